Context: an optimization exercise on an open-source flow, tuned for small area. The choices shown serve that exercise and are no tape-out recipe. At most, simulation tests tie the RTL to the original design; equivalence was not proved. Order is by start time. A run may have started before the one above it ended, and the first run may already hold edits. Some runs may be left out. An edit can pass the tests and still lose a function that they never use. Function not checked in runs 5 and 13: the RTL went through the layout flow alone. The clock cells of runs 8 to 13 come from the design's own scripts or RTL, not from TritonCTS. The clock port is modelled as an ideal driver, which makes a skipped or thinned clock tree look cheaper than it is; a real chip needs a root buffer or a tree. Power figures rest on the tool's default switching activity, not on a simulated workload.

<file path="flow/config.mk">
export PLATFORM = sky130hd
export DESIGN_NAME = fir4c_fig11_42
export DESIGN_NICKNAME = fir4c_fig11_42
export VERILOG_FILES = /design/flow/design.v
export SDC_FILE = /design/flow/constraint.sdc
export NUM_CORES = 4
export LEC_CHECK = 0
export CAP_MARGIN = 20
export CORE_MARGIN = 2
export CORE_UTILIZATION = 40
export SLEW_MARGIN = 20
</file>
<file path="flow/constraint.sdc">
create_clock -name core_clock -period 3.2 [get_ports {clk}]
set_input_delay 0.6400 -clock core_clock [delete_from_list [all_inputs] [get_ports {clk}]]
set_output_delay 0.6400 -clock core_clock [all_outputs]
set_load 0.01 [all_outputs]
</file>
<file path="flow/design.v">
module fir4c_fig11_42 #(parameter w=16)(
  input                       clk, 
                              reset,
  input        [w-1:0] a, 		 
  output logic [w+1:0] s);		 
  logic        signed [w-1:0] ar, br, cr, dr;
  logic         [w-1:0] csa4_s;    
  logic         [w  :0] csa4_c;
  logic         [w  :0] csa5_s;    
  logic         [w+1:0] csa5_c;
  logic         [w+1:0] sum;	   
  always_comb begin
    csa4_c[0] = 0;                 
    csa5_c[0] = 0; 
    for(int i=0; i<w; i++)
      {csa4_c[i+1],csa4_s[i]} = ar[i]+br[i]+cr[i];
    for(int i=0; i<w; i++)
      {csa5_c[i+1],csa5_s[i]} = csa4_c[i]+csa4_s[i]+dr[i];
    csa5_s[w] = csa4_c[w];	       
    csa5_c[w+1] = 0;
    sum = csa5_c + csa5_s;         
  end
  always_ff @(posedge clk)			 
    if(reset) begin					 
	  ar <= 'b0;
	  br <= 'b0;
	  cr <= 'b0;
	  dr <= 'b0;
	  s  <= 'b0;
    end
    else begin					     
	  ar <= a;
	  br <= ar;
	  cr <= br;
	  dr <= cr;
	  s  <= sum; 
	end
endmodule
</file>
<file path="flow/run.sh">
#!/bin/bash
# synth_recipe.tcl (not shown) runs the flow's synth.tcl, then flattens the netlist and writes it again
# the make line also repeats each setting of config.mk as NAME=value (left out here)
make -C /OpenROAD-flow-scripts/flow DESIGN_CONFIG=/design/flow/config.mk WORK_HOME=/design/flow/orfs CLKGATE_MAP_FILE= SYNTH_SCRIPT=/design/flow/synth_recipe.tcl finish
</file>
==> run_results.csv, run 1 <==
group,metric,value,unit
drt,wirelength,5685,um
sta,hold_viol_final,0,
final_layout,drive_gt1_share,10.42,%
synthesis,synthCells,313,
power,vdd_drop_max,238.0,uV
setup_path,end_kind,"flop",
cts,clock-root-buffer,"clkbuf_8",
setup_path,required,3.44,ns
synthesis,synth_top_family_by_area,"adder cells",
cts,cts_max_path_buffers,2,
synthesis,synth-async-reset-ratio,0,%
sta,setup_violations,0,
sta,maxSlewHeadroom,42.26,%
synthesis,synth-xor-area-share,1.441,%
synthesis,yosysSeqAreaShare,45.02,%
drt,antenna_left,0,
cts,clk_latency,0.35,ns
sta,tns,0,ns
power,switchingPower,548.0,uW
global_routing,antenna_found_initial,0,
synthesis,syn_avg_cell_area,11.65,um2
synthesis,synth_fa_ha_area_share,23.40,%
synthesis,synth-seq-cells,82,
sta,timing.fmax,332.1,MHz
power,share_comb_of_total_power,14.2,%
synthesis,synth-compound-area-share,8.717,%
sta,worst_slew_pin_slew,0.8661,ns
cts,cts_hold_buf,0,
cts,cts_buffers,9,
power,swShare,23.53,%
floorplan,die_area,9894,um2
power,internal-power,1781,uW
power,seqPwrFrac,47.2,%
final_layout,diodes,0,
synthesis,synth_cell_type_count,46,
placed_design,numPortBuffers,35,
synthesis,synthFlopType,"dfxtp_1",
setup_path,r2r_end,"s[13]",
final_layout,regArea,1642,um2
floorplan,start_util,41.60,%
synthesis,yosys_warnings,1,
synthesis,synth-simple-area-share,17.12,%
synthesis,mappedNetlistArea,3646,um2
global_routing,track_usage,12.95,%
final_layout,multiInputGateArea,1909,um2
flow_run,cap_violations,0,
setup_path,r2r_slack,0.19,ns
power,powerDensity,537.6,nW/um2
floorplan,die_x,99.47,um
setup_path,crit_start,"ar[1]",
synthesis,synthMuxAreaShare,1.201,%
cts,cts_tree,"done",
final_layout,layout_commonest_cell,"dfxtp_1",
power,clockPowerShare,38.6,%
drt,wire_per_inst,12.28,um
cts,cts_num_sinks,82,
setup_path,path_max_fanout,4,
outcome,outcome,"complete, no violations",
floorplan,rows,34,
drt,num_vias,2187,
global_routing,grt_start_max_net_pins,50,
drt,dr.pass1.iters,4,
global_routing,grt_pass1_wl,10120,um
sta,slew_viol_final,0,
drt,route.detailed.drc,0,
setup_path,startpoint_type,"flop",
hold_path,holdCritPathClass,"reg2reg",
final_layout,final_core_util,49.43,%
cts,clkSlewWorstSetupHoldPaths,0.08,ns
final_layout,fillers,786,
power,leakage,0.001853,uW
final_layout,area_growth_syn_to_layout,18.81,%
setup_path,cp.arrival,3.25,ns
setup_path,reg2regPathDepth,9,
drt,drt_iter0_markers,56,
synthesis,synth_top_cell_area_share,45.02,%
placed_design,hpwl,4194,um
placed_design,routabilityCongestion,0.7227,
global_routing,grt-ovfl-total,0,
floorplan,io_pins,36,
setup_path,critical_path_class,"reg2reg",
drt,via_per_inst,4.724,
final_layout,final_cell_mix,"dfxtp_1, nor2b_1, clkdlybuf4s50_1",
floorplan,dieHeight,99.47,um
floorplan,coreArea,8763,um2
setup_path,worstSetupEndpoint,"s[13]",
sta,clock_skew,0.008312,ns
cts,htreeDepth,3,
synthesis,synth_nets,380,
global_routing,grt_pass1_vias,2205,
sta,min_period,3.011,ns
setup_path,r2r-start,"ar[1]",
final_layout,nets,417,
sta,rsz0062_at_grt,"no",
sta,period_share,94.10,%
synthesis,yosysTopAreaCell,"dfxtp_1",
synthesis,synthTopCellsByArea,"dfxtp_1, fa_1, nor2b_1",
synthesis,synth_edf_count,0,
==> power by group through the flow <==
stage               combinational, uW  clock [uW]  sequential [uW]
floorplan                         211           0             1130
global placement                  325           0             1120
detailed placement                332           0             1120
CTS                               332         917             1100
global route                      376         962             1110
finish                            331         899             1100
==> worst min-delay path by stage <==
stage                     slack, ns  cells after the start   from     to
after global routing           0.48                      1  cr[5]  dr[5]
final                          0.47                      1  cr[5]  dr[5]
after floorplan                0.46                      1  cr[0]  dr[0]
after detailed placement       0.47                      1  cr[7]  dr[7]
after global placement         0.46                      1  cr[9]  dr[9]
after CTS                      0.48                      1  cr[5]  dr[5]
==> logic make-up (layout without fill, tap and decap cells) <==
group           after synthesis  after routing
compound gates               45             45
xor+xnor                      6              6
fa+ha+maj                    49             49
buf+inv                      20             62
flops                        82             82
mux                           4              4
simple gates                107            107
==> synth_stat cells (3+ instances only) <==
cell,instances
o21a_1,3
nand3_1,5
nand2_1,5
mux2_2,3
xor2_1,4
nor2_1,10
inv_1,7
fa_1,32
a21o_1,6
clkbuf_1,7
ha_1,17
dfxtp_1,82
o21ai_0,5
a21oi_1,13
nor2b_1,70
nor3_1,7
==> per-layer routing <==
metal / GRT usage [%] / share of wire, % / up-vias
met1: 17.34 / 51 / 1030
li1: - / - / 1108
met3: 4.006 / 4.8 / 10
met4: 5.269 / 1.7 / 0
met5: 0 / 0 / -
met2: 19.59 / 42 / 39
==> cell type report <==
class / instances / area share, %
Multi-Input combinational cell: 211 / 44.08
Sequential cell: 82 / 37.90
Clock inverter: 4 / 2.282
Clock buffer: 12 / 3.351
Tap cell: 108 / 3.120
Inverter: 7 / 0.6066
Timing Repair Buffer: 39 / 8.666
==> stage by stage <==
step / setup slack, ns / instances / power [uW] / hold WS [ns] / instance area (um2)
6_report: 0.1889 / 463 / 2329 / 0.4713 / 4332
5_1_grt: 0.02640 / 463 / 2444 / 0.4783 / 4332
4_1_cts: 0.03481 / 461 / 2350 / 0.4764 / 4303
3_5_place_dp: -0.003735 / 445 / 1456 / 0.4703 / 4055
3_3_place_gp: 0.09774 / 445 / 1448 / 0.4635 / 4055
2_1_floorplan: 0.2300 / 313 / 1343 / 0.4583 / 3646
==> critical path, cell delays in order, from the launching register on <==
cell and delay [ns]:
dfxtp_1 0.33, fa_1 0.55, fa_1 0.42, ha_2 0.22
fa_2 0.37, a21oi_2 0.17, o211a_1 0.23, nor2_1 0.09
a21oi_2 0.17, mux2_2 0.35
==> state kept, by name (all words and copies together) (netlist names) <==
| register | cells |
|---|---|
| cr | 16 |
| ar | 16 |
| s | 18 |
| br | 16 |
| dr | 16 |
==> repair_timing <==
item                                    4_1_cts  5_1_grt
endpoints found under the setup margin        1        3
buffers inserted                              0        2
resized for setup                             1        4
pin swaps                                     0        2
==> inputs of run 2 (changes only) <==
==> flow/flow/run.sh (new file) <==
#!/bin/bash
# Standard ORFS layout with smaller port buffers and a lighter clock tree.
set -euo pipefail
export BUFFER_PORTS_ARGS="-buffer_cell sky130_fd_sc_hd__buf_1"
export CTS_ARGS="-sink_clustering_enable -repair_clock_nets -dont_use_dummy_load -buf_list {sky130_fd_sc_hd__clkbuf_4 sky130_fd_sc_hd__clkbuf_8} -sink_clustering_size 30 -sink_clustering_max_diameter 60"
export RECOVER_POWER=100
bash standard.sh > flow_make.log 2>&1
==> flow/standard.sh (new file) <==
#!/bin/bash
# synth_recipe.tcl (not shown) runs the flow's synth.tcl, then flattens the netlist and writes it again
# the make line also repeats each setting of config.mk as NAME=value (left out here)
make -C /OpenROAD-flow-scripts/flow DESIGN_CONFIG=/design/flow/config.mk WORK_HOME=/design/flow/orfs CLKGATE_MAP_FILE= SYNTH_SCRIPT=/design/flow/synth_recipe.tcl "${@:-finish}"
--- a/flow/config.mk
+++ b/flow/config.mk
@@ -8,4 +8,5 @@
 export CAP_MARGIN = 20
 export CORE_MARGIN = 2
-export CORE_UTILIZATION = 40
+export CORE_UTILIZATION = 60
+export PLACE_DENSITY = 0.7
 export SLEW_MARGIN = 20
removed: flow/run.sh
==> run_results.csv, run 2 <==
group,metric,value,unit
drt,wl_met1,2678,um
outcome,outcome,"failed layout checks",
synthesis,synth_nets,380,
setup_path,path_max_fanout,4,
synthesis,synth_cell_type_count,46,
drt,top_layer,"met4",
sta,worst_slew_pin_slew,1.722,ns
synthesis,syn_avg_cell_area,11.65,um2
cts,clk_latency,0.35,ns
placed_design,hpwl,3882,um
global_routing,antenna_found_initial,0,
synthesis,synth-seq-cells,82,
synthesis,ys_top_cells_by_count,"dfxtp_1, nor2b_1, fa_1",
setup_path,critical-path-max-stage-delay,0.55,ns
cts,cts_max_path_buffers,2,
global_routing,grt_pass1_vias,2057,
drt,wirelength,5302,um
final_layout,stdcell_count,421,
drt,met2_length,2308,um
synthesis,yosysSeqAreaShare,45.02,%
floorplan,dieHeight,81.95,um
synthesis,mappedNetlistArea,3646,um2
drt,num_vias,2146,
outcome,failed_checks,"max-capacitance violations, max-slew violations",
power,vdd_drop_max,388.6,uV
sta,layout_setup_ws,0.1577,ns
hold_path,holdCritPathClass,"reg2reg",
setup_path,critical_path_class,"reg2reg",
synthesis,yosysTopAreaCell,"dfxtp_1",
setup_path,required,3.42,ns
floorplan,die_x,81.95,um
setup_path,startpoint_type,"flop",
final_layout,area_growth_syn_to_layout,7.584,%
sta,rsz0062_at_grt,"no",
final_layout,largest_register,"s",
floorplan,rows,28,
global_routing,track_usage,18.27,%
cts,cts_num_sinks,82,
setup_path,slowest_stage,"fa_1",
final_layout,final_cell_mix,"dfxtp_1, nor2b_1, buf_1",
cts,cts_buffers,9,
placed_design,routabilityCongestion,0.8045,
global_routing,grt_pass1_wl,9128,um
final_layout,diodes,0,
floorplan,coreArea,5886,um2
final_layout,layout_commonest_cell,"dfxtp_1",
setup_path,end_kind,"flop",
power,powerDensity,494.3,nW/um2
sta,min_period,3.042,ns
sta,setup_violations,0,
drt,via_per_inst,5.097,
sta,tns,0,ns
cts,clkSlewWorstSetupHoldPaths,0.07,ns
global_routing,grt-ovfl-total,0,
synthesis,synthCells,313,
drt,antenna_left,0,
synthesis,synth_edf_count,0,
cts,cts_tree,"done",
floorplan,start_util,61.95,%
setup_path,crit_path_cell_trace,"fa_1 > fa_1 > ha_1 > fa_2 > a21oi_2 > o211a_1 > nor2_1 > a21oi_2 > mux2_2",
sta,period_share,95.07,%
final_layout,nets,415,
cts,htreeDepth,3,
synthesis,synth_top_cell_area_share,45.02,%
synthesis,yosys_warnings,1,
flow_run,cap_violations,1,
sta,timing.fmax,328.7,MHz
sta,hold_viol_final,0,
placed_design,place_inst,412,
drt,dr.pass1.iters,4,
synthesis,synth-async-reset-ratio,0,%
drt,wire_per_inst,12.59,um
drt,route.met3.wl,241,um
global_routing,grt_start_max_net_pins,43,
drt,drt_iter0_markers,41,
power,leakage,0.001693,uW
placed_design,pre_cts_ws,0.04457,ns
final_layout,fillers,460,
drt,route.detailed.drc,0,
floorplan,die_area,6716,um2
synthesis,synthFlopType,"dfxtp_1",
floorplan,io_pins,36,
synthesis,yosysMostFrequentCell,"dfxtp_1",
sta,clock_skew,0.01827,ns
cts,clock-root-buffer,"clkbuf_8",
final_layout,largest_reg_flops,18,
placed_design,numPortBuffers,35,
final_layout,drive_gt1_share,6.936,%
setup_path,cp.arrival,3.26,ns
sta,maxSlewHeadroom,-14.80,%
synthesis,synthTopCellsByArea,"dfxtp_1, fa_1, nor2b_1",
sta,slew_viol_final,43,
==> run 2: cell counts after synthesis <==
No cell type changed its count.
==> run 2: layer usage <==
| layer | global-route usage (%) | vias up |
|---|---|---|
| met5 | 0 | - |
| met4 | 6.000 | 0 |
| met3 | 6.923 | 8 |
| met2 | 27.56 | 38 |
| met1 | 24.32 | 1001 |
| li1 | - | 1099 |
==> run 2: final cells by class <==
cell class                      count  area [um2]  area share [%]
Tap cell                           75       93.84           2.392
Clock buffer                        9       123.9           3.158
Sequential cell                    82        1642           41.85
Inverter                            7       26.28          0.6699
Timing Repair Buffer               37       138.9           3.541
Multi-Input combinational cell    211        1898           48.39
==> run 2: what timing repair did <==
item,4_1_cts,5_1_grt
buffers inserted,0,0
setup endpoints to repair,0,2
gates resized for setup,0,3
hold buffers,0,0
==> run 2: per-stage QoR <==
step	power (uW)	cell area (um2)	utilization [%]	hold WS [ns]
6_report	1939	3923	66.65	0.4802
5_1_grt	2043	3923	66.65	0.4766
4_1_cts	1966	3925	66.69	0.4697
3_5_place_dp	1406	3801	64.58	0.4710
3_3_place_gp	1400	3801	64.58	0.4620
2_1_floorplan	1343	3646	-	0.4583
==> run 2: path summary, 6_finish.rpt <==
| path | startpoint | end | slack (ns) | cells past startpoint |
|---|---|---|---|---|
| min | cr[6] | dr[6] | 0.48 | 1 |
| max | ar[1] | s[13] | 0.16 | 9 |
| max reg2reg | ar[1] | s[13] | 0.16 | 9 |
| min reg2reg | cr[6] | dr[6] | 0.48 | 1 |
==> run 2: report_power, final <==
group	internal [uW]	leakage, uW	switching [uW]	total, uW
Clock	251	0.0000647	306	557
Sequential	1070	0.000673	25.6	1100
Combinational	121	0.000955	162	282
==> run 2: logic make-up (layout without fill, tap and decap cells) <==
| family | count (synthesis) | count (layout) | synth area share [%] |
|---|---|---|---|
| AND/OR/NAND/NOR | 107 | 107 | 17.12 |
| flip-flops | 82 | 82 | 45.02 |
| adder cells (fa/ha/maj) | 49 | 49 | 23.40 |
| AO/OA/AOI/OAI | 45 | 45 | 8.716 |
| buffers and inverters | 20 | 53 | 3.089 |
| XOR/XNOR | 6 | 6 | 1.441 |
| multiplexers | 4 | 4 | 1.201 |
==> run 2: worst max-delay path: cells and delay by family (launching register included) <==
family	cells	cell delay, ns
AO/OA/AOI/OAI	3	0.57
multiplexers	1	0.34
AND/OR/NAND/NOR	1	0.09
adder cells (fa/ha/maj)	4	1.60
flip-flops	1	0.32
==> inputs of run 3 (changes only) <==
==> flow/flow/run.sh (replaced) <==
#!/bin/bash
# Standard ORFS layout with smaller port buffers and a lighter clock tree.
set -euo pipefail
export BUFFER_PORTS_ARGS="-buffer_cell sky130_fd_sc_hd__buf_1"
export CTS_ARGS="-sink_clustering_enable -repair_clock_nets -dont_use_dummy_load -buf_list {sky130_fd_sc_hd__clkbuf_2 sky130_fd_sc_hd__clkbuf_4}"
bash standard.sh > flow_make.log 2>&1
==> run_results.csv, run 3 <==
group,metric,value,unit
power,powerDensity,465.0,nW/um2
final_layout,layout_commonest_cell,"dfxtp_1",
cts,clk_latency,0.43,ns
placed_design,place_inst,412,
synthesis,synthTopCellsByArea,"dfxtp_1, fa_1, nor2b_1",
setup_path,reg2regPathDepth,9,
floorplan,io_pins,36,
outcome,outcome,"complete, no violations",
drt,wirelength,5256,um
cts,cts_buffers,9,
cts,cts_tree,"done",
sta,hold_viol_final,0,
setup_path,critical_path_class,"reg2reg",
drt,num_vias,2154,
synthesis,synthFlopType,"dfxtp_1",
flow_run,cap_violations,0,
synthesis,ys_top_cells_by_count,"dfxtp_1, nor2b_1, fa_1",
synthesis,yosysMostFrequentCell,"dfxtp_1",
global_routing,grt_pass1_vias,2058,
power,share_comb_of_total_power,15.7,%
hold_path,whs_path_depth,2,
sta,slew_viol_final,0,
setup_path,startpoint_type,"flop",
synthesis,syn_avg_cell_area,11.65,um2
floorplan,die_area,6716,um2
setup_path,cp.arrival,3.34,ns
drt,dr.pass1.iters,4,
cts,htreeDepth,3,
global_routing,grt_pass1_wl,9080,um
floorplan,coreArea,5886,um2
cts,cts_hold_buf,0,
sta,period_share,94.91,%
setup_path,r2r_slack,0.16,ns
final_layout,drive_gt1_share,8.092,%
drt,wire_per_inst,12.48,um
final_layout,stdcell_count,421,
sta,tns,0,ns
final_layout,largest_register,"s",
synthesis,synthCells,313,
floorplan,start_util,61.95,%
sta,worst_slew_pin_slew,0.8057,ns
drt,via_per_inst,5.116,
synthesis,synth_top_cell_area_share,45.02,%
synthesis,yosysSeqAreaShare,45.02,%
global_routing,track_usage,18.10,%
sta,setup_violations,0,
synthesis,synth_edf_count,0,
drt,antenna_left,0,
cts,clkSlewWorstSetupHoldPaths,0.12,ns
global_routing,grt_start_max_net_pins,43,
hold_path,hp-start,"a[4]",
setup_path,end_kind,"flop",
final_layout,regArea,1642,um2
floorplan,die_x,81.95,um
sta,clock_skew,0.02641,ns
hold_path,worstHoldEndpoint,"ar[4]",
cts,cts_num_sinks,82,
synthesis,synth_cell_type_count,46,
floorplan,dieHeight,81.95,um
sta,maxSlewHeadroom,46.29,%
final_layout,nets,415,
placed_design,routabilityCongestion,0.8045,
synthesis,yosys_warnings,1,
power,switchingPower,477.6,uW
setup_path,crit_path_cell_trace,"fa_1 > fa_1 > ha_1 > fa_2 > a21oi_2 > o211a_1 > nor2_1 > a21oi_2 > mux2_2",
power,leakage,0.001680,uW
synthesis,yosysTopAreaCell,"dfxtp_1",
setup_path,r2r_end,"s[13]",
setup_path,slowest_stage,"fa_1",
power,internal-power,1326,uW
power,seqPwrFrac,60.9,%
sta,min_period,3.037,ns
global_routing,grt-ovfl-total,0,
sta,timing.fmax,329.3,MHz
hold_path,holdCritPathClass,"in2reg",
final_layout,area_growth_syn_to_layout,6.383,%
synthesis,mappedNetlistArea,3646,um2
synthesis,synth_nets,380,
drt,route.detailed.drc,0,
final_layout,largest_reg_flops,18,
power,swShare,26.49,%
placed_design,hpwl,3882,um
global_routing,antenna_found_initial,0,
setup_path,path_max_fanout,4,
cts,cts_max_path_buffers,2,
placed_design,numPortBuffers,35,
drt,drt_iter0_markers,48,
power,vdd_drop_max,295.3,uV
floorplan,rows,28,
final_layout,final_cell_mix,"dfxtp_1, nor2b_1, buf_1",
synthesis,synth-async-reset-ratio,0,%
setup_path,critical-path-max-stage-delay,0.55,ns
final_layout,diodes,0,
sta,rsz0062_at_grt,"no",
cts,clock-root-buffer,"clkbuf_4",
power,clockPowerShare,23.4,%
synthesis,synth-seq-cells,82,
setup_path,r2r-start,"ar[1]",
final_layout,multiInputGateArea,1902,um2
setup_path,required,3.50,ns
final_layout,fillers,463,
[run 3: logic make-up after synthesis]
kind of cell / count (synthesis) / share of synthesized area, %
and+or+nand+nor: 107 / 17.12
DFF: 82 / 45.02
adders and majority gates: 49 / 23.40
AOI/OAI and AO/OA: 45 / 8.716
buffers and inverters: 20 / 3.089
xor gates and xnor gates: 6 / 1.441
muxes: 4 / 1.201
[run 3: timing repair]
action                                  in CTS  in global routing
endpoints found under the setup margin       0                  2
gates resized for setup                      0                  3
buffers inserted                             0                  0
[run 3: through the flow]
| step | hold slack, ns | worst slack [ns] | cell area, um2 | utilization, % | power [uW] |
|---|---|---|---|---|---|
| 2_1_floorplan | 0.4583 | 0.2300 | 3646 | - | 1343 |
| 4_1_cts | 0.3686 | 0.01059 | 3869 | 65.73 | 1829 |
| 5_1_grt | 0.3826 | 0.01436 | 3879 | 65.90 | 1905 |
| 3_3_place_gp | 0.4620 | 0.1177 | 3801 | 64.58 | 1400 |
| 6_report | 0.3988 | 0.1629 | 3879 | 65.90 | 1803 |
| 3_5_place_dp | 0.4710 | 0.04457 | 3801 | 64.58 | 1406 |
[run 3: worst max-delay path: cells and delay by family (launching register included)]
kind | cells | cell delay [ns]
mux | 1 | 0.34
compound gates | 3 | 0.58
flops | 1 | 0.33
simple gates | 1 | 0.09
fa+ha+maj | 4 | 1.59
[run 3: metal layers]
layer	vias to the layer above	part of all wire (%)	global-route usage [%]
li1	1104	-	-
met1	996	50	24.00
met2	42	44	27.07
met3	12	4.6	4.945
met4	0	1.6	9.500
met5	-	0	0
[run 3: how the worst max path moves through the flow]
stage	from	slack, ns	cells past startpoint	endpoint
after floorplan	ar[1]	0.23	9	s[13]
after global placement	ar[1]	0.12	9	s[13]
after detailed placement	ar[1]	0.04	9	s[13]
after CTS	ar[1]	0.01	9	s[13]
after global routing	ar[2]	0.01	8	s[12]
final	ar[1]	0.16	9	s[13]
[run 3: power by group through the flow]
stage / combinational [uW] / clock [uW] / sequential [uW]
2_1_floorplan: 211 / 0 / 1130
3_3_place_gp: 278 / 0 / 1120
3_5_place_dp: 282 / 0 / 1120
4_1_cts: 285 / 444 / 1100
5_1_grt: 328 / 471 / 1110
6_report: 284 / 421 / 1100
[run 3: cell type report]
cell class / instances / share of cell area [%]
clock buffer: 9 / 1.742
inverter: 7 / 0.6774
multi-input combinational: 211 / 49.03
sequential: 82 / 42.32
tap: 75 / 2.419
timing repair buffer: 37 / 3.806
==> inputs of run 4 (changes only) <==
==> flow/design.v (replaced) <==
module fir4c_fig11_42 #(parameter w=16)(
  input                clk,
                       reset,
  input        [w-1:0] a,
  output logic [w+1:0] s);
  logic [w-1:0] ar, br, cr, dr;
  logic [w-1:0] s1;            
  logic [w  :0] c1;
  logic [w  :0] s2;            
  logic [w+1:0] c2;
  logic [w+1:0] sum;
  always_comb begin
    c1[0] = 1'b0;
    c2[0] = 1'b0;
    for (int i=0; i<w; i++)
      {c1[i+1], s1[i]} = ar[i] + br[i] + cr[i];
    for (int i=0; i<w; i++)
      {c2[i+1], s2[i]} = s1[i] + c1[i] + dr[i];
    s2[w]   = c1[w];
    c2[w+1] = 1'b0;
  end
  logic [w+1:0] x, y, p, g;
  assign x = {1'b0, s2};
  assign y = c2;
  assign p = x ^ y;
  assign g = x & y;
  wire gg1 = g[1] | (p[1] & g[0]);
  wire pp1 = p[1] & p[0];
  wire gg2 = g[3] | (p[3] & g[2]);
  wire pp2 = p[3] & p[2];
  wire gg3 = g[5] | (p[5] & g[4]);
  wire pp3 = p[5] & p[4];
  wire gg4 = g[7] | (p[7] & g[6]);
  wire pp4 = p[7] & p[6];
  wire gg5 = g[9] | (p[9] & g[8]);
  wire pp5 = p[9] & p[8];
  wire gg6 = g[11] | (p[11] & g[10]);
  wire pp6 = p[11] & p[10];
  wire gg7 = g[13] | (p[13] & g[12]);
  wire pp7 = p[13] & p[12];
  wire gg8 = g[15] | (p[15] & g[14]);
  wire pp8 = p[15] & p[14];
  wire gg9 = g[17] | (p[17] & g[16]);
  wire pp9 = p[17] & p[16];
  wire gg10 = gg2 | (pp2 & gg1);
  wire pp10 = pp2 & pp1;
  wire gg11 = gg4 | (pp4 & gg3);
  wire pp11 = pp4 & pp3;
  wire gg12 = gg6 | (pp6 & gg5);
  wire pp12 = pp6 & pp5;
  wire gg13 = gg8 | (pp8 & gg7);
  wire pp13 = pp8 & pp7;
  wire gg14 = gg11 | (pp11 & gg10);
  wire pp14 = pp11 & pp10;
  wire gg15 = gg13 | (pp13 & gg12);
  wire pp15 = pp13 & pp12;
  wire gg16 = gg15 | (pp15 & gg14);
  wire pp16 = pp15 & pp14;
  wire gg17 = gg12 | (pp12 & gg14);
  wire pp17 = pp12 & pp14;
  wire gg18 = gg3 | (pp3 & gg10);
  wire pp18 = pp3 & pp10;
  wire gg19 = gg5 | (pp5 & gg14);
  wire pp19 = pp5 & pp14;
  wire gg20 = gg7 | (pp7 & gg17);
  wire pp20 = pp7 & pp17;
  wire gg21 = gg9 | (pp9 & gg16);
  wire pp21 = pp9 & pp16;
  wire gg22 = g[2] | (p[2] & gg1);
  wire pp22 = p[2] & pp1;
  wire gg23 = g[4] | (p[4] & gg10);
  wire pp23 = p[4] & pp10;
  wire gg24 = g[6] | (p[6] & gg18);
  wire pp24 = p[6] & pp18;
  wire gg25 = g[8] | (p[8] & gg14);
  wire pp25 = p[8] & pp14;
  wire gg26 = g[10] | (p[10] & gg19);
  wire pp26 = p[10] & pp19;
  wire gg27 = g[12] | (p[12] & gg17);
  wire pp27 = p[12] & pp17;
  wire gg28 = g[14] | (p[14] & gg20);
  wire pp28 = p[14] & pp20;
  wire gg29 = g[16] | (p[16] & gg16);
  wire pp29 = p[16] & pp16;
  assign sum[0] = p[0];
  assign sum[1] = p[1] ^ g[0];
  assign sum[2] = p[2] ^ gg1;
  assign sum[3] = p[3] ^ gg22;
  assign sum[4] = p[4] ^ gg10;
  assign sum[5] = p[5] ^ gg23;
  assign sum[6] = p[6] ^ gg18;
  assign sum[7] = p[7] ^ gg24;
  assign sum[8] = p[8] ^ gg14;
  assign sum[9] = p[9] ^ gg25;
  assign sum[10] = p[10] ^ gg19;
  assign sum[11] = p[11] ^ gg26;
  assign sum[12] = p[12] ^ gg17;
  assign sum[13] = p[13] ^ gg27;
  assign sum[14] = p[14] ^ gg20;
  assign sum[15] = p[15] ^ gg28;
  assign sum[16] = p[16] ^ gg16;
  assign sum[17] = p[17] ^ gg29;
  always_ff @(posedge clk)
    if (reset) begin
      ar <= '0; br <= '0; cr <= '0; dr <= '0; s <= '0;
    end else begin
      ar <= a; br <= ar; cr <= br; dr <= cr; s <= sum;
    end
endmodule
==> flow/flow/run.sh (replaced) <==
#!/bin/bash
# Standard ORFS layout with smaller port buffers and a lighter clock tree.
set -euo pipefail
export BUFFER_PORTS_ARGS="-buffer_cell sky130_fd_sc_hd__buf_1"
export CTS_ARGS="-sink_clustering_enable -repair_clock_nets -dont_use_dummy_load -buf_list sky130_fd_sc_hd__clkbuf_4 -sink_clustering_size 40 -sink_clustering_max_diameter 80"
bash standard.sh > flow_make.log 2>&1
==> run_results.csv, run 4 <==
group,metric,value,unit
outcome,outcome,"failed layout checks",
outcome,failed_checks,"negative setup slack",
sta,worst_slew_pin_slew,0.7237,ns
setup_path,cp.arrival,3.50,ns
synthesis,synth_nets,348,
setup_path,startpoint_type,"flop",
sta,period_share,100.7,%
synthesis,synthCells,275,
final_layout,nets,391,
cts,clk_latency,0.41,ns
synthesis,syn_avg_cell_area,12.48,um2
final_layout,diodes,0,
synthesis,mappedNetlistArea,3433,um2
final_layout,layout_commonest_cell,"dfxtp_1",
floorplan,start_util,62.35,%
synthesis,synth_cell_type_count,25,
cts,htreeDepth,3,
drt,dr.pass1.iters,4,
drt,wirelength,4640,um
drt,via_per_inst,4.881,
final_layout,area_growth_syn_to_layout,9.730,%
sta,rsz0062_at_grt,"yes",
setup_path,critical-path-max-stage-delay,0.56,ns
power,powerDensity,470.9,nW/um2
synthesis,yosys_warnings,1,
setup_path,crit_buf_inv,0,
floorplan,die_area,6343,um2
setup_path,end_kind,"flop",
sta,hold_viol_final,0,
setup_path,crit_top_cell,"fa_1",
synthesis,synth-async-reset-ratio,0,%
setup_path,slowest_stage,"fa_1",
final_layout,final_core_util,68.42,%
global_routing,grt_pass1_wl,7838,um
floorplan,io_pins,36,
sta,timing.fmax,310.4,MHz
setup_path,crit_path_cell_trace,"fa_1 > fa_1 > ha_1 > a211o_1 > a211o_1 > a41oi_2 > a21oi_2 > fa_1 > xnor2_1 > nor2_1",
power,leakage,0.001640,uW
global_routing,grt-ovfl-total,0,
placed_design,place_inst,377,
sta,maxSlewHeadroom,51.75,%
hold_path,holdCritPathClass,"in2reg",
global_routing,grt_start_max_net_pins,47,
setup_path,path_max_fanout,3,
flow_run,cap_violations,0,
sta,clock_skew,0.02799,ns
synthesis,synthTopCellsByArea,"dfxtp_1, fa_1, nor2b_1",
placed_design,routabilityCongestion,0.8156,
synthesis,yosysMostFrequentCell,"dfxtp_1",
final_layout,fillers,413,
cts,clkSlewWorstSetupHoldPaths,0.12,ns
cts,clock-root-buffer,"clkbuf_4",
synthesis,synth_edf_count,0,
setup_path,required,3.48,ns
floorplan,rows,27,
sta,setup_violations,2,
power,fin_total_pwr,1774,uW
power,vdd_drop_max,305.9,uV
floorplan,dieHeight,79.65,um
drt,antenna_left,0,
placed_design,numPortBuffers,35,
final_layout,drive_gt1_share,7.278,%
synthesis,synth_top_cell_area_share,47.81,%
synthesis,ys_top_cells_by_count,"dfxtp_1, nor2b_1, fa_1",
setup_path,cpLargestDelayFamily,"adder cells",
synthesis,yosysSeqAreaShare,47.81,%
drt,wire_per_inst,11.96,um
synthesis,synthFlopType,"dfxtp_1",
placed_design,hpwl,3521,um
final_layout,largest_register,"s",
sta,slew_viol_final,0,
floorplan,coreArea,5507,um2
synthesis,synth-seq-cells,82,
global_routing,track_usage,16.61,%
final_layout,largest_reg_flops,18,
floorplan,die_x,79.65,um
cts,cts_buffers,9,
cts,cts_num_sinks,82,
global_routing,antenna_found_initial,0,
sta,layout_setup_ws,-0.02136,ns
drt,route.detailed.drc,0,
final_layout,final_cell_mix,"dfxtp_1, nor2b_1, fa_1",
setup_path,critical_path_class,"reg2reg",
global_routing,grt_pass1_vias,1819,
cts,cts_max_path_buffers,2,
final_layout,stdcell_count,388,
synthesis,yosysTopAreaCell,"dfxtp_1",
cts,cts_tree,"done",
drt,num_vias,1894,
sta,min_period,3.221,ns
cts,cts_hold_buf,0,
drt,drt_iter0_markers,42,
-- run 4: cell count changes in the layout (fill, tap and decap cells not counted), sizes merged, moves of 4 or more --
cell   change
buf        +4
inv        +5
a21oi     -10
nor2       +6
nor3       -6
nand3      -5
fa         +7
o21ai      -4
-- run 4: layer usage --
layer	wire [um]	global-route usage (%)
met5	0	0
met4	115	9.310
met3	151	4.412
met2	2107	24.87
met1	2266	21.93
-- run 4: power breakdown --
| group | leakage, uW | switching, uW | total [uW] | internal [uW] |
|---|---|---|---|---|
| logic | 0.000925 | 134 | 260 | 125 |
| clock network | 0.0000414 | 284 | 415 | 131 |
| registers | 0.000674 | 26.2 | 1100 | 1070 |
-- run 4: path summary, 6_finish.rpt --
check,startpoint,depth (start not counted),slack [ns],end
worst max-delay path,ar[2],10,-0.02,s[15]
worst min-delay path,a[10],2,0.42,ar[10]
worst max register to register,ar[2],10,-0.02,s[15]
worst min register to register,br[10],1,0.46,cr[10]
-- run 4: final cells by class --
| type | instances | area [um2] | area share [%] |
|---|---|---|---|
| clock buffers | 9 | 67.56 | 1.793 |
| multi-input cells | 172 | 1729 | 45.90 |
| repair buffers | 41 | 190.2 | 5.048 |
| well taps | 72 | 90.09 | 2.391 |
| inverters | 12 | 45.04 | 1.196 |
| flip-flops and latches | 82 | 1645 | 43.67 |
-- run 4: worst register-to-register path: cells and delay by family (launching register included) --
family	cells	cell delay, ns
compound gates	4	0.89
xor+xnor	1	0.14
simple gates	1	0.05
flops	1	0.34
fa+ha+maj	4	1.68
-- run 4: logic make-up (layout without fill, tap and decap cells) --
family | count (synthesis) | in the layout | synth area share [%]
AOI/OAI and AO/OA | 22 | 22 | 4.848
xor gates and xnor gates | 7 | 7 | 1.786
DFF | 82 | 82 | 47.81
buffers and inverters | 21 | 62 | 2.296
and+or+nand+nor | 88 | 88 | 14.69
adders and majority gates | 55 | 55 | 28.57
-- run 4: what timing repair did --
item | CTS | global route
buffers inserted | 1 | 1
pin swaps | 7 | 6
setup endpoints to repair | 5 | 5
resized for setup | 3 | 2
-- run 4: metrics by stage --
stage	hold WS [ns]	setup slack (ns)	area (um2)	TNS [ns]
after floorplan	0.4583	0.04143	3433	0
after global placement	0.4615	-0.03633	3665	-0.03633
after detailed placement	0.4707	-0.09140	3665	-0.1528
after CTS	0.3905	-0.07848	3746	-0.1638
after global routing	0.3929	-0.1594	3767	-0.5296
final	0.4176	-0.02136	3767	-0.02517
==> inputs of run 5 (changes only) <==
==> flow/design.v (replaced) <==
module fir4c_fig11_42 #(parameter w=16)(
  input                clk,
                       reset,
  input        [w-1:0] a,
  output logic [w+1:0] s);
  logic [w-1:0] ar, br, cr, dr;
  logic [w-1:0] s1;            
  logic [w  :0] c1;
  logic [w  :0] s2;            
  logic [w+1:0] c2;
  logic [w+1:0] sum;
  always_comb begin
    c1[0] = 1'b0;
    c2[0] = 1'b0;
    for (int i=0; i<w; i++)
      {c1[i+1], s1[i]} = ar[i] + br[i] + cr[i];
    for (int i=0; i<w; i++)
      {c2[i+1], s2[i]} = s1[i] + c1[i] + dr[i];
    s2[w]   = c1[w];
    c2[w+1] = 1'b0;
  end
  logic [w+1:0] x, y, p, g;
  assign x = {1'b0, s2};
  assign y = c2;
  assign p = x ^ y;
  assign g = x & y;
  wire gg1 = g[1] | (p[1] & g[0]);
  wire pp1 = p[1] & p[0];
  wire gg2 = g[3] | (p[3] & g[2]);
  wire pp2 = p[3] & p[2];
  wire gg3 = g[5] | (p[5] & g[4]);
  wire pp3 = p[5] & p[4];
  wire gg4 = g[7] | (p[7] & g[6]);
  wire pp4 = p[7] & p[6];
  wire gg5 = g[9] | (p[9] & g[8]);
  wire pp5 = p[9] & p[8];
  wire gg6 = g[11] | (p[11] & g[10]);
  wire pp6 = p[11] & p[10];
  wire gg7 = g[13] | (p[13] & g[12]);
  wire pp7 = p[13] & p[12];
  wire gg8 = g[15] | (p[15] & g[14]);
  wire pp8 = p[15] & p[14];
  wire gg9 = g[17] | (p[17] & g[16]);
  wire pp9 = p[17] & p[16];
  wire gg10 = g[2] | (p[2] & gg1);
  wire pp10 = p[2] & pp1;
  wire gg11 = gg2 | (pp2 & gg1);
  wire pp11 = pp2 & pp1;
  wire gg12 = g[6] | (p[6] & gg3);
  wire pp12 = p[6] & pp3;
  wire gg13 = gg4 | (pp4 & gg3);
  wire pp13 = pp4 & pp3;
  wire gg14 = g[10] | (p[10] & gg5);
  wire pp14 = p[10] & pp5;
  wire gg15 = gg6 | (pp6 & gg5);
  wire pp15 = pp6 & pp5;
  wire gg16 = g[14] | (p[14] & gg7);
  wire pp16 = p[14] & pp7;
  wire gg17 = gg8 | (pp8 & gg7);
  wire pp17 = pp8 & pp7;
  wire gg18 = g[4] | (p[4] & gg11);
  wire pp18 = p[4] & pp11;
  wire gg19 = gg3 | (pp3 & gg11);
  wire pp19 = pp3 & pp11;
  wire gg20 = gg12 | (pp12 & gg11);
  wire pp20 = pp12 & pp11;
  wire gg21 = gg13 | (pp13 & gg11);
  wire pp21 = pp13 & pp11;
  wire gg22 = g[12] | (p[12] & gg15);
  wire pp22 = p[12] & pp15;
  wire gg23 = gg7 | (pp7 & gg15);
  wire pp23 = pp7 & pp15;
  wire gg24 = gg16 | (pp16 & gg15);
  wire pp24 = pp16 & pp15;
  wire gg25 = gg17 | (pp17 & gg15);
  wire pp25 = pp17 & pp15;
  wire gg26 = g[8] | (p[8] & gg21);
  wire pp26 = p[8] & pp21;
  wire gg27 = gg5 | (pp5 & gg21);
  wire pp27 = pp5 & pp21;
  wire gg28 = gg14 | (pp14 & gg21);
  wire pp28 = pp14 & pp21;
  wire gg29 = gg15 | (pp15 & gg21);
  wire pp29 = pp15 & pp21;
  wire gg30 = gg22 | (pp22 & gg21);
  wire pp30 = pp22 & pp21;
  wire gg31 = gg23 | (pp23 & gg21);
  wire pp31 = pp23 & pp21;
  wire gg32 = gg24 | (pp24 & gg21);
  wire pp32 = pp24 & pp21;
  wire gg33 = gg25 | (pp25 & gg21);
  wire pp33 = pp25 & pp21;
  wire gg34 = g[16] | (p[16] & gg33);
  wire pp34 = p[16] & pp33;
  wire gg35 = gg9 | (pp9 & gg33);
  wire pp35 = pp9 & pp33;
  assign sum[0] = p[0];
  assign sum[1] = p[1] ^ g[0];
  assign sum[2] = p[2] ^ gg1;
  assign sum[3] = p[3] ^ gg10;
  assign sum[4] = p[4] ^ gg11;
  assign sum[5] = p[5] ^ gg18;
  assign sum[6] = p[6] ^ gg19;
  assign sum[7] = p[7] ^ gg20;
  assign sum[8] = p[8] ^ gg21;
  assign sum[9] = p[9] ^ gg26;
  assign sum[10] = p[10] ^ gg27;
  assign sum[11] = p[11] ^ gg28;
  assign sum[12] = p[12] ^ gg29;
  assign sum[13] = p[13] ^ gg30;
  assign sum[14] = p[14] ^ gg31;
  assign sum[15] = p[15] ^ gg32;
  assign sum[16] = p[16] ^ gg33;
  assign sum[17] = p[17] ^ gg34;
  always_ff @(posedge clk)
    if (reset) begin
      ar <= '0; br <= '0; cr <= '0; dr <= '0; s <= '0;
    end else begin
      ar <= a; br <= ar; cr <= br; dr <= cr; s <= sum;
    end
endmodule
--- a/flow/config.mk
+++ b/flow/config.mk
@@ -10,3 +10,4 @@
 export CORE_UTILIZATION = 60
 export PLACE_DENSITY = 0.7
+export SETUP_SLACK_MARGIN = 0.1
 export SLEW_MARGIN = 20
==> run_results.csv, run 5 <==
group,metric,value,unit
power,switchingPower,460.9,uW
setup_path,critical-path-max-stage-delay,0.55,ns
setup_path,path_max_fanout,2,
cts,clkSlewWorstSetupHoldPaths,0.12,ns
power,powerDensity,458.9,nW/um2
sta,rsz0062_at_grt,"yes",
sta,worst_slew_pin_slew,0.6839,ns
final_layout,area_growth_syn_to_layout,15.27,%
synthesis,yosysMostFrequentCell,"dfxtp_1",
global_routing,met3_usage,3.846,%
power,swShare,25.32,%
floorplan,rows,27,
drt,num_vias,1938,
synthesis,ys_top_cells_by_count,"dfxtp_1, nor2b_1, fa_1",
setup_path,end_kind,"flop",
flow_run,cap_violations,0,
placed_design,routabilityCongestion,0.7333,
drt,dr.pass1.iters,4,
sta,whs,0.4147,ns
drt,wirelength,4690,um
floorplan,start_util,62.49,%
synthesis,syn_avg_cell_area,12.20,um2
placed_design,hpwl,3452,um
global_routing,antenna_found_initial,0,
cts,cts_max_path_buffers,2,
synthesis,synth_cell_type_count,34,
sta,hold_viol_final,0,
global_routing,grt_use_met1,21.54,%
drt,via_per_inst,4.715,
power,vdd_drop_max,271.8,uV
outcome,failed_checks,"negative setup slack",
sta,slew_viol_final,0,
floorplan,coreArea,5507,um2
synthesis,synth_edf_count,0,
sta,timing.fmax,295.2,MHz
power,leakage,0.001743,uW
sta,period_share,105.9,%
synthesis,synth-seq-cells,82,
floorplan,die_x,79.73,um
global_routing,met2_usage,25.29,%
synthesis,yosys_warnings,1,
setup_path,crit_buf_inv,0,
placed_design,numPortBuffers,35,
cts,clock-root-buffer,"clkbuf_4",
setup_path,cp.arrival,3.74,ns
setup_path,critical_path_class,"reg2reg",
setup_path,startpoint_type,"flop",
final_layout,final_cell_mix,"dfxtp_1, nor2b_1, buf_1",
synthesis,synthFlopType,"dfxtp_1",
final_layout,drive_gt1_share,16.22,%
sta,clock_skew,0.03325,ns
drt,route.detailed.drc,0,
global_routing,track_usage,16.64,%
synthesis,synth_nets,351,
sta,min_period,3.388,ns
synthesis,synthCells,282,
hold_path,holdCritPathClass,"in2reg",
drt,antenna_left,0,
cts,cts_hold_buf,0,
floorplan,dieHeight,79.73,um
cts,cts_tree,"done",
setup_path,required,3.56,ns
floorplan,io_pins,36,
sta,layout_setup_ws,-0.1876,ns
sta,setup_violations,1,
cts,htreeDepth,3,
global_routing,grt_pass1_vias,1907,
synthesis,synth-async-reset-ratio,0,%
global_routing,grt_pass1_wl,7969,um
final_layout,largest_reg_flops,18,
final_layout,final_core_util,72.03,%
global_routing,grt.busiest_layer,"met2",
setup_path,slowest_stage,"fa_1",
synthesis,synth_top_cell_area_share,47.71,%
final_layout,fillers,391,
synthesis,yosysTopAreaCell,"dfxtp_1",
cts,cts_num_sinks,82,
global_routing,grt-ovfl-total,0,
synthesis,yosysSeqAreaShare,47.71,%
setup_path,crit_top_cell,"fa_1",
drt,wire_per_inst,11.41,um
drt,drt_iter0_markers,33,
power,share_comb_of_total_power,16.6,%
outcome,outcome,"failed layout checks",
placed_design,pre_cts_ws,-0.3471,ns
sta,maxSlewHeadroom,54.40,%
floorplan,die_area,6356,um2
global_routing,grt_start_max_net_pins,56,
final_layout,layout_commonest_cell,"dfxtp_1",
synthesis,mappedNetlistArea,3441,um2
synthesis,synthTopCellsByArea,"dfxtp_1, fa_1, nor2b_1",
setup_path,cpLargestDelayFamily,"adder cells",
cts,cts_buffers,9,
power,seqPwrFrac,60.5,%
setup_path,crit_path_cell_trace,"fa_1 > fa_1 > ha_1 > a21o_1 > a21oi_2 > o21ai_2 > a211o_2 > a221o_2 > a21oi_2 > fa_1 > nor2_1",
power,internal-power,1359,uW
final_layout,largest_register,"s",
cts,clk_latency,0.41,ns
final_layout,nets,410,
power,clockPowerShare,22.9,%
final_layout,diodes,0,
==> run 5: power groups by stage <==
stage	registers, uW	clock network, uW	logic, uW
floorplan	1130	0	181
global placement	1120	0	282
detailed placement	1120	0	290
CTS	1100	442	303
global route	1110	474	345
finish	1100	417	303
==> run 5: worst paths after layout <==
check / from / to / slack, ns / cells after the start
setup reg to reg: ar[2] / s[16] / -0.19 / 11
hold reg to reg: cr[3] / dr[3] / 0.46 / 1
setup / recovery: ar[2] / s[16] / -0.19 / 11
hold / removal: a[5] / ar[5] / 0.41 / 2
==> run 5: area by class of cell <==
class | instances | area [um2] | area share [%]
flip-flops and latches | 82 | 1645 | 41.48
multi-input cells | 175 | 1789 | 45.11
inverters | 16 | 60.06 | 1.514
repair buffers | 57 | 314.1 | 7.918
clock buffers | 9 | 67.56 | 1.703
well taps | 72 | 90.09 | 2.271
==> run 5: metal layers <==
layer,vias to the layer above,wire (um),share of wire (%)
li1,994,-,-
met1,897,2327,50
met2,34,2045,44
met3,13,191,4.1
met4,0,125,2.7
met5,-,0,0
==> run 5: what timing repair did <==
item | in CTS | in global routing
resized for setup | 9 | 7
setup endpoints to repair | 7 | 8
buffers inserted | 3 | 1
pin swaps | 12 | 10
==> run 5: stage by stage <==
stage	power (uW)	setup TNS (ns)	area [um2]	instances
CTS	1846	-0.3650	3934	410
finish	1820	-0.1876	3966	411
global placement	1406	-0.4374	3794	398
floorplan	1315	-0.1983	3457	282
global route	1927	-0.7073	3966	411
detailed placement	1415	-0.8456	3794	398
==> run 5: kinds of logic after synthesis <==
| family | after synthesis | share of synthesized area, % |
|---|---|---|
| buffers and inverters | 25 | 2.727 |
| xor gates and xnor gates | 7 | 1.782 |
| and+or+nand+nor | 94 | 15.89 |
| muxes | 3 | 1.091 |
| DFF | 82 | 47.71 |
| AOI/OAI and AO/OA | 20 | 4.618 |
| adders and majority gates | 51 | 26.18 |
==> inputs of run 6 (changes only) <==
==> flow/design.v: back to that of run 4 <==
==> run_results.csv, run 6 <==
group,metric,value,unit
power,fin_total_pwr,1795,uW
drt,via_per_inst,4.851,
sta,rsz0062_at_grt,"yes",
power,powerDensity,467.8,nW/um2
floorplan,dieHeight,79.65,um
drt,antenna_left,0,
synthesis,synth_edf_count,0,
final_layout,diodes,0,
cts,cts_hold_buf,0,
setup_path,r2r_end,"s[14]",
sta,clock_skew,0.03325,ns
setup_path,r2r_slack,-0.1,ns
drt,drt_iter0_markers,58,
final_layout,final_cell_mix,"dfxtp_1, nor2b_1, fa_1",
synthesis,ys_top_cells_by_count,"dfxtp_1, nor2b_1, fa_1",
synthesis,synth-seq-cells,82,
setup_path,required,3.53,ns
hold_path,worstHoldEndpoint,"ar[9]",
setup_path,reg2regPathDepth,9,
outcome,failed_checks,"negative setup slack",
hold_path,holdCritPathClass,"in2reg",
final_layout,final_core_util,69.69,%
synthesis,synthTopCellsByArea,"dfxtp_1, fa_1, nor2b_1",
power,vdd_drop_max,350.9,uV
synthesis,synth_top_cell_area_share,47.81,%
placed_design,numPortBuffers,35,
cts,cts_max_path_buffers,2,
floorplan,rows,27,
sta,period_share,103.0,%
drt,dr.pass1.iters,4,
global_routing,grt_pass1_wl,8045,um
sta,maxSlewHeadroom,42.39,%
placed_design,routabilityCongestion,0.7458,
final_layout,largest_register,"s",
synthesis,yosysSeqAreaShare,47.81,%
floorplan,die_area,6343,um2
setup_path,path_max_fanout,3,
flow_run,cap_violations,0,
cts,clkSlewWorstSetupHoldPaths,0.12,ns
floorplan,io_pins,36,
setup_path,cp.arrival,3.63,ns
drt,wire_per_inst,12.65,um
cts,cts_tree,"done",
global_routing,grt-ovfl-total,0,
final_layout,area_growth_syn_to_layout,11.77,%
final_layout,drive_gt1_share,11.71,%
placed_design,postPlaceCellArea,3666,um2
setup_path,critical_path_class,"reg2reg",
sta,slew_viol_final,0,
final_layout,fin_area,3837,um2
hold_path,hp-start,"a[9]",
placed_design,hpwl,3425,um
final_layout,layout_commonest_cell,"dfxtp_1",
synthesis,synthCells,275,
sta,tns,-0.3043,ns
setup_path,r2r-start,"ar[2]",
synthesis,synth-async-reset-ratio,0,%
global_routing,grt_start_max_net_pins,42,
synthesis,yosysTopAreaCell,"dfxtp_1",
cts,cts_buffers,9,
final_layout,largest_reg_flops,18,
outcome,outcome,"failed layout checks",
floorplan,die_x,79.65,um
global_routing,antenna_found_initial,0,
global_routing,grt_pass1_vias,1882,
global_routing,track_usage,17.07,%
synthesis,yosys_warnings,1,
synthesis,synth_cell_type_count,25,
synthesis,syn_avg_cell_area,12.48,um2
setup_path,startpoint_type,"flop",
synthesis,mappedNetlistArea,3433,um2
cts,clock-root-buffer,"clkbuf_4",
sta,hold_viol_final,0,
floorplan,start_util,62.35,%
final_layout,nets,391,
drt,route.detailed.drc,0,
drt,num_vias,1882,
sta,min_period,3.297,ns
synthesis,synthFlopType,"dfxtp_1",
sta,setup_violations,5,
cts,htreeDepth,3,
drt,wirelength,4910,um
cts,cts_num_sinks,82,
power,leakage,0.001634,uW
final_layout,stdcell_count,388,
floorplan,coreArea,5507,um2
cts,clk_latency,0.41,ns
synthesis,synth_nets,348,
setup_path,end_kind,"flop",
hold_path,whs_path_depth,2,
placed_design,place_inst,378,
synthesis,yosysMostFrequentCell,"dfxtp_1",
sta,layout_setup_ws,-0.09714,ns
sta,worst_slew_pin_slew,0.8642,ns
sta,timing.fmax,303.3,MHz
## run 6: cell type report
cell class / instances / area (um2)
clock buffer: 9 / 67.56
fill: 427 / 1669
inverter: 12 / 45.04
multi-input combinational: 172 / 1809
sequential: 82 / 1648
tap: 72 / 90.09
timing repair buffer: 41 / 177.7
## run 6: how the worst max path moves through the flow
stage                from    end  slack (ns)  depth (start not counted)
detailed placement  ar[2]  s[14]       -0.05                          9
global route        ar[2]  s[14]       -0.20                          9
global placement    ar[2]  s[14]       0.006                          9
floorplan           ar[2]  s[14]        0.11                          9
finish              ar[2]  s[14]        -0.1                          9
CTS                 ar[2]  s[14]       -0.09                          9
## run 6: repair_timing
action                                  4_1_cts  5_1_grt
setup buffers                                 0        1
gates resized for setup                       1       16
endpoints found under the setup margin        6        9
endpoints found under the hold margin         0        0
pin swaps                                     1       14
## run 6: worst max-delay path, cell delays in order (launching register included)
cell and delay, ns:
dfxtp_2 0.34, fa_1 0.50, fa_1 0.57, ha_4 0.22
a211o_1 0.28, a211o_1 0.30, a41oi_2 0.28, a21oi_2 0.10
fa_2 0.52, nor2b_4 0.12
## run 6: cells by family (layout without fill, tap and decap cells)
family / Yosys count / count (layout) / share of synthesized area (%)
flip-flops: 82 / 82 / 47.81
XOR/XNOR: 7 / 7 / 1.786
adder cells (fa/ha/maj): 55 / 55 / 28.57
buffers and inverters: 21 / 62 / 2.296
AND/OR/NAND/NOR: 88 / 88 / 14.69
AO/OA/AOI/OAI: 22 / 22 / 4.848
## run 6: report_power, final
group,total [uW],leakage (uW),switching [uW],internal [uW]
registers,1100,0.000675,25.7,1070
clock network,415,0.0000414,284,131
logic,281,0.000918,145,136
total,1800,0.00163,455,1340
## run 6: layer usage
layer / global-route usage (%) / routed length, um / up-vias
met5: 0 / 0 / -
met2: 26.30 / 2455 / 35
met3: 5.656 / 175 / 8
met4: 8.448 / 79 / 0
li1: - / - / 943
met1: 21.63 / 2200 / 896
## run 6: metrics by stage
step / worst slack, ns / hold WS, ns
6_report: -0.09714 / 0.4123
3_3_place_gp: 0.006472 / 0.4629
3_5_place_dp: -0.05234 / 0.4690
5_1_grt: -0.2041 / 0.3865
2_1_floorplan: 0.1066 / 0.4583
4_1_cts: -0.09032 / 0.3759
==> inputs of run 7 (changes only) <==
==> flow/design.v (replaced) <==
module fir4c_fig11_42 #(parameter w=16)(
  input                       clk, 
                              reset,
  input        [w-1:0] a, 		 
  output logic [w+1:0] s);		 
  logic        signed [w-1:0] ar, br, cr, dr;
  logic         [w-1:0] csa4_s;    
  logic         [w  :0] csa4_c;
  logic         [w  :0] csa5_s;    
  logic         [w+1:0] csa5_c;
  logic         [w+1:0] sum;	   
  always_comb begin
    csa4_c[0] = 0;                 
    csa5_c[0] = 0; 
    for(int i=0; i<w; i++)
      {csa4_c[i+1],csa4_s[i]} = ar[i]+br[i]+cr[i];
    for(int i=0; i<w; i++)
      {csa5_c[i+1],csa5_s[i]} = csa4_c[i]+csa4_s[i]+dr[i];
    csa5_s[w] = csa4_c[w];	       
    csa5_c[w+1] = 0;
    sum = csa5_c + csa5_s;         
  end
  always_ff @(posedge clk)			 
    if(reset) begin					 
	  ar <= 'b0;
	  br <= 'b0;
	  cr <= 'b0;
	  dr <= 'b0;
	  s  <= 'b0;
    end
    else begin					     
	  ar <= a;
	  br <= ar;
	  cr <= br;
	  dr <= cr;
	  s  <= sum; 
	end
endmodule
--- a/flow/config.mk
+++ b/flow/config.mk
@@ -10,4 +10,3 @@
 export CORE_UTILIZATION = 60
 export PLACE_DENSITY = 0.7
-export SETUP_SLACK_MARGIN = 0.1
 export SLEW_MARGIN = 20
==> run_results.csv, run 7 <==
group,metric,value,unit
power,fin_total_pwr,1803,uW
final_layout,drive_gt1_share,8.092,%
cts,cts_num_sinks,82,
synthesis,synthCells,313,
synthesis,syn_avg_cell_area,11.65,um2
setup_path,path_max_fanout,4,
setup_path,startpoint_type,"flop",
cts,cts_buffers,9,
sta,tns,0,ns
synthesis,yosysSeqAreaShare,45.02,%
setup_path,critical-path-max-stage-delay,0.55,ns
power,vdd_drop_max,295.3,uV
cts,postCtsSetupRepairBufs,0,
setup_path,end_kind,"flop",
setup_path,required,3.50,ns
floorplan,rows,28,
sta,clock_skew,0.02641,ns
final_layout,fin_area,3879,um2
drt,via_per_inst,5.116,
sta,whs,0.3988,ns
setup_path,r2r_slack,0.16,ns
synthesis,synth-compound-area-share,8.717,%
placed_design,postPlaceCellArea,3801,um2
floorplan,io_pins,36,
sta,worst_slew_pin_slew,0.8057,ns
drt,wirelength,5256,um
synthesis,synthTopCellsByArea,"dfxtp_1, fa_1, nor2b_1",
floorplan,dieHeight,81.95,um
global_routing,grt_pass1_wl,9080,um
sta,min_period,3.037,ns
synthesis,ys_top_cells_by_count,"dfxtp_1, nor2b_1, fa_1",
drt,num_vias,2154,
cts,cts_max_path_buffers,2,
placed_design,routabilityCongestion,0.8045,
global_routing,grt_start_max_net_pins,43,
sta,hold_viol_final,0,
floorplan,die_area,6716,um2
flow_run,cap_violations,0,
synthesis,yosys_warnings,1,
final_layout,nets,415,
synthesis,mappedNetlistArea,3646,um2
sta,rsz0062_at_grt,"no",
cts,cts_tree,"done",
sta,timing.fmax,329.3,MHz
placed_design,hpwl,3882,um
hold_path,holdCritPathClass,"in2reg",
cts,clk_latency,0.43,ns
final_layout,largest_register,"s",
floorplan,die_x,81.95,um
synthesis,yosysTopAreaCell,"dfxtp_1",
cts,clock-root-buffer,"clkbuf_4",
drt,dr.pass1.iters,4,
drt,wire_per_inst,12.48,um
final_layout,diodes,0,
synthesis,synthFlopType,"dfxtp_1",
cts,cts_resized,0,
sta,maxSlewHeadroom,46.29,%
synthesis,yosysMostFrequentCell,"dfxtp_1",
floorplan,coreArea,5886,um2
setup_path,critical_path_class,"reg2reg",
synthesis,synth_fa_ha_area_share,23.40,%
synthesis,synth-simple-area-share,17.12,%
synthesis,synth_nets,380,
sta,period_share,94.91,%
cts,htreeDepth,3,
setup_path,crit_path_cell_trace,"fa_1 > fa_1 > ha_1 > fa_2 > a21oi_2 > o211a_1 > nor2_1 > a21oi_2 > mux2_2",
power,leakage,0.001680,uW
global_routing,grt_pass1_vias,2058,
setup_path,slowest_stage,"fa_1",
cts,clkSlewWorstSetupHoldPaths,0.12,ns
synthesis,synth_top_family_by_area,"adder cells",
drt,drt_iter0_markers,48,
placed_design,numPortBuffers,35,
synthesis,synthMuxAreaShare,1.201,%
synthesis,synth_cell_type_count,46,
outcome,outcome,"complete, no violations",
final_layout,largest_reg_flops,18,
final_layout,area_growth_syn_to_layout,6.383,%
global_routing,track_usage,18.10,%
cts,cts_hold_buf,0,
synthesis,synth-seq-cells,82,
final_layout,final_cell_mix,"dfxtp_1, nor2b_1, buf_1",
power,powerDensity,465.0,nW/um2
drt,route.detailed.drc,0,
synthesis,synth_top_cell_area_share,45.02,%
sta,setup_violations,0,
sta,slew_viol_final,0,
setup_path,cp.arrival,3.34,ns
synthesis,synth_edf_count,0,
floorplan,start_util,61.95,%
drt,antenna_left,0,
final_layout,layout_commonest_cell,"dfxtp_1",
synthesis,synth-async-reset-ratio,0,%
global_routing,grt-ovfl-total,0,
synthesis,synth-xor-area-share,1.441,%
global_routing,antenna_found_initial,0,
[run 7: kinds of logic (layout without fill, tap and decap cells)]
group	after synthesis	count (layout)
buf+inv	20	53
simple gates	107	107
flops	82	82
xor+xnor	6	6
mux	4	4
fa+ha+maj	49	49
compound gates	45	45
[run 7: critical path, delay by kind of cell, from the launching register on]
kind | cells | cell delay (ns)
mux | 1 | 0.34
simple gates | 1 | 0.09
compound gates | 3 | 0.58
flops | 1 | 0.33
fa+ha+maj | 4 | 1.59
[run 7: final timing paths]
kind / start / endpoint / cells past startpoint
worst min-delay path: a[4] / ar[4] / 2
worst max-delay path: ar[1] / s[13] / 9
worst min register to register: br[15] / cr[15] / 1
worst max register to register: ar[1] / s[13] / 9
[run 7: cell type report]
| type | instances | area, um2 |
|---|---|---|
| fillers | 463 | 2007 |
| repair buffers | 37 | 147.6 |
| flip-flops and latches | 82 | 1642 |
| well taps | 75 | 93.84 |
| clock buffers | 9 | 67.56 |
| inverters | 7 | 26.28 |
| multi-input cells | 211 | 1902 |
[run 7: per-layer routing]
metal / track usage, % / up-vias / part of all wire [%]
met4: 9.500 / 0 / 1.6
met1: 24.00 / 996 / 50
met5: 0 / - / 0
met3: 4.945 / 12 / 4.6
met2: 27.07 / 42 / 44
li1: - / 1104 / -
[run 7: power breakdown]
group | leakage, uW | switching [uW] | internal (uW) | total [uW]
combinational | 0.000966 | 162 | 122 | 284
clock | 0.0000414 | 290 | 131 | 421
sequential | 0.000673 | 25.6 | 1070 | 1100
[run 7: through the flow]
step	std cells	setup WS [ns]	utilization [%]
global placement	412	0.1177	64.58
detailed placement	412	0.04457	64.58
floorplan	313	0.2300	-
CTS	421	0.01059	65.73
global route	421	0.01436	65.90
finish	421	0.1629	65.90
==> inputs of run 8 (changes only) <==
==> flow/design.v: back to that of run 4 <==
==> flow/flow/run.sh (replaced) <==
#!/bin/bash
# Standard ORFS layout with buf_1 port buffers and a hand-built clock tree
# (flow/cts_hook.tcl) in place of TritonCTS.
set -euo pipefail
here=$(pwd)
export BUFFER_PORTS_ARGS="-buffer_cell sky130_fd_sc_hd__buf_1"
export PRE_CTS_TCL=$here/flow/cts_hook.tcl
export CLK_ROOT_BUF=sky130_fd_sc_hd__clkbuf_4
export CLK_LEAF_BUF=sky130_fd_sc_hd__clkbuf_8
export CLK_NLEAF=3
export CLK_SKEW_CHAIN="sky130_fd_sc_hd__clkbuf_1"
export CLK_S_LEAF_BUF=sky130_fd_sc_hd__clkbuf_8
bash standard.sh > flow_make.log 2>&1
==> flow/flow/cts_hook.tcl (new file) <==
# Sourced before CTS. Replaces TritonCTS with a small hand-built clock tree.
# A root buffer on the clock port drives CLK_NLEAF leaf buffers, one per
# cluster of delay-line registers (clustered by place), and a chain of
# CLK_SKEW_CHAIN buffers that ends in one leaf buffer for the output-sum
# registers s[*]. The chain's delay gives the adder between the delay line
# and s more time; the s -> output paths have slack to spare.
rename clock_tree_synthesis my_tritoncts

proc my_center {iterms} {
  set sx 0.0; set sy 0.0
  foreach it $iterms {
    set b [[$it getInst] getBBox]
    set sx [expr {$sx + ([$b xMin] + [$b xMax]) / 2.0}]
    set sy [expr {$sy + ([$b yMin] + [$b yMax]) / 2.0}]
  }
  set n [llength $iterms]
  return [list [expr {$sx / $n}] [expr {$sy / $n}]]
}

proc my_xy {it} {
  set b [[$it getInst] getBBox]
  return [list [expr {([$b xMin] + [$b xMax]) / 2.0}] [expr {([$b yMin] + [$b yMax]) / 2.0}]]
}

# k-means on sink positions; returns a list of k lists of iterms
proc my_cluster {iterms k} {
  set pts {}
  foreach it $iterms { lappend pts [my_xy $it] }
  set n [llength $iterms]
  set sorted [lsort -real -index 0 [lmap p $pts i [lsearch -all $pts *] {list [lindex $p 0] $i}]]
  set cent {}
  for {set c 0} {$c < $k} {incr c} {
    set i [lindex $sorted [expr {int(($c + 0.5) * $n / $k)}] 1]
    lappend cent [lindex $pts $i]
  }
  for {set iter 0} {$iter < 50} {incr iter} {
    set asg {}
    foreach p $pts {
      set best 0; set bd 1e30
      for {set c 0} {$c < $k} {incr c} {
        set d [expr {abs([lindex $p 0] - [lindex $cent $c 0]) + abs([lindex $p 1] - [lindex $cent $c 1])}]
        if {$d < $bd} { set bd $d; set best $c }
      }
      lappend asg $best
    }
    set new {}
    for {set c 0} {$c < $k} {incr c} {
      set sx 0.0; set sy 0.0; set m 0
      foreach p $pts a $asg { if {$a == $c} { set sx [expr {$sx + [lindex $p 0]}]; set sy [expr {$sy + [lindex $p 1]}]; incr m } }
      if {$m > 0} { lappend new [list [expr {$sx / $m}] [expr {$sy / $m}]] } else { lappend new [lindex $cent $c] }
    }
    set cent $new
  }
  set groups {}
  for {set c 0} {$c < $k} {incr c} {
    set g {}
    foreach it $iterms a $asg { if {$a == $c} { lappend g $it } }
    if {[llength $g]} { lappend groups $g }
  }
  return $groups
}

proc my_buf {master name in_net loc} {
  set db [ord::get_db]
  set block [ord::get_db_block]
  set inst [odb::dbInst_create $block [$db findMaster $master] $name]
  set out [odb::dbNet_create $block ${name}_net]
  $out setSigType CLOCK
  [$inst findITerm A] connect $in_net
  [$inst findITerm X] connect $out
  $inst setLocation [expr {int([lindex $loc 0])}] [expr {int([lindex $loc 1])}]
  $inst setPlacementStatus PLACED
  return $out
}

proc clock_tree_synthesis {args} {
  set block [ord::get_db_block]
  set clk [$block findNet clk]
  set rs {}
  set ss {}
  foreach it [$clk getITerms] {
    if {[regexp {^s\\?\[} [[$it getInst] getName]]} { lappend ss $it } else { lappend rs $it }
  }
  set groups [my_cluster $rs $::env(CLK_NLEAF)]
  puts "clock tree: [llength $rs] delay-line sinks in [llength $groups] clusters, [llength $ss] skewed sinks"
  set all [concat $rs $ss]
  foreach it $all { $it disconnect }
  set root_net [my_buf $::env(CLK_ROOT_BUF) clkroot $clk [my_center $all]]
  set i 0
  foreach g $groups {
    set n [my_buf $::env(CLK_LEAF_BUF) clkleaf$i $root_net [my_center $g]]
    foreach it $g { $it connect $n }
    incr i
  }
  set n $root_net
  set sc [my_center $ss]
  set j 0
  foreach m $::env(CLK_SKEW_CHAIN) {
    set n [my_buf $m clkskew$j $n $sc]
    incr j
  }
  set n [my_buf $::env(CLK_S_LEAF_BUF) clksleaf $n $sc]
  foreach it $ss { $it connect $n }
  set_propagated_clock [all_clocks]
}
==> run_results.csv, run 8 <==
group,metric,value,unit
drt,dr.pass1.iters,3,
flow_run,cap_violations,0,
final_layout,nets,387,
setup_path,startpoint_type,"flop",
final_layout,layout_commonest_cell,"dfxtp_1",
power,share_comb_of_total_power,14.3,%
setup_path,r2r-start,"ar[2]",
synthesis,yosysSeqAreaShare,47.81,%
global_routing,antenna_found_initial,0,
setup_path,required,3.57,ns
global_routing,grt_start_max_net_pins,47,
setup_path,r2r_slack,0.10,ns
sta,min_period,3.098,ns
synthesis,synthTopCellsByArea,"dfxtp_1, fa_1, nor2b_1",
final_layout,stdcell_count,384,
power,swShare,25.05,%
synthesis,synth_top_family_by_area,"adder cells",
final_layout,fin_area,3744,um2
sta,layout_setup_ws,0.1017,ns
setup_path,reg2regPathDepth,10,
sta,maxSlewHeadroom,51.60,%
sta,rsz0062_at_grt,"yes",
final_layout,largest_register,"s",
setup_path,worstSetupEndpoint,"s[15]",
final_layout,multiInputGateArea,1717,um2
final_layout,final_cell_mix,"dfxtp_1, nor2b_1, fa_1",
final_layout,final_core_util,67.98,%
synthesis,yosysTopAreaCell,"dfxtp_1",
synthesis,synth_fa_ha_area_share,28.57,%
power,seqPwrFrac,62.0,%
setup_path,r2r_end,"s[15]",
drt,drt_iter0_markers,47,
global_routing,grt_pass1_wl,7893,um
synthesis,synthFlopType,"dfxtp_1",
power,clockPowerShare,23.7,%
synthesis,synth_edf_count,0,
synthesis,synth_cell_type_count,25,
hold_path,holdCritPathClass,"in2reg",
synthesis,synth-seq-cells,82,
floorplan,coreArea,5507,um2
drt,via_per_inst,4.891,
cts,clkSlewWorstSetupHoldPaths,0.12,ns
global_routing,grt_pass1_vias,1811,
drt,route.detailed.drc,0,
sta,worst_slew_pin_slew,0.7261,ns
sta,period_share,96.82,%
synthesis,yosys_warnings,1,
power,vdd_drop_max,503.1,uV
final_layout,drive_gt1_share,4.808,%
floorplan,dieHeight,79.65,um
final_layout,regArea,1643,um2
floorplan,start_util,62.35,%
drt,num_vias,1878,
sta,hold_viol_final,0,
synthesis,synth_top_cell_area_share,47.81,%
floorplan,io_pins,36,
synthesis,synthCells,275,
sta,clock_skew,0.1075,ns
global_routing,grt-ovfl-total,0,
cts,cts_hold_buf,0,
setup_path,crit_top_cell,"fa_1",
synthesis,syn_avg_cell_area,12.48,um2
power,leakage,0.001630,uW
drt,wire_per_inst,12.00,um
power,switchingPower,444.2,uW
setup_path,crit_path_cell_trace,"fa_1 > fa_1 > ha_1 > a211o_1 > a211o_1 > a41oi_2 > a21oi_2 > fa_1 > xnor2_1 > nor2_1",
final_layout,area_growth_syn_to_layout,9.038,%
synthesis,synth_nets,348,
setup_path,critical_path_class,"reg2reg",
sta,tns,0,ns
setup_path,end_kind,"flop",
cts,clk_latency,0.46,ns
drt,wirelength,4607,um
sta,timing.fmax,322.8,MHz
synthesis,mappedNetlistArea,3433,um2
setup_path,critical-path-max-stage-delay,0.56,ns
placed_design,numPortBuffers,35,
global_routing,track_usage,15.24,%
floorplan,die_area,6343,um2
sta,slew_viol_final,0,
synthesis,synthMuxAreaShare,0,%
synthesis,synth-xor-area-share,1.786,%
outcome,outcome,"complete, no violations",
placed_design,routabilityCongestion,0.8156,
floorplan,rows,27,
setup_path,crit_start,"ar[2]",
drt,antenna_left,0,
sta,setup_violations,0,
floorplan,die_x,79.65,um
setup_path,slowest_stage,"fa_1",
setup_path,path_max_fanout,3,
final_layout,diodes,0,
power,powerDensity,473.6,nW/um2
setup_path,cp.arrival,3.46,ns
placed_design,pre_cts_ws,-0.09140,ns
synthesis,synth-compound-area-share,4.847,%
final_layout,fillers,421,
synthesis,ys_top_cells_by_count,"dfxtp_1, nor2b_1, fa_1",
synthesis,yosysMostFrequentCell,"dfxtp_1",
placed_design,hpwl,3521,um
synthesis,synth-async-reset-ratio,0,%
power,internal-power,1329,uW
placed_design,postPlaceCellArea,3665,um2
placed_design,place_inst,377,
final_layout,largest_reg_flops,18,
synthesis,synth-simple-area-share,14.69,%
run 8: cell count changes after synthesis, moves of 3 or more:
cell,before,now
nor2_1,10,16
inv_1,7,12
nor3_1,7,1
nand3_1,5,0
a21oi_1,13,4
mux2_2,3,0
fa_1,32,39
nand2_1,5,2
o21ai_0,5,2
run 8: stage by stage:
stage,hold WS (ns),power (uW)
floorplan,0.4583,1303
global placement,0.4615,1372
detailed placement,0.4707,1379
CTS,0.4473,1800
global route,0.4415,1878
finish,0.4690,1773
run 8: cell type report:
| cell class | count | share of cell area [%] |
|---|---|---|
| sequential | 82 | 43.88 |
| timing repair buffer | 40 | 4.880 |
| tap | 72 | 2.406 |
| inverter | 12 | 1.203 |
| multi-input combinational | 172 | 45.86 |
| buffer | 6 | 1.771 |
run 8: metal layers:
layer | vias up | wire [um] | GRT usage [%]
li1 | 932 | - | -
met1 | 917 | 2226 | 21.55
met2 | 24 | 2198 | 26.47
met3 | 5 | 126 | 1.357
met4 | 0 | 55 | 1.897
met5 | - | 0 | 0
run 8: how the worst min path moves through the flow:
stage / start / to / slack [ns] / depth (start not counted)
after floorplan: cr[0] / dr[0] / 0.46 / 1
after global placement: cr[5] / dr[5] / 0.46 / 1
after detailed placement: cr[9] / dr[9] / 0.47 / 1
after CTS: a[4] / ar[4] / 0.45 / 2
after global routing: a[3] / ar[3] / 0.44 / 2
final: a[5] / ar[5] / 0.47 / 2
run 8: logic make-up (layout without fill, tap and decap cells):
| family | count (synthesis) | count (layout) |
|---|---|---|
| and+or+nand+nor | 88 | 88 |
| DFF | 82 | 82 |
| adders and majority gates | 55 | 55 |
| AOI/OAI and AO/OA | 22 | 22 |
| buffers and inverters | 21 | 58 |
| xor gates and xnor gates | 7 | 7 |
run 8: repair_timing:
action / 4_1_cts / 5_1_grt
gates cloned: 0 / 0
resized for setup: 2 / 0
endpoints found under the setup margin: 1 / 4
setup buffers: 0 / 1
pin swaps: 3 / 3
run 8: power by group through the flow:
stage | Combinational (uW) | Clock, uW | Sequential [uW]
2_1_floorplan | 171 | 0 | 1130
5_1_grt | 292 | 479 | 1110
4_1_cts | 257 | 442 | 1100
3_3_place_gp | 249 | 0 | 1120
6_report | 253 | 421 | 1100
3_5_place_dp | 255 | 0 | 1120
run 8: worst max-delay path: cells and delay by family, from the launching register on:
family / cells / cell delay (ns)
adders and majority gates: 4 / 1.69
AOI/OAI and AO/OA: 4 / 0.89
DFF: 1 / 0.35
xor gates and xnor gates: 1 / 0.14
and+or+nand+nor: 1 / 0.05
==> inputs of run 9 (changes only) <==
--- a/flow/flow/run.sh
+++ b/flow/flow/run.sh
@@ -9,5 +9,5 @@
 export CLK_LEAF_BUF=sky130_fd_sc_hd__clkbuf_8
 export CLK_NLEAF=3
-export CLK_SKEW_CHAIN="sky130_fd_sc_hd__clkbuf_1"
+export CLK_SKEW_CHAIN="sky130_fd_sc_hd__clkdlybuf4s50_1"
 export CLK_S_LEAF_BUF=sky130_fd_sc_hd__clkbuf_8
 bash standard.sh > flow_make.log 2>&1
--- a/flow/config.mk
+++ b/flow/config.mk
@@ -6,4 +6,5 @@
 export NUM_CORES = 4
 export LEC_CHECK = 0
+export ABC_CLOCK_PERIOD_IN_PS = 3700
 export CAP_MARGIN = 20
 export CORE_MARGIN = 2
==> run_results.csv, run 9 <==
group,metric,value,unit
outcome,outcome,"complete, no violations",
cts,clk_latency,0.85,ns
hold_path,hp-start,"dr[0]",
cts,postCtsSetupRepairBufs,0,
setup_path,end_kind,"flop",
synthesis,yosys_warnings,1,
floorplan,start_util,62.35,%
drt,route.detailed.drc,0,
setup_path,path_max_fanout,3,
setup_path,cp.arrival,3.56,ns
setup_path,crit_buf_inv,0,
floorplan,coreArea,5507,um2
synthesis,syn_avg_cell_area,12.48,um2
setup_path,r2r-start,"ar[2]",
setup_path,cpLargestDelayFamily,"adder cells",
setup_path,crit_start,"ar[2]",
power,share_comb_of_total_power,13.9,%
setup_path,required,3.96,ns
hold_path,holdCritPathClass,"reg2reg",
floorplan,io_pins,36,
drt,antenna_left,0,
global_routing,grt_start_max_net_pins,47,
setup_path,critical-path-max-stage-delay,0.56,ns
floorplan,rows,27,
sta,min_period,2.805,ns
synthesis,synth_nets,348,
synthesis,synthFlopType,"dfxtp_1",
sta,worst_slew_pin_slew,0.7163,ns
setup_path,slowest_stage,"fa_1",
power,powerDensity,477.8,nW/um2
drt,via_per_inst,4.883,
setup_path,startpoint_type,"flop",
final_layout,largest_register,"s",
synthesis,synthTopCellsByArea,"dfxtp_1, fa_1, nor2b_1",
synthesis,synth_top_cell_area_share,47.81,%
drt,wire_per_inst,12.01,um
power,switchingPower,443.6,uW
placed_design,hpwl,3521,um
sta,setup_violations,0,
synthesis,yosysMostFrequentCell,"dfxtp_1",
sta,clock_skew,0.5009,ns
power,clockPowerShare,24.5,%
power,vdd_drop_max,503.4,uV
placed_design,place_inst,377,
global_routing,grt-ovfl-total,0,
drt,drt_iter0_markers,38,
power,swShare,24.84,%
drt,num_vias,1870,
synthesis,synth_edf_count,0,
global_routing,antenna_found_initial,0,
synthesis,yosysSeqAreaShare,47.81,%
drt,dr.pass1.iters,4,
floorplan,dieHeight,79.65,um
synthesis,yosysTopAreaCell,"dfxtp_1",
setup_path,critical_path_class,"reg2reg",
sta,timing.fmax,356.5,MHz
final_layout,multiInputGateArea,1713,um2
floorplan,die_x,79.65,um
final_layout,largest_reg_flops,18,
synthesis,synthCells,275,
cts,clkSlewWorstSetupHoldPaths,0.12,ns
power,seqPwrFrac,61.6,%
synthesis,synth_cell_type_count,25,
final_layout,layout_commonest_cell,"dfxtp_1",
final_layout,regArea,1642,um2
sta,slew_viol_final,0,
global_routing,grt_pass1_wl,7935,um
power,leakage,0.001627,uW
sta,period_share,87.65,%
hold_path,whs_path_depth,2,
global_routing,grt_pass1_vias,1820,
synthesis,synth-async-reset-ratio,0,%
setup_path,r2r_end,"s[15]",
setup_path,reg2regPathDepth,10,
hold_path,worstHoldEndpoint,"s[0]",
placed_design,routabilityCongestion,0.8156,
flow_run,cap_violations,0,
final_layout,final_cell_mix,"dfxtp_1, nor2b_1, fa_1",
synthesis,synth-seq-cells,82,
placed_design,numPortBuffers,35,
setup_path,r2r_slack,0.40,ns
cts,cts_hold_buf,0,
drt,wirelength,4601,um
setup_path,crit_top_cell,"fa_1",
sta,maxSlewHeadroom,52.25,%
sta,rsz0062_at_grt,"no",
final_layout,diodes,0,
sta,whs,0.1211,ns
global_routing,track_usage,15.31,%
cts,cts_resized,0,
floorplan,die_area,6343,um2
setup_path,crit_path_cell_trace,"fa_1 > fa_1 > ha_1 > a211o_1 > a211o_1 > a41oi_2 > a21oi_1 > fa_1 > xnor2_1 > nor2_1",
final_layout,drive_gt1_share,3.859,%
final_layout,nets,386,
final_layout,area_growth_syn_to_layout,8.856,%
synthesis,ys_top_cells_by_count,"dfxtp_1, nor2b_1, fa_1",
synthesis,mappedNetlistArea,3433,um2
sta,hold_viol_final,0,
power,internal-power,1342,uW
final_layout,stdcell_count,383,
final_layout,fillers,420,
[run 9: changes by cell type in the layout (fill, tap and decap cells not counted), sizes merged]
| cell | change |
|---|---|
| buf | -1 |
| clkbuf | -1 |
| clkdlybuf4s50 | +1 |
[run 9: kinds of logic (layout without fill, tap and decap cells)]
logic type	Yosys count	count (layout)	share of synthesized area, %
compound gates	22	22	4.848
flops	82	82	47.81
fa+ha+maj	55	55	28.57
xor+xnor	7	7	1.786
buf+inv	21	57	2.296
simple gates	88	88	14.69
[run 9: per-stage QoR]
step	total power [uW]	cell area, um2	setup TNS, ns	util, %	setup WS, ns
3_3_place_gp	1372	3665	-0.03633	66.55	-0.03633
6_report	1786	3737	0	67.87	0.3953
5_1_grt	1892	3737	0	67.87	0.2913
3_5_place_dp	1379	3665	-0.1528	66.55	-0.09140
2_1_floorplan	1303	3433	0	-	0.04143
4_1_cts	1815	3737	0	67.87	0.3844
[run 9: worst reg2reg max path, stage by stage (launching register included)]
cell     delay, ns
dfxtp_1       0.34
fa_1          0.57
fa_1          0.44
ha_1          0.33
a211o_1       0.28
a211o_1       0.33
a41oi_2       0.21
a21oi_1       0.12
fa_1          0.38
xnor2_1       0.16
nor2_1        0.05
[run 9: layer usage]
layer / vias to the layer above / GRT usage (%) / wire [um]
met2: 25 / 26.64 / 2191
met3: 5 / 1.471 / 142
met5: - / 0 / 0
met1: 912 / 21.55 / 2207
met4: 0 / 1.897 / 59
li1: 928 / - / -
[run 9: final cells by class]
| class | count | area share (%) |
|---|---|---|
| tap | 72 | 2.410 |
| inverter | 12 | 1.205 |
| multi-input combinational | 172 | 45.83 |
| buffer | 6 | 1.942 |
| timing repair buffer | 39 | 4.687 |
| sequential | 82 | 43.92 |
[run 9: worst max path at each step]
stage,to,slack [ns],cells past startpoint
after floorplan,s[15],0.04,10
after global placement,s[15],-0.04,10
after detailed placement,s[15],-0.09,10
after CTS,s[15],0.38,10
after global routing,s[15],0.29,10
final,s[15],0.40,10
[run 9: power by group through the flow]
stage | Clock (uW) | Combinational [uW] | Sequential [uW]
final | 437 | 249 | 1100
after global placement | 0 | 249 | 1120
after floorplan | 0 | 171 | 1130
after CTS | 459 | 256 | 1100
after detailed placement | 0 | 255 | 1120
after global routing | 497 | 288 | 1110
==> inputs of run 10 (changes only) <==
--- a/flow/config.mk
+++ b/flow/config.mk
@@ -6,5 +6,4 @@
 export NUM_CORES = 4
 export LEC_CHECK = 0
-export ABC_CLOCK_PERIOD_IN_PS = 3700
 export CAP_MARGIN = 20
 export CORE_MARGIN = 2
==> run_results.csv, run 10 <==
group,metric,value,unit
sta,setup_violations,0,
power,vdd_drop_max,503.4,uV
global_routing,track_usage,15.31,%
setup_path,crit_start,"ar[2]",
global_routing,grt_pass1_wl,7935,um
cts,clkSlewWorstSetupHoldPaths,0.12,ns
global_routing,antenna_found_initial,0,
sta,clock_skew,0.5009,ns
synthesis,synth-async-reset-ratio,0,%
sta,maxSlewHeadroom,52.25,%
final_layout,layout_commonest_cell,"dfxtp_1",
sta,slew_viol_final,0,
final_layout,fin_area,3737,um2
hold_path,holdCritPathClass,"reg2reg",
synthesis,synthTopCellsByArea,"dfxtp_1, fa_1, nor2b_1",
synthesis,synthFlopType,"dfxtp_1",
power,powerDensity,477.8,nW/um2
sta,period_share,87.65,%
cts,cts_hold_buf,0,
drt,drt_iter0_markers,38,
setup_path,critical-path-max-stage-delay,0.56,ns
placed_design,routabilityCongestion,0.8156,
final_layout,final_core_util,67.87,%
cts,postCtsSetupRepairBufs,0,
sta,tns,0,ns
synthesis,synth_nets,348,
drt,dr.pass1.iters,4,
floorplan,dieHeight,79.65,um
global_routing,grt-ovfl-total,0,
setup_path,slowest_stage,"fa_1",
final_layout,largest_register,"s",
drt,antenna_left,0,
synthesis,synthCells,275,
floorplan,io_pins,36,
cts,clk_latency,0.85,ns
setup_path,required,3.96,ns
synthesis,synth-seq-cells,82,
power,leakage,0.001627,uW
sta,min_period,2.805,ns
floorplan,rows,27,
sta,timing.fmax,356.5,MHz
power,internal-power,1342,uW
sta,worst_slew_pin_slew,0.7163,ns
final_layout,nets,386,
final_layout,area_growth_syn_to_layout,8.856,%
synthesis,yosysSeqAreaShare,47.81,%
setup_path,cp.arrival,3.56,ns
power,switchingPower,443.6,uW
floorplan,start_util,62.35,%
power,clockPowerShare,24.5,%
final_layout,largest_reg_flops,18,
global_routing,grt_pass1_vias,1820,
drt,num_vias,1870,
setup_path,critical_path_class,"reg2reg",
synthesis,yosys_warnings,1,
flow_run,cap_violations,0,
sta,rsz0062_at_grt,"no",
placed_design,numPortBuffers,35,
sta,hold_viol_final,0,
setup_path,crit_top_cell,"fa_1",
setup_path,end_kind,"flop",
synthesis,synth_edf_count,0,
final_layout,final_cell_mix,"dfxtp_1, nor2b_1, fa_1",
synthesis,syn_avg_cell_area,12.48,um2
floorplan,die_area,6343,um2
power,swShare,24.84,%
placed_design,postPlaceCellArea,3665,um2
synthesis,ys_top_cells_by_count,"dfxtp_1, nor2b_1, fa_1",
drt,wire_per_inst,12.01,um
final_layout,diodes,0,
setup_path,startpoint_type,"flop",
power,share_comb_of_total_power,13.9,%
setup_path,crit_path_cell_trace,"fa_1 > fa_1 > ha_1 > a211o_1 > a211o_1 > a41oi_2 > a21oi_1 > fa_1 > xnor2_1 > nor2_1",
power,seqPwrFrac,61.6,%
drt,wirelength,4601,um
setup_path,path_max_fanout,3,
drt,route.detailed.drc,0,
global_routing,grt_start_max_net_pins,47,
placed_design,hpwl,3521,um
synthesis,synth_top_cell_area_share,47.81,%
floorplan,coreArea,5507,um2
outcome,outcome,"complete, no violations",
synthesis,synth_cell_type_count,25,
cts,cts_resized,0,
placed_design,place_inst,377,
final_layout,drive_gt1_share,3.859,%
floorplan,die_x,79.65,um
setup_path,r2r-start,"ar[2]",
drt,via_per_inst,4.883,
synthesis,yosysTopAreaCell,"dfxtp_1",
synthesis,mappedNetlistArea,3433,um2
final_layout,stdcell_count,383,
synthesis,yosysMostFrequentCell,"dfxtp_1",
hold_path,hp-start,"dr[0]",
==> run 10: cell counts after synthesis <==
Identical to the previous run, type by type.
==> run 10: logic make-up after synthesis <==
logic type / synth area share, %
and+or+nand+nor: 14.69
AOI/OAI and AO/OA: 4.848
xor gates and xnor gates: 1.786
DFF: 47.81
buffers and inverters: 2.296
adders and majority gates: 28.57
==> run 10: routing by layer <==
layer	track usage, %	part of all wire (%)
met1	21.55	48
met4	1.897	1.3
met2	26.64	48
met5	0	0
met3	1.471	3.1
==> run 10: cell type report <==
class | instances | area [um2]
fillers | 420 | 1769
inverters | 12 | 45.04
multi-input cells | 172 | 1713
repair buffers | 39 | 175.2
well taps | 72 | 90.09
flip-flops and latches | 82 | 1642
plain buffers | 6 | 72.57
==> run 10: worst max-delay path, delay by kind of cell (launching register included) <==
family | cells | cell delay, ns
XOR/XNOR | 1 | 0.16
AND/OR/NAND/NOR | 1 | 0.05
flip-flops | 1 | 0.34
adder cells (fa/ha/maj) | 4 | 1.71
AO/OA/AOI/OAI | 4 | 0.94
==> run 10: through the flow <==
stage | hold WS [ns] | power (uW) | worst slack (ns)
final | 0.1211 | 1786 | 0.3953
after global routing | 0.1477 | 1892 | 0.2913
after CTS | 0.1200 | 1815 | 0.3844
after detailed placement | 0.4707 | 1379 | -0.09140
after global placement | 0.4615 | 1372 | -0.03633
after floorplan | 0.4583 | 1303 | 0.04143
==> run 10: path summary, 6_finish.rpt <==
kind	to	slack, ns	cells past startpoint
setup / recovery	s[15]	0.40	10
hold / removal	s[0]	0.12	2
setup reg to reg	s[15]	0.40	10
hold reg to reg	s[0]	0.12	2
==> run 10: power by group through the flow <==
stage / sequential, uW / combinational (uW) / clock (uW)
2_1_floorplan: 1130 / 171 / 0
3_3_place_gp: 1120 / 249 / 0
3_5_place_dp: 1120 / 255 / 0
4_1_cts: 1100 / 256 / 459
5_1_grt: 1110 / 288 / 497
6_report: 1100 / 249 / 437
==> inputs of run 11 (changes only) <==
==> flow/design.v (replaced) <==
module fir4c_fig11_42 #(parameter w=16)(
  input                clk,
                       reset,
  input        [w-1:0] a,
  output logic [w+1:0] s);
  logic [w-1:0] ar;          
  logic [w  :0] q1;          
  logic [w  :0] q2n;         
  logic [w  :0] q3;          
  logic         rn;
  assign rn = ~reset;
  wire qa_p0, qa_g0;
  ha qa_h0 (.a(a[0]), .b(ar[0]), .s(qa_p0), .co(qa_g0));
  wire qa_p1, qa_g1;
  ha qa_h1 (.a(a[1]), .b(ar[1]), .s(qa_p1), .co(qa_g1));
  wire qa_p2, qa_g2;
  ha qa_h2 (.a(a[2]), .b(ar[2]), .s(qa_p2), .co(qa_g2));
  wire qa_p3, qa_g3;
  ha qa_h3 (.a(a[3]), .b(ar[3]), .s(qa_p3), .co(qa_g3));
  wire qa_p4, qa_g4;
  ha qa_h4 (.a(a[4]), .b(ar[4]), .s(qa_p4), .co(qa_g4));
  wire qa_p5, qa_g5;
  ha qa_h5 (.a(a[5]), .b(ar[5]), .s(qa_p5), .co(qa_g5));
  wire qa_p6, qa_g6;
  ha qa_h6 (.a(a[6]), .b(ar[6]), .s(qa_p6), .co(qa_g6));
  wire qa_p7, qa_g7;
  ha qa_h7 (.a(a[7]), .b(ar[7]), .s(qa_p7), .co(qa_g7));
  wire qa_p8, qa_g8;
  ha qa_h8 (.a(a[8]), .b(ar[8]), .s(qa_p8), .co(qa_g8));
  wire qa_p9, qa_g9;
  ha qa_h9 (.a(a[9]), .b(ar[9]), .s(qa_p9), .co(qa_g9));
  wire qa_p10, qa_g10;
  ha qa_h10 (.a(a[10]), .b(ar[10]), .s(qa_p10), .co(qa_g10));
  wire qa_p11, qa_g11;
  ha qa_h11 (.a(a[11]), .b(ar[11]), .s(qa_p11), .co(qa_g11));
  wire qa_p12, qa_g12;
  ha qa_h12 (.a(a[12]), .b(ar[12]), .s(qa_p12), .co(qa_g12));
  wire qa_p13, qa_g13;
  ha qa_h13 (.a(a[13]), .b(ar[13]), .s(qa_p13), .co(qa_g13));
  wire qa_p14, qa_g14;
  ha qa_h14 (.a(a[14]), .b(ar[14]), .s(qa_p14), .co(qa_g14));
  wire qa_p15, qa_g15;
  ha qa_h15 (.a(a[15]), .b(ar[15]), .s(qa_p15), .co(qa_g15));
  wire qa_t1 = qa_g1 | (qa_p1 & qa_g0);
  wire qa_t2 = qa_p1 & qa_p0;
  wire qa_t3 = qa_g3 | (qa_p3 & qa_g2);
  wire qa_t4 = qa_p3 & qa_p2;
  wire qa_t5 = qa_g5 | (qa_p5 & qa_g4);
  wire qa_t6 = qa_p5 & qa_p4;
  wire qa_t7 = qa_g7 | (qa_p7 & qa_g6);
  wire qa_t8 = qa_p7 & qa_p6;
  wire qa_t9 = qa_g9 | (qa_p9 & qa_g8);
  wire qa_t10 = qa_p9 & qa_p8;
  wire qa_t11 = qa_g11 | (qa_p11 & qa_g10);
  wire qa_t12 = qa_p11 & qa_p10;
  wire qa_t13 = qa_g13 | (qa_p13 & qa_g12);
  wire qa_t14 = qa_p13 & qa_p12;
  wire qa_t15 = qa_g15 | (qa_p15 & qa_g14);
  wire qa_t16 = qa_p15 & qa_p14;
  wire qa_t17 = qa_t3 | (qa_t4 & qa_t1);
  wire qa_t18 = qa_t4 & qa_t2;
  wire qa_t19 = qa_t7 | (qa_t8 & qa_t5);
  wire qa_t20 = qa_t8 & qa_t6;
  wire qa_t21 = qa_t11 | (qa_t12 & qa_t9);
  wire qa_t22 = qa_t12 & qa_t10;
  wire qa_t23 = qa_t15 | (qa_t16 & qa_t13);
  wire qa_t24 = qa_t16 & qa_t14;
  wire qa_t25 = qa_t19 | (qa_t20 & qa_t17);
  wire qa_t26 = qa_t20 & qa_t18;
  wire qa_t27 = qa_t23 | (qa_t24 & qa_t21);
  wire qa_t28 = qa_t24 & qa_t22;
  wire qa_t29 = qa_t27 | (qa_t28 & qa_t25);
  wire qa_t30 = qa_t28 & qa_t26;
  wire qa_t31 = qa_t21 | (qa_t22 & qa_t25);
  wire qa_t32 = qa_t22 & qa_t26;
  wire qa_t33 = qa_t5 | (qa_t6 & qa_t17);
  wire qa_t34 = qa_t6 & qa_t18;
  wire qa_t35 = qa_t9 | (qa_t10 & qa_t25);
  wire qa_t36 = qa_t10 & qa_t26;
  wire qa_t37 = qa_t13 | (qa_t14 & qa_t31);
  wire qa_t38 = qa_t14 & qa_t32;
  wire qa_t39 = qa_g2 | (qa_p2 & qa_t1);
  wire qa_t40 = qa_p2 & qa_t2;
  wire qa_t41 = qa_g4 | (qa_p4 & qa_t17);
  wire qa_t42 = qa_p4 & qa_t18;
  wire qa_t43 = qa_g6 | (qa_p6 & qa_t33);
  wire qa_t44 = qa_p6 & qa_t34;
  wire qa_t45 = qa_g8 | (qa_p8 & qa_t25);
  wire qa_t46 = qa_p8 & qa_t26;
  wire qa_t47 = qa_g10 | (qa_p10 & qa_t35);
  wire qa_t48 = qa_p10 & qa_t36;
  wire qa_t49 = qa_g12 | (qa_p12 & qa_t31);
  wire qa_t50 = qa_p12 & qa_t32;
  wire qa_t51 = qa_g14 | (qa_p14 & qa_t37);
  wire qa_t52 = qa_p14 & qa_t38;
  logic [w:0] qsum;
  assign qsum[0] = qa_p0;
  assign qsum[1] = qa_p1 ^ qa_g0;
  assign qsum[2] = qa_p2 ^ qa_t1;
  assign qsum[3] = qa_p3 ^ qa_t39;
  assign qsum[4] = qa_p4 ^ qa_t17;
  assign qsum[5] = qa_p5 ^ qa_t41;
  assign qsum[6] = qa_p6 ^ qa_t33;
  assign qsum[7] = qa_p7 ^ qa_t43;
  assign qsum[8] = qa_p8 ^ qa_t25;
  assign qsum[9] = qa_p9 ^ qa_t45;
  assign qsum[10] = qa_p10 ^ qa_t35;
  assign qsum[11] = qa_p11 ^ qa_t47;
  assign qsum[12] = qa_p12 ^ qa_t31;
  assign qsum[13] = qa_p13 ^ qa_t49;
  assign qsum[14] = qa_p14 ^ qa_t37;
  assign qsum[15] = qa_p15 ^ qa_t51;
  assign qsum[16] = qa_t29;
  wire sa_r0, sa_k1;
  ha sa_f0 (.a(q1[0]), .b(q3[0]), .s(sa_r0), .co(sa_k1));
  wire sa_r1, sa_k2;
  fa sa_f1 (.a(q1[1]), .b(q3[1]), .c(sa_k1), .s(sa_r1), .co(sa_k2));
  wire sa_r2, sa_k3;
  fa sa_f2 (.a(q1[2]), .b(q3[2]), .c(sa_k2), .s(sa_r2), .co(sa_k3));
  wire sa_p3, sa_g3;
  ha sa_h3 (.a(q1[3]), .b(q3[3]), .s(sa_p3), .co(sa_g3));
  wire sa_p4, sa_g4;
  ha sa_h4 (.a(q1[4]), .b(q3[4]), .s(sa_p4), .co(sa_g4));
  wire sa_p5, sa_g5;
  ha sa_h5 (.a(q1[5]), .b(q3[5]), .s(sa_p5), .co(sa_g5));
  wire sa_p6, sa_g6;
  ha sa_h6 (.a(q1[6]), .b(q3[6]), .s(sa_p6), .co(sa_g6));
  wire sa_p7, sa_g7;
  ha sa_h7 (.a(q1[7]), .b(q3[7]), .s(sa_p7), .co(sa_g7));
  wire sa_p8, sa_g8;
  ha sa_h8 (.a(q1[8]), .b(q3[8]), .s(sa_p8), .co(sa_g8));
  wire sa_p9, sa_g9;
  ha sa_h9 (.a(q1[9]), .b(q3[9]), .s(sa_p9), .co(sa_g9));
  wire sa_p10, sa_g10;
  ha sa_h10 (.a(q1[10]), .b(q3[10]), .s(sa_p10), .co(sa_g10));
  wire sa_p11, sa_g11;
  ha sa_h11 (.a(q1[11]), .b(q3[11]), .s(sa_p11), .co(sa_g11));
  wire sa_p12, sa_g12;
  ha sa_h12 (.a(q1[12]), .b(q3[12]), .s(sa_p12), .co(sa_g12));
  wire sa_p13, sa_g13;
  ha sa_h13 (.a(q1[13]), .b(q3[13]), .s(sa_p13), .co(sa_g13));
  wire sa_p14, sa_g14;
  ha sa_h14 (.a(q1[14]), .b(q3[14]), .s(sa_p14), .co(sa_g14));
  wire sa_p15, sa_g15;
  ha sa_h15 (.a(q1[15]), .b(q3[15]), .s(sa_p15), .co(sa_g15));
  wire sa_p16, sa_g16;
  ha sa_h16 (.a(q1[16]), .b(q3[16]), .s(sa_p16), .co(sa_g16));
  wire sa_t53 = sa_g3 | (sa_p3 & sa_k3);
  wire sa_t54 = sa_g4 | (sa_p4 & sa_t53);
  wire sa_t55 = sa_p4 & sa_p3;
  wire sa_t56 = sa_g6 | (sa_p6 & sa_g5);
  wire sa_t57 = sa_p6 & sa_p5;
  wire sa_t58 = sa_g8 | (sa_p8 & sa_g7);
  wire sa_t59 = sa_p8 & sa_p7;
  wire sa_t60 = sa_g10 | (sa_p10 & sa_g9);
  wire sa_t61 = sa_p10 & sa_p9;
  wire sa_t62 = sa_g12 | (sa_p12 & sa_g11);
  wire sa_t63 = sa_p12 & sa_p11;
  wire sa_t64 = sa_g14 | (sa_p14 & sa_g13);
  wire sa_t65 = sa_p14 & sa_p13;
  wire sa_t66 = sa_g16 | (sa_p16 & sa_g15);
  wire sa_t67 = sa_p16 & sa_p15;
  wire sa_t68 = sa_t56 | (sa_t57 & sa_t54);
  wire sa_t69 = sa_t57 & sa_t55;
  wire sa_t70 = sa_t60 | (sa_t61 & sa_t58);
  wire sa_t71 = sa_t61 & sa_t59;
  wire sa_t72 = sa_t64 | (sa_t65 & sa_t62);
  wire sa_t73 = sa_t65 & sa_t63;
  wire sa_t74 = sa_t70 | (sa_t71 & sa_t68);
  wire sa_t75 = sa_t71 & sa_t69;
  wire sa_t76 = sa_t72 | (sa_t73 & sa_t74);
  wire sa_t77 = sa_t73 & sa_t75;
  wire sa_t78 = sa_t58 | (sa_t59 & sa_t68);
  wire sa_t79 = sa_t59 & sa_t69;
  wire sa_t80 = sa_t62 | (sa_t63 & sa_t74);
  wire sa_t81 = sa_t63 & sa_t75;
  wire sa_t82 = sa_t66 | (sa_t67 & sa_t76);
  wire sa_t83 = sa_t67 & sa_t77;
  wire sa_t84 = sa_g5 | (sa_p5 & sa_t54);
  wire sa_t85 = sa_p5 & sa_t55;
  wire sa_t86 = sa_g7 | (sa_p7 & sa_t68);
  wire sa_t87 = sa_p7 & sa_t69;
  wire sa_t88 = sa_g9 | (sa_p9 & sa_t78);
  wire sa_t89 = sa_p9 & sa_t79;
  wire sa_t90 = sa_g11 | (sa_p11 & sa_t74);
  wire sa_t91 = sa_p11 & sa_t75;
  wire sa_t92 = sa_g13 | (sa_p13 & sa_t80);
  wire sa_t93 = sa_p13 & sa_t81;
  wire sa_t94 = sa_g15 | (sa_p15 & sa_t76);
  wire sa_t95 = sa_p15 & sa_t77;
  logic [w+1:0] ssum;
  assign ssum[0] = sa_r0;
  assign ssum[1] = sa_r1;
  assign ssum[2] = sa_r2;
  assign ssum[3] = sa_p3 ^ sa_k3;
  assign ssum[4] = sa_p4 ^ sa_t53;
  assign ssum[5] = sa_p5 ^ sa_t54;
  assign ssum[6] = sa_p6 ^ sa_t84;
  assign ssum[7] = sa_p7 ^ sa_t68;
  assign ssum[8] = sa_p8 ^ sa_t86;
  assign ssum[9] = sa_p9 ^ sa_t78;
  assign ssum[10] = sa_p10 ^ sa_t88;
  assign ssum[11] = sa_p11 ^ sa_t74;
  assign ssum[12] = sa_p12 ^ sa_t90;
  assign ssum[13] = sa_p13 ^ sa_t80;
  assign ssum[14] = sa_p14 ^ sa_t92;
  assign ssum[15] = sa_p15 ^ sa_t76;
  assign ssum[16] = sa_p16 ^ sa_t94;
  assign ssum[17] = sa_t82;
  logic [w:0] q2n_d, q3_d;
  for (genvar i = 0; i <= w; i++) begin : dl
    rnand g2 (.a(q1[i]),  .rn(rn),   .y(q2n_d[i]));    
    rnor  g3 (.a(q2n[i]), .r(reset), .y(q3_d[i]));     
  end
  always_ff @(posedge clk) begin
    ar  <= a & {w{rn}};
    q1  <= qsum & {(w+1){rn}};
    q2n <= q2n_d;
    q3  <= q3_d;
    s   <= ssum & {(w+2){rn}};
  end
endmodule
module fa (input a, b, c, output s, co);
  assign {co, s} = a + b + c;
endmodule
module ha (input a, b, output s, co);
  assign {co, s} = a + b;
endmodule
module rnand (input a, rn, output y);
  assign y = ~(a & rn);
endmodule
module rnor (input a, r, output y);
  assign y = ~(a | r);
endmodule
--- a/flow/flow/run.sh
+++ b/flow/flow/run.sh
@@ -8,6 +8,7 @@
 export CLK_ROOT_BUF=sky130_fd_sc_hd__clkbuf_4
 export CLK_LEAF_BUF=sky130_fd_sc_hd__clkbuf_8
-export CLK_NLEAF=3
+export CLK_NLEAF=4
 export CLK_SKEW_CHAIN="sky130_fd_sc_hd__clkdlybuf4s50_1"
 export CLK_S_LEAF_BUF=sky130_fd_sc_hd__clkbuf_8
+export CLK_S_NLEAF=2
 bash standard.sh > flow_make.log 2>&1
--- a/flow/flow/cts_hook.tcl
+++ b/flow/flow/cts_hook.tcl
@@ -34,13 +34,22 @@
     lappend cent [lindex $pts $i]
   }
-  for {set iter 0} {$iter < 50} {incr iter} {
-    set asg {}
+  set cap [expr {($n + $k - 1) / $k}]
+  for {set iter 0} {$iter < 30} {incr iter} {
+    # balanced assignment: nearest free cluster first, at most cap sinks each
+    set pairs {}
+    set i 0
     foreach p $pts {
-      set best 0; set bd 1e30
       for {set c 0} {$c < $k} {incr c} {
-        set d [expr {abs([lindex $p 0] - [lindex $cent $c 0]) + abs([lindex $p 1] - [lindex $cent $c 1])}]
-        if {$d < $bd} { set bd $d; set best $c }
+        lappend pairs [list [expr {abs([lindex $p 0] - [lindex $cent $c 0]) + abs([lindex $p 1] - [lindex $cent $c 1])}] $i $c]
       }
-      lappend asg $best
+      incr i
+    }
+    set asg [lrepeat $n -1]
+    set used [lrepeat $k 0]
+    foreach pr [lsort -real -index 0 $pairs] {
+      lassign $pr d i c
+      if {[lindex $asg $i] >= 0 || [lindex $used $c] >= $cap} continue
+      lset asg $i $c
+      lset used $c [expr {[lindex $used $c] + 1}]
     }
     set new {}
@@ -100,6 +109,10 @@
     incr j
   }
-  set n [my_buf $::env(CLK_S_LEAF_BUF) clksleaf $n $sc]
-  foreach it $ss { $it connect $n }
+  set i 0
+  foreach g [my_cluster $ss $::env(CLK_S_NLEAF)] {
+    set m [my_buf $::env(CLK_S_LEAF_BUF) clksleaf$i $n [my_center $g]]
+    foreach it $g { $it connect $m }
+    incr i
+  }
   set_propagated_clock [all_clocks]
 }
--- a/flow/config.mk
+++ b/flow/config.mk
@@ -11,2 +11,3 @@
 export PLACE_DENSITY = 0.7
 export SLEW_MARGIN = 20
+export SYNTH_HIERARCHICAL = 1
==> run_results.csv, run 11 <==
group,metric,value,unit
synthesis,synth_top_cell_area_share,52.23,%
drt,wl_met1,2525,um
synthesis,yosysTopAreaCell,"dfxtp_1",
final_layout,fin_area,3592,um2
power,seqPwrFrac,60.1,%
synthesis,ys_top_cells_by_count,"dfxtp_1, nor2_1, ha_1",
drt,drt_iter0_markers,43,
sta,whs,0.04260,ns
power,swShare,24.93,%
synthesis,yosys_warnings,7,
drt,wire_per_inst,11.55,um
setup_path,worstSetupEndpoint,"s[16]",
setup_path,r2r_slack,0.32,ns
placed_design,hpwl,3471,um
power,switchingPower,486.9,uW
power,clockPowerShare,26.5,%
final_layout,largest_register,"s",
global_routing,grt_pass1_wl,8424,um
outcome,outcome,"complete, no violations",
setup_path,reg2regPathDepth,15,
power,vdd_drop_max,468.0,uV
floorplan,start_util,62.99,%
setup_path,crit_start,"q1[0]",
final_layout,diodes,0,
setup_path,crit_path_cell_trace,"ha_1 > fa_2 > fa_1 > ha_1 > or2_2 > ha_1 > o211ai_1 > nand2_1 > a31oi_1 > nor3b_1 > nor2_1 > ha_1 > nor2_1 > xor2_1 > nor2_1",
synthesis,syn_avg_cell_area,10.61,um2
floorplan,rows,26,
setup_path,path_max_fanout,3,
cts,cts_resized,0,
final_layout,layout_commonest_cell,"dfxtp_1",
drt,top_layer,"met4",
final_layout,drive_gt1_share,4.871,%
cts,clk_latency,0.90,ns
final_layout,fillers,416,
global_routing,track_usage,16.64,%
final_layout,final_core_util,69.45,%
synthesis,synth_cell_type_count,28,
floorplan,die_x,77.69,um
sta,rsz0062_at_grt,"no",
sta,setup_violations,0,
setup_path,cp.arrival,3.67,ns
sta,timing.fmax,346.7,MHz
sta,period_share,90.13,%
setup_path,end_kind,"flop",
drt,wirelength,4838,um
setup_path,r2r-start,"q1[0]",
drt,route.met3.wl,146,um
sta,min_period,2.884,ns
synthesis,yosysSeqAreaShare,52.23,%
drt,num_vias,2043,
sta,clock_skew,0.5399,ns
cts,postCtsSetupRepairBufs,0,
hold_path,holdCritPathClass,"reg2reg",
final_layout,nets,418,
placed_design,place_inst,411,
synthesis,mappedNetlistArea,3258,um2
floorplan,coreArea,5172,um2
drt,dr.pass1.iters,4,
flow_run,cap_violations,0,
power,share_comb_of_total_power,13.3,%
synthesis,synth-async-reset-ratio,0,%
drt,antenna_left,0,
synthesis,synth_edf_count,0,
power,fin_total_pwr,1953,uW
drt,met2_length,2070,um
sta,hold_viol_final,0,
synthesis,synth-seq-cells,85,
final_layout,final_cell_mix,"dfxtp_1, nor2_1, ha_1",
final_layout,largest_reg_flops,18,
placed_design,routabilityCongestion,0.8627,
placed_design,numPortBuffers,35,
floorplan,dieHeight,77.69,um
global_routing,grt_start_max_net_pins,36,
setup_path,critical_path_class,"reg2reg",
drt,route.detailed.drc,0,
final_layout,area_growth_syn_to_layout,10.25,%
global_routing,antenna_found_initial,0,
sta,slew_viol_final,0,
final_layout,stdcell_count,419,
cts,cts_hold_buf,0,
placed_design,postPlaceCellArea,3492,um2
global_routing,grt_pass1_vias,1930,
power,leakage,0.001665,uW
setup_path,crit_top_cell,"ha_1",
setup_path,r2r_end,"s[16]",
synthesis,yosysMostFrequentCell,"dfxtp_1",
setup_path,startpoint_type,"flop",
synthesis,synthCells,307,
synthesis,synth_nets,374,
floorplan,io_pins,36,
global_routing,grt-ovfl-total,0,
sta,maxSlewHeadroom,75.24,%
power,internal-power,1466,uW
setup_path,slowest_stage,"fa_1",
setup_path,critical-path-max-stage-delay,0.37,ns
synthesis,synthTopCellsByArea,"dfxtp_1, ha_1, nor2b_1",
setup_path,required,3.98,ns
power,powerDensity,543.6,nW/um2
cts,clkSlewWorstSetupHoldPaths,0.09,ns
sta,worst_slew_pin_slew,0.3689,ns
floorplan,die_area,6036,um2
drt,via_per_inst,4.876,
synthesis,synthFlopType,"dfxtp_1",
-- run 11: cell count changes in the layout (fill, tap and decap cells not counted), moves of 6 or more --
cell,before,now
fa_1,39,1
nor2_1,16,49
ha_1,16,47
a21oi_1,4,10
xor2_1,4,13
nand2_1,2,25
nor2b_1,69,37
inv_1,12,1
-- run 11: power by group through the flow --
stage               clock network, uW  registers, uW  logic [uW]
global placement                    0           1200         258
detailed placement                  0           1200         260
global route                      583           1180         303
CTS                               539           1180         264
finish                            518           1170         261
floorplan                           0           1200         177
-- run 11: worst min path at each step --
stage,startpoint,end,cells past startpoint
after global placement,q2n[6],q3[6],1
after global routing,q3[0],s[0],2
after detailed placement,q2n[10],q3[10],1
after CTS,q3[0],s[0],2
final,q3[0],s[0],2
after floorplan,q2n[0],q3[0],1
-- run 11: logic make-up (layout without fill, tap and decap cells) --
kind of cell / after synthesis / count (layout) / synth area share (%)
AO/OA/AOI/OAI: 32 / 32 / 6.606
XOR/XNOR: 13 / 13 / 3.495
adder cells (fa/ha/maj): 49 / 49 / 19.28
buffers and inverters: 6 / 48 / 0.6912
flip-flops: 85 / 85 / 52.23
AND/OR/NAND/NOR: 122 / 122 / 17.70
-- run 11: per-module statistics from Yosys (local to each module, per instance) --
module / flops+latches / area, um2 / cells
ha: 0 / 12.51 / 1
fa: 0 / 20.02 / 1
fir4c_fig11_42: 85 / 2703 / 240
rnor: 0 / 3.754 / 1
rnand: 0 / 3.754 / 1
-- run 11: metrics by stage --
| stage | setup TNS (ns) | worst slack [ns] |
|---|---|---|
| after CTS | 0 | 0.3006 |
| after floorplan | 0 | 0.002258 |
| after detailed placement | -0.7682 | -0.2351 |
| after global routing | 0 | 0.1113 |
| final | 0 | 0.3158 |
| after global placement | -0.5466 | -0.1874 |
-- run 11: cell type report --
type	instances	area, um2	area share [%]
inverters	1	3.754	0.1045
well taps	70	87.58	2.438
repair buffers	39	162.7	4.528
flip-flops and latches	85	1702	47.37
multi-input cells	216	1536	42.77
plain buffers	8	100.1	2.786
-- run 11: metal layers --
metal / GRT usage (%) / vias to the layer above
met3: 1.860 / 9
met5: 0 / -
li1: - / 1106
met4: 3.929 / 0
met2: 27.41 / 35
met1: 23.55 / 893
-- run 11: critical path: cells and delay by family, from the launching register on --
family          cells  cell delay (ns)
fa+ha+maj           6             1.48
simple gates        6             0.94
compound gates      2             0.43
flops               1             0.32
xor+xnor            1             0.16
==> inputs of run 12 (changes only) <==
--- a/flow/flow/run.sh
+++ b/flow/flow/run.sh
@@ -7,6 +7,6 @@
 export PRE_CTS_TCL=$here/flow/cts_hook.tcl
 export CLK_ROOT_BUF=sky130_fd_sc_hd__clkbuf_4
-export CLK_LEAF_BUF=sky130_fd_sc_hd__clkbuf_8
-export CLK_NLEAF=4
+export CLK_LEAF_BUF=sky130_fd_sc_hd__clkbuf_16
+export CLK_NLEAF=2
 export CLK_SKEW_CHAIN="sky130_fd_sc_hd__clkdlybuf4s50_1"
 export CLK_S_LEAF_BUF=sky130_fd_sc_hd__clkbuf_8
==> run_results.csv, run 12 <==
group,metric,value,unit
outcome,outcome,"complete, no violations",
drt,wl_met1,2511,um
setup_path,cp.arrival,3.67,ns
power,internal-power,1468,uW
synthesis,yosysTopAreaCell,"dfxtp_1",
final_layout,drive_gt1_share,4.323,%
sta,layout_setup_ws,0.2918,ns
final_layout,largest_register,"s",
drt,wirelength,4792,um
global_routing,grt_start_max_net_pins,36,
cts,clk_latency,0.88,ns
sta,timing.fmax,343.9,MHz
synthesis,yosysSeqAreaShare,52.23,%
sta,period_share,90.88,%
placed_design,pre_cts_ws,-0.2351,ns
setup_path,crit_start,"q1[0]",
drt,num_vias,2039,
synthesis,ys_top_cells_by_count,"dfxtp_1, nor2_1, ha_1",
cts,cts_hold_buf,0,
synthesis,synth-async-reset-ratio,0,%
setup_path,critical_path_class,"reg2reg",
final_layout,final_cell_mix,"dfxtp_1, nor2_1, ha_1",
power,powerDensity,542.8,nW/um2
synthesis,synthTopCellsByArea,"dfxtp_1, ha_1, nor2b_1",
final_layout,diodes,0,
final_layout,largest_reg_flops,18,
power,vdd_drop_max,451.1,uV
final_layout,multiInputGateArea,1536,um2
synthesis,yosys_warnings,7,
sta,worst_slew_pin_slew,0.3665,ns
final_layout,layout_commonest_cell,"dfxtp_1",
sta,maxSlewHeadroom,75.40,%
power,switchingPower,479.1,uW
cts,clkSlewWorstSetupHoldPaths,0.12,ns
sta,hold_viol_final,0,
floorplan,die_area,6036,um2
synthesis,syn_avg_cell_area,10.61,um2
setup_path,end_kind,"flop",
setup_path,startpoint_type,"flop",
setup_path,path_max_fanout,3,
global_routing,grt_pass1_wl,8224,um
floorplan,dieHeight,77.69,um
sta,rsz0062_at_grt,"no",
synthesis,synth_cell_type_count,28,
sta,clock_skew,0.5233,ns
final_layout,regArea,1702,um2
floorplan,io_pins,36,
synthesis,synth_edf_count,0,
floorplan,coreArea,5172,um2
synthesis,synthFlopType,"dfxtp_1",
cts,postCtsSetupRepairBufs,0,
synthesis,synth_nets,374,
flow_run,cap_violations,0,
global_routing,track_usage,16.31,%
power,seqPwrFrac,60.3,%
setup_path,crit_path_cell_trace,"ha_1 > fa_2 > fa_1 > ha_1 > or2_2 > ha_1 > o211ai_1 > nand2_1 > a31oi_1 > nor3b_1 > nor2_1 > ha_1 > nor2_1 > xor2_1 > nor2_1",
synthesis,yosysMostFrequentCell,"dfxtp_1",
drt,dr.pass1.iters,4,
sta,slew_viol_final,0,
hold_path,holdCritPathClass,"reg2reg",
setup_path,slowest_stage,"fa_1",
cts,cts_resized,0,
placed_design,hpwl,3471,um
setup_path,required,3.97,ns
final_layout,fillers,419,
final_layout,nets,416,
global_routing,grt-ovfl-total,0,
synthesis,mappedNetlistArea,3258,um2
final_layout,area_growth_syn_to_layout,10.10,%
synthesis,synth_top_cell_area_share,52.23,%
synthesis,synthCells,307,
power,clockPowerShare,26.2,%
drt,via_per_inst,4.890,
sta,setup_violations,0,
drt,top_layer,"met4",
power,swShare,24.61,%
placed_design,routabilityCongestion,0.8627,
sta,min_period,2.908,ns
drt,antenna_left,0,
drt,drt_iter0_markers,69,
drt,route.met3.wl,144,um
floorplan,start_util,62.99,%
drt,met2_length,2069,um
hold_path,hp-start,"q3[0]",
drt,route.detailed.drc,0,
placed_design,numPortBuffers,35,
floorplan,rows,26,
setup_path,r2r-start,"q1[0]",
power,leakage,0.001661,uW
setup_path,critical-path-max-stage-delay,0.37,ns
setup_path,crit_top_cell,"ha_1",
synthesis,synth-seq-cells,85,
drt,wire_per_inst,11.49,um
global_routing,antenna_found_initial,0,
global_routing,grt_pass1_vias,1888,
power,share_comb_of_total_power,13.4,%
power,fin_total_pwr,1947,uW
floorplan,die_x,77.69,um
run 12: stage by stage:
step | util [%] | std cells | hold WS, ns | cell area [um2] | TNS (ns)
finish | 69.35 | 417 | 0.07237 | 3587 | 0
global route | 69.35 | 417 | 0.1312 | 3587 | 0
CTS | 69.35 | 417 | 0.06628 | 3587 | 0
detailed placement | 67.51 | 411 | 0.3653 | 3492 | -0.7682
global placement | 67.51 | 411 | 0.3638 | 3492 | -0.5466
floorplan | - | 307 | 0.3627 | 3261 | 0
run 12: layer usage:
layer / vias to the layer above / GRT usage, %
li1: 1101 / -
met1: 900 / 23.02
met2: 32 / 27.67
met3: 6 / 1.628
met4: 0 / 2.679
met5: - / 0
run 12: kinds of logic (layout without fill, tap and decap cells):
logic type                 after synthesis  after routing  share of synthesized area, %
buffers and inverters                    6             46                        0.6912
AOI/OAI and AO/OA                       32             32                         6.606
DFF                                     85             85                         52.23
and+or+nand+nor                        122            122                         17.70
adders and majority gates               49             49                         19.28
xor gates and xnor gates                13             13                         3.495
run 12: worst max-delay path: cells and delay by family, from the launching register on:
| kind | cells | cell delay, ns |
|---|---|---|
| adder cells (fa/ha/maj) | 6 | 1.48 |
| XOR/XNOR | 1 | 0.16 |
| AO/OA/AOI/OAI | 2 | 0.42 |
| AND/OR/NAND/NOR | 6 | 0.94 |
| flip-flops | 1 | 0.33 |
run 12: area by class of cell:
type,instances,share of cell area [%]
plain buffers,6,2.651
repair buffers,39,4.534
well taps,70,2.442
flip-flops and latches,85,47.44
inverters,1,0.1046
multi-input cells,216,42.83
run 12: power by group through the flow:
stage	logic, uW	clock network (uW)	registers [uW]
after detailed placement	260	0	1200
after global placement	258	0	1200
after CTS	265	534	1180
after floorplan	177	0	1200
after global routing	304	566	1180
final	261	511	1170
run 12: Yosys stat by module, one instance, submodules excluded:
| module | copies in the design | cell area [um2] | cells inside | flops+latches |
|---|---|---|---|---|
| fir4c_fig11_42 | 1 | 2703 | 240 | 85 |
| fa | 2 | 20.02 | 1 | 0 |
| ha | 31 | 12.51 | 1 | 0 |
| rnand | 17 | 3.754 | 1 | 0 |
| rnor | 17 | 3.754 | 1 | 0 |
run 12: final timing paths:
path / endpoint / slack [ns] / depth (start not counted)
min: s[0] / 0.07 / 2
max reg2reg: s[16] / 0.29 / 15
min reg2reg: s[0] / 0.07 / 2
max: s[16] / 0.29 / 15
==> inputs of run 13 (changes only) <==
--- a/flow/design.v
+++ b/flow/design.v
@@ -208,15 +208,19 @@
   assign ssum[16] = sa_p16 ^ sa_t94;
   assign ssum[17] = sa_t82;
+  logic       rd, rr, rrn;
+  assign rr  = reset | rd;
+  assign rrn = ~rr;
   logic [w:0] q2n_d, q3_d;
   for (genvar i = 0; i <= w; i++) begin : dl
-    rnand g2 (.a(q1[i]),  .rn(rn),   .y(q2n_d[i]));    
+    rnand g2 (.a(q1[i]),  .rn(rrn),  .y(q2n_d[i]));    
     rnor  g3 (.a(q2n[i]), .r(reset), .y(q3_d[i]));     
   end
   always_ff @(posedge clk) begin
+    rd  <= reset;
     ar  <= a & {w{rn}};
-    q1  <= qsum & {(w+1){rn}};
+    q1  <= qsum;
     q2n <= q2n_d;
     q3  <= q3_d;
-    s   <= ssum & {(w+2){rn}};
+    s   <= ssum & {(w+2){rrn}};
   end
 endmodule
==> run_results.csv, run 13 <==
group,metric,value,unit
setup_path,crit_top_cell,"ha_1",
synthesis,synth_edf_count,0,
drt,dr.pass1.iters,4,
setup_path,startpoint_type,"flop",
setup_path,end_kind,"flop",
setup_path,crit_buf_inv,0,
final_layout,drive_gt1_share,6.805,%
global_routing,grt_pass1_wl,7893,um
global_routing,grt_start_max_net_pins,35,
power,powerDensity,564.4,nW/um2
sta,worst_slew_pin_slew,0.3591,ns
drt,wire_per_inst,10.81,um
sta,rsz0062_at_grt,"no",
global_routing,grt-ovfl-total,0,
final_layout,largest_register,"s",
synthesis,yosysMostFrequentCell,"dfxtp_1",
sta,timing.fmax,347.6,MHz
floorplan,io_pins,36,
hold_path,hp-start,"q3[0]",
synthesis,synth_cell_type_count,38,
outcome,outcome,"complete, no violations",
final_layout,fin_area,3586,um2
setup_path,path_max_fanout,3,
final_layout,largest_reg_flops,18,
floorplan,dieHeight,77.82,um
flow_run,cap_violations,0,
final_layout,layout_commonest_cell,"dfxtp_1",
drt,antenna_left,0,
setup_path,reg2regPathDepth,15,
floorplan,die_area,6055,um2
setup_path,r2r_slack,0.32,ns
setup_path,r2r-start,"q1[0]",
placed_design,hpwl,3333,um
synthesis,synthTopCellsByArea,"dfxtp_1, ha_1, nor2_1",
setup_path,path_depth,15,
cts,clkSlewWorstSetupHoldPaths,0.11,ns
synthesis,synth-async-reset-ratio,0,%
synthesis,yosys_warnings,7,
placed_design,numPortBuffers,35,
power,leakage,0.001604,uW
cts,cts_hold_buf,0,
drt,drt_iter0_markers,43,
floorplan,rows,26,
floorplan,die_x,77.82,um
drt,via_per_inst,4.836,
final_layout,diodes,0,
synthesis,yosysSeqAreaShare,52.66,%
synthesis,ys_top_cells_by_count,"dfxtp_1, ha_1, nor2_1",
floorplan,coreArea,5172,um2
setup_path,slowest_stage,"fa_1",
sta,clock_skew,0.5355,ns
power,vdd_drop_max,312.6,uV
setup_path,crit_start,"q1[0]",
setup_path,critical_path_class,"reg2reg",
final_layout,nets,407,
drt,route.detailed.drc,0,
global_routing,antenna_found_initial,0,
synthesis,synthFlopType,"dfxtp_1",
sta,maxSlewHeadroom,76.06,%
setup_path,crit_path_cell_trace,"ha_1 > fa_1 > fa_1 > ha_1 > or2_2 > ha_1 > o21a_1 > o41ai_2 > o21bai_2 > a21oi_2 > a21oi_1 > ha_1 > nor2_1 > xor2_1 > nor2_1",
synthesis,syn_avg_cell_area,11.01,um2
sta,period_share,89.90,%
setup_path,required,3.97,ns
sta,hold_viol_final,0,
drt,wirelength,4409,um
setup_path,cpLargestDelayFamily,"adder cells",
final_layout,area_growth_syn_to_layout,9.682,%
synthesis,mappedNetlistArea,3269,um2
setup_path,worstSetupEndpoint,"s[16]",
cts,cts_resized,0,
setup_path,r2r_end,"s[16]",
floorplan,start_util,63.21,%
synthesis,synth_nets,364,
sta,min_period,2.877,ns
synthesis,yosysTopAreaCell,"dfxtp_1",
global_routing,track_usage,15.45,%
placed_design,postPlaceCellArea,3491,um2
placed_design,routabilityCongestion,0.8017,
final_layout,final_cell_mix,"dfxtp_1, ha_1, nor2_1",
drt,num_vias,1973,
hold_path,holdCritPathClass,"reg2reg",
synthesis,synth_top_cell_area_share,52.66,%
global_routing,grt_pass1_vias,1799,
cts,postCtsSetupRepairBufs,0,
synthesis,synth-seq-cells,86,
setup_path,cp.arrival,3.65,ns
final_layout,final_core_util,69.33,%
setup_path,critical-path-max-stage-delay,0.38,ns
sta,slew_viol_final,0,
cts,clk_latency,0.90,ns
sta,setup_violations,0,
synthesis,synthCells,297,
==> run 13: cell count changes in the layout (fill, tap and decap cells not counted), moves of 7 or more <==
cell     before  now
and2_1        2   11
xnor2_1       0    7
nor2_1       49   41
xor2_1       13    6
nor2b_1      37   17
==> run 13: routing by layer <==
metal  track usage [%]  up-vias  part of all wire [%]  wire [um]
met5                 0        -                     0          0
met4             2.321        0                   1.7         77
met3             1.395        7                   5.4        238
met2             24.83       44                    39       1734
met1             23.11      848                    54       2359
li1                  -     1074                     -          -
==> run 13: cell families after synthesis <==
family | after synthesis | synth area share (%)
adder cells (fa/ha/maj) | 49 | 19.21
AND/OR/NAND/NOR | 108 | 15.81
AO/OA/AOI/OAI | 35 | 7.846
XOR/XNOR | 13 | 3.483
buffers and inverters | 6 | 0.9947
flip-flops | 86 | 52.66
==> run 13: tightest hold or removal path, stage by stage, from the launching register on <==
cell and delay [ns]:
dfxtp_1 0.33, ha_1 0.12, and2_1 0.11
==> run 13: report_power, final <==
part	switching, uW	internal [uW]	total, uW
clock	295	206	501
sequential	43.1	1170	1210
combinational	167	143	310
total	506	1520	2020
==> run 13: area by class of cell <==
cell class | instances | area [um2]
Multi-Input combinational cell | 205 | 1515
Buffer | 6 | 95.09
Tap cell | 70 | 87.58
Sequential cell | 86 | 1722
Inverter | 3 | 12.51
Fill cell | 418 | 1587
Timing Repair Buffer | 38 | 153.9
==> run 13: per-stage QoR <==
stage	setup TNS [ns]	hold slack [ns]	setup slack, ns	power (uW)	cells
floorplan	0	0.3627	0.01869	1457	297
global placement	-0.1921	0.3636	-0.1141	1544	402
detailed placement	-0.5147	0.3666	-0.1995	1545	402
CTS	0	0.05717	0.2978	2049	408
global route	0	0.09200	0.1358	2143	408
finish	0	0.06167	0.3231	2024	408
==> run 13: per-module statistics from Yosys, one instance, submodules excluded <==
module / area (um2) / cells / copies in the design / flip-flops and latches
fir4c_fig11_42: 2714 / 230 / 1 / 86
rnor: 3.754 / 1 / 17 / 0
fa: 20.02 / 1 / 2 / 0
rnand: 3.754 / 1 / 17 / 0
ha: 12.51 / 1 / 31 / 0
==> run 13: worst min-delay path by stage <==
| stage | to | slack (ns) | cells past startpoint |
|---|---|---|---|
| final | s[0] | 0.06 | 2 |
| after global routing | s[0] | 0.09 | 2 |
| after CTS | s[0] | 0.06 | 2 |
| after detailed placement | q3[10] | 0.37 | 1 |
| after global placement | q3[11] | 0.36 | 1 |
| after floorplan | q3[0] | 0.36 | 1 |

## separate check: timing with driven ports
The results above use ideal ports. As a check the final layouts listed here were re-extracted and re-timed, cells and wires unchanged.
Step 1 sets driving cells, clkbuf_16 on the clock port and buf_2 on the other inputs (assumed; they add their load-dependent delay and slew).
Step 2, shift: input delay + t, output delay - t, t = (earliest + latest rising clock arrival at the registers) / 2. This alone moves slack from input paths to output paths.
Three values: no drivers, after step 1, after step 2; two values: the first two.
run	t (ns)	setup WS [ns]	worst setup path at the end	latest minus earliest clock arrival (ns)
run 1	0.374	0.189 / 0.189 / 0.189	register to register	0.009 / 0.008
run 2	0.368	0.158 / 0.158 / 0.158	register to register	0.019 / 0.019
run 3	0.441	0.163 / 0.163 / 0.163	register to register	0.027 / 0.027
run 4	0.417	-0.021 / -0.021 / -0.021	register to register	0.028 / 0.029
run 5	0.423	-0.188 / -0.188 / -0.188	register to register	0.033 / 0.033
run 6	0.423	-0.097 / -0.097 / -0.097	register to register	0.033 / 0.033
run 7	0.441	0.163 / 0.163 / 0.163	register to register	0.027 / 0.027
run 8	0.433	0.102 / 0.102 / 0.102	register to register	0.107 / 0.108
run 9	0.630	0.395 / 0.395 / 0.395	register to register	0.501 / 0.502
run 10	0.630	0.395 / 0.395 / 0.395	register to register	0.501 / 0.502
run 11	0.652	0.316 / 0.316 / 0.001	input to register	0.540 / 0.540
run 12	0.642	0.292 / 0.292 / 0.007	input to register	0.523 / 0.524
run 13	0.655	0.323 / 0.323 / 0.323	register to register	0.535 / 0.535
Clock arrivals are far apart in 5 of these runs, so t is only a midpoint there and step 2 fits no single register. For run 11, which loses most, drivers alone change the setup slack by 0.000 ns; drivers and shift together by -0.315 ns.
